This is an optimization exercise on Yosys and OpenROAD, whose aim is small area and a short achievable clock period, not a production implementation.
RTL that was checked went through simulation tests only; none was proved equivalent to the original.
Order is by start time. A run may have started before the one above it ended, and the first run may already hold edits.
The series may have gaps, and a smaller design here may also do less where the tests do not look.
Only the layout flow was run in runs 3 and 4; the RTL was not checked for function there.
Power and IR drop assume default switching activity.

===== design/flow/run.sh =====
#!/bin/bash
# synth_recipe.tcl (not shown) runs the flow's synth.tcl, then flattens the netlist and writes it again
# the make line also repeats each setting of config.mk as NAME=value (left out here)
make -C /OpenROAD-flow-scripts/flow DESIGN_CONFIG=/design/flow/config.mk WORK_HOME=/design/flow/orfs CLKGATE_MAP_FILE= SYNTH_SCRIPT=/design/flow/synth_recipe.tcl finish

===== design/flow/config.mk =====
export PLATFORM = sky130hd
export DESIGN_NAME = coast_cpu
export DESIGN_NICKNAME = coast_cpu
export VERILOG_FILES = /design/flow/design.v
export SDC_FILE = /design/flow/constraint.sdc
export NUM_CORES = 4
export LEC_CHECK = 0
export CAP_MARGIN = 20
export CORE_MARGIN = 2
export CORE_UTILIZATION = 40
export SLEW_MARGIN = 20

===== design/flow/constraint.sdc =====
create_clock -name core_clock -period 26.0 [get_ports {clk_i}]
set_input_delay 5.2000 -clock core_clock [delete_from_list [all_inputs] [get_ports {clk_i}]]
set_output_delay 5.2000 -clock core_clock [all_outputs]
set_load 0.01 [all_outputs]

===== design/flow/design.v =====
module rom
(
     clk_i
    ,rst_i
    ,pc_i
    ,w_rom_data
    ,w_rom_addr
    ,en_w_rom
    ,inst_o
);
    input clk_i;
    input rst_i;
    input [15:0] pc_i;
    input [31:0] w_rom_data;
    input [15:0] w_rom_addr;
    input en_w_rom; 
    output reg [31:0] inst_o;
reg [31:0] ROM[63:0];
integer row;
always @(posedge clk_i) begin
    if (rst_i == 1'b1) begin
        inst_o <= 32'b00010001010000000000000000000000;
        for(row = 0; row <= 63; row = row + 1)
            ROM[row] <= 32'b00010001010000000000000000000000;
    end
    else if (en_w_rom == 1'b1) begin
        inst_o <= 32'b00010001000000000000000000000000;
        ROM[w_rom_addr[5:0]] <= w_rom_data;
    end
    else begin
        inst_o <= ROM[pc_i[5:0]];
    end
end
endmodule
module inst_mode
(
     clk_i
    ,rst_i
    ,mode_sel_i
    ,imm_inst_i
    ,rom_inst_i
    ,inst_o
);
    input clk_i;
    input rst_i;
    input mode_sel_i;
    input [31:0] imm_inst_i;
    input [31:0] rom_inst_i;
    output [31:0] inst_o;
reg [1:0] bubble_counter;
always @(posedge clk_i) begin
    if (rst_i == 1'b1) begin
        bubble_counter <= 0;
    end
    else if(mode_sel_i == 1'b1) begin
        if (bubble_counter == 3) begin
            bubble_counter <= 0;
        end
        else begin
            bubble_counter <= bubble_counter + 1;
        end
    end
    else begin
        bubble_counter <= 0;
    end
end
assign inst_o = (bubble_counter == 0)?((mode_sel_i)?rom_inst_i:imm_inst_i):32'b00010001000000000000000000000000;
endmodule
module decode
(
     inst_i
    ,alu_o
    ,pc_o
    ,reg_o
    ,imm_o
    ,mem_o
    ,reg_addr_1_o
    ,reg_addr_2_o
    ,reg_addr_3_o
    ,reg_addr_4_o
    ,ram_addr_o
    ,imm_data_1_o
    ,imm_data_2_o
    ,npu_ram_addr_o
    ,npu_w_reg_addr_o
);
    input [31:0] inst_i;
    output [7:0] alu_o;
    output [1:0] pc_o;
    output [1:0] reg_o;
    output imm_o;
    output mem_o;
    output [4:0] reg_addr_1_o;
    output [4:0] reg_addr_2_o;
    output [4:0] reg_addr_3_o;
    output [4:0] reg_addr_4_o;
    output [15:0] ram_addr_o;
    output [7:0] imm_data_1_o;
    output [7:0] imm_data_2_o;
    output [7:0] npu_ram_addr_o;
    output [4:0] npu_w_reg_addr_o;
function [4:0] reg_addr_1;
    input [31:0] inst_i;
    case(inst_i[19])
        1'b1: begin
            case(inst_i[31:24])
                8'b00000001: reg_addr_1 = inst_i[9:5];
                8'b00000010: reg_addr_1 = inst_i[9:5];
                8'b00000101: reg_addr_1 = inst_i[9:5];
                8'b00000110: reg_addr_1 = inst_i[9:5];
                8'b00000111: reg_addr_1 = inst_i[9:5];
                8'b00001000: reg_addr_1 = inst_i[9:5];
                8'b00001001: reg_addr_1 = inst_i[9:5];
                8'b00001010: reg_addr_1 = inst_i[9:5];
                default: reg_addr_1 = 8'b00000000;
            endcase
        end
        1'b0: begin
            case(inst_i[31:24])
                8'b00000001: reg_addr_1 = inst_i[17:13];
                8'b00000010: reg_addr_1 = inst_i[17:13];
                8'b00000011: reg_addr_1 = inst_i[17:13];
                8'b00000100: reg_addr_1 = inst_i[17:13];
                8'b00000101: reg_addr_1 = inst_i[17:13];
                8'b00000110: reg_addr_1 = inst_i[17:13];
                8'b00000111: reg_addr_1 = inst_i[17:13];
                8'b00001000: reg_addr_1 = inst_i[17:13];
                8'b00001001: reg_addr_1 = inst_i[17:13];
                8'b00001010: reg_addr_1 = inst_i[17:13];            
                8'b00001011: reg_addr_1 = inst_i[17:13];
                8'b00001101: reg_addr_1 = inst_i[17:13];
                8'b00001110: reg_addr_1 = inst_i[17:13];
                8'b00001111: reg_addr_1 = inst_i[17:13];
                8'b00010000: reg_addr_1 = inst_i[17:13];
                8'b00010001: reg_addr_1 = 8'b00000000;
                8'b00010010:  reg_addr_1 = 5'd27;
                default: reg_addr_1 = 8'b00000000;
            endcase
        end
        default: reg_addr_1 = 8'b00000000;
    endcase
endfunction
function [4:0] reg_addr_2;
    input [31:0] inst_i;
    case(inst_i[19])
        1'b1: begin
            case(inst_i[31:24])
                8'b00000001: reg_addr_2 = inst_i[4:0];
                8'b00000010: reg_addr_2 = inst_i[4:0];
                8'b00000101: reg_addr_2 = inst_i[4:0];
                8'b00000110: reg_addr_2 = inst_i[4:0];
                8'b00001000: reg_addr_2 = inst_i[4:0];
                8'b00001001: reg_addr_2 = inst_i[4:0];
                default: reg_addr_2 = 8'b00000000;
            endcase
        end
        1'b0: begin
            case(inst_i[31:24])
                8'b00000001: reg_addr_2 = inst_i[12:8];
                8'b00000010: reg_addr_2 = inst_i[12:8];
                8'b00000011: reg_addr_2 = inst_i[12:8];
                8'b00000100: reg_addr_2 = inst_i[12:8];
                8'b00000101: reg_addr_2 = inst_i[12:8];
                8'b00000110: reg_addr_2 = inst_i[12:8];
                8'b00000111: reg_addr_2 = inst_i[12:8];
                8'b00001000: reg_addr_2 = inst_i[12:8];
                8'b00001001: reg_addr_2 = inst_i[12:8];
                8'b00001010: reg_addr_2 = inst_i[12:8];            
                8'b00001011: reg_addr_2 = inst_i[12:8];
                8'b00001101: reg_addr_2 = inst_i[12:8];
                8'b00001110: reg_addr_2 = inst_i[12:8];
                8'b00001111: reg_addr_2 = inst_i[12:8];
                8'b00010000: reg_addr_2 = inst_i[12:8];
                8'b00010001: reg_addr_2 = 8'b00000000;
                default: reg_addr_2 = 8'b00000000;
            endcase
        end
        default: reg_addr_2 = 8'b00000000;
    endcase
endfunction
function [4:0] reg_addr_3;
    input [31:0] inst_i;
    case(inst_i[19])
        1'b1: begin
            case(inst_i[31:24])
                default: reg_addr_3 = 8'b00000000;
            endcase
        end
        1'b0: begin
            case(inst_i[31:24])
                8'b00000001: reg_addr_3 = inst_i[7:3];
                8'b00000010: reg_addr_3 = inst_i[7:3];
                8'b00000011: reg_addr_3 = inst_i[7:3];
                8'b00000100: reg_addr_3 = 5'd24;
                8'b00000101: reg_addr_3 = inst_i[7:3];
                8'b00000110: reg_addr_3 = inst_i[7:3];
                8'b00001000: reg_addr_3 = inst_i[7:3];
                8'b00001001: reg_addr_3 = inst_i[7:3];           
                8'b00001011: reg_addr_3 = inst_i[7:3];
                8'b00001110: reg_addr_3 = 5'd30;
                8'b00001111: reg_addr_3 = 5'd30;
                8'b00010000: reg_addr_3 = inst_i[7:3];
                8'b00010001: reg_addr_3 = 8'b00000000;
                default: reg_addr_3 = 8'b00000000;
            endcase
        end
        default: reg_addr_3 = 8'b00000000;
    endcase
endfunction
function [4:0] reg_addr_4;
    input [31:0] inst_i;
    case(inst_i[19])
        1'b1: begin
            case(inst_i[31:24])
                default: reg_addr_4 = 8'b00000000;
            endcase
        end
        1'b0: begin
            case(inst_i[31:24])
                8'b00000100: reg_addr_4 = 5'd23;
                8'b00001110: reg_addr_4 = 5'd29;
                8'b00001111: reg_addr_4 = 5'd29;
                8'b00010001: reg_addr_4 = 8'b00000000;
                default: reg_addr_4 = 8'b00000000;
            endcase
        end
        default: reg_addr_4 = 8'b00000000;
    endcase
endfunction
function [7:0] imm_data_1;
    input [31:0]inst_i;
    case(inst_i[19])
        1'b1: begin
            case(inst_i[31:24])
                8'b00000001: imm_data_1 = inst_i[17:10];
                8'b00000010: imm_data_1 = inst_i[17:10];
                8'b00000101: imm_data_1 = inst_i[17:10];
                8'b00000110: imm_data_1 = inst_i[17:10];
                8'b00000111: imm_data_1 = inst_i[17:10];
                8'b00001000: imm_data_1 = inst_i[17:10];
                8'b00001001: imm_data_1 = inst_i[17:10];
                8'b00001010: imm_data_1 = inst_i[17:10];
                8'b00001100: imm_data_1 = inst_i[17:10];
                default: imm_data_1 = 8'b00000000;
            endcase
        end
        1'b0: begin
            case(inst_i[31:24])
                default: imm_data_1 = 8'b00000000;
            endcase
        end
        default: imm_data_1 = 8'b00000000;
    endcase
endfunction
function [7:0] imm_data_2;
    input [31:0]inst_i;
    case(inst_i[19])
        1'b1: begin
            case(inst_i[31:24])
                8'b00001100: imm_data_2 = inst_i[9:2];
                default: imm_data_2 = 8'b00000000;
            endcase
        end
        1'b0: begin
            case(inst_i[31:24])
                default: imm_data_2 = 8'b00000000;
            endcase
        end
        default: imm_data_2 = 8'b00000000;
    endcase
endfunction
assign alu_o = inst_i[31:24];
assign pc_o = inst_i[23:22];
assign reg_o = inst_i[21:20];
assign imm_o = inst_i[19];
assign mem_o = inst_i[18];
assign reg_addr_1_o = reg_addr_1(inst_i);
assign reg_addr_2_o = reg_addr_2(inst_i);
assign reg_addr_3_o = reg_addr_3(inst_i);
assign reg_addr_4_o = reg_addr_4(inst_i);
assign ram_addr_o = (alu_o == 8'b00001100)?inst_i[17:2]:8'b00000000;
assign imm_data_1_o = imm_data_1(inst_i);
assign imm_data_2_o = imm_data_2(inst_i);
assign npu_ram_addr_o = inst_i[17:10];
assign npu_w_reg_addr_o = inst_i[9:5];
endmodule
module ram
(
     clk_i
    ,rst_i
    ,en_w_ram_i
    ,w_ram_data_i
    ,w_ram_addr_i
    ,r_ram_addr_i
    ,r_ram_data_o
);
    input clk_i;
    input rst_i;
    input en_w_ram_i;
    input [7:0] w_ram_data_i;
    input [15:0] w_ram_addr_i;
    input [15:0] r_ram_addr_i;
    output reg [7:0] r_ram_data_o;
reg [7:0] RAM[63:0];
integer row;
always @(posedge clk_i) begin
    if (rst_i == 1'b1) begin
        r_ram_data_o <= 0;
        for(row = 0; row <= 63; row = row + 1)
            RAM[row] <= 0;
    end
    else if (en_w_ram_i == 1'b1) begin
        r_ram_data_o <= 0;
        RAM[w_ram_addr_i[5:0]] <= w_ram_data_i;
    end
    else begin
        r_ram_data_o <= RAM[r_ram_addr_i[5:0]];
    end
end
endmodule
module register
(
     clk_i
    ,rst_i
    ,en_w_reg_i
    ,w_reg_data_1_i
    ,w_reg_data_2_i
    ,w_reg_addr_1_i
    ,w_reg_addr_2_i
    ,r_reg_addr_1_i
    ,r_reg_addr_2_i
    ,r_reg_addr_3_i
    ,r_reg_addr_4_i
    ,r_reg_data_1_o
    ,r_reg_data_2_o
    ,r_reg_data_3_o
    ,r_reg_data_4_o
);
    input clk_i;
    input rst_i;
    input en_w_reg_i;
    input [7:0] w_reg_data_1_i;
    input [7:0] w_reg_data_2_i;
    input [4:0] w_reg_addr_1_i;
    input [4:0] w_reg_addr_2_i;
    input [4:0] r_reg_addr_1_i;
    input [4:0] r_reg_addr_2_i;
    input [4:0] r_reg_addr_3_i;
    input [4:0] r_reg_addr_4_i;
    output reg [7:0] r_reg_data_1_o;
    output reg [7:0] r_reg_data_2_o;
    output reg [7:0] r_reg_data_3_o;
    output reg [7:0] r_reg_data_4_o;
reg [7:0] REG[31:0];  
integer row;
always @(posedge clk_i) begin
    if (rst_i == 1'b1) begin
        r_reg_data_1_o <= 0;
        r_reg_data_2_o <= 0;
        r_reg_data_3_o <= 0;
        r_reg_data_4_o <= 0;
        for(row = 0; row <= 31; row = row + 1)
            REG[row] <= 0;
    end
    else if (en_w_reg_i == 1'b1) begin
        r_reg_data_1_o <= 0;
        r_reg_data_2_o <= 0;
        r_reg_data_3_o <= 0;
        r_reg_data_4_o <= 0;
        REG[w_reg_addr_1_i] <= w_reg_data_1_i;
        REG[w_reg_addr_2_i] <= w_reg_data_2_i;
    end
    else begin
        r_reg_data_1_o <= REG[r_reg_addr_1_i];
        r_reg_data_2_o <= REG[r_reg_addr_2_i];
        r_reg_data_3_o <= REG[r_reg_addr_3_i];
        r_reg_data_4_o <= REG[r_reg_addr_4_i];
    end
end
endmodule
module inst_buffer
(
     clk_i
    ,rst_i
    ,alu_i
    ,pc_i
    ,reg_i
    ,imm_i
    ,mem_i
    ,reg_addr_1_i
    ,reg_addr_2_i
    ,reg_addr_3_i
    ,reg_addr_4_i
    ,ram_addr_i
    ,imm_data_1_i
    ,imm_data_2_i
    ,npu_ram_addr_i
    ,npu_w_reg_addr_i
    ,alu_o
    ,pc_o
    ,reg_o
    ,imm_o
    ,mem_o
    ,reg_addr_1_o
    ,reg_addr_2_o
    ,reg_addr_3_o
    ,reg_addr_4_o
    ,ram_addr_o
    ,imm_data_1_o
    ,imm_data_2_o
    ,npu_ram_addr_o
    ,npu_w_reg_addr_o
);
    input clk_i;
    input rst_i;
    input [7:0] alu_i;
    input [1:0] pc_i;
    input [1:0] reg_i;
    input imm_i;
    input mem_i;
    input [4:0] reg_addr_1_i;
    input [4:0] reg_addr_2_i;
    input [4:0] reg_addr_3_i;
    input [4:0] reg_addr_4_i;
    input [15:0] ram_addr_i;
    input [7:0] imm_data_1_i;
    input [7:0] imm_data_2_i;
    input [7:0] npu_ram_addr_i;
    input [4:0] npu_w_reg_addr_i;
    output reg [7:0] alu_o;
    output reg [1:0] pc_o;
    output reg [1:0] reg_o;
    output reg imm_o;
    output reg mem_o;
    output reg [4:0] reg_addr_1_o;
    output reg [4:0] reg_addr_2_o;
    output reg [4:0] reg_addr_3_o;
    output reg [4:0] reg_addr_4_o;
    output reg [15:0] ram_addr_o;
    output reg [7:0] imm_data_1_o;
    output reg [7:0] imm_data_2_o;
    output reg [7:0] npu_ram_addr_o;
    output reg [4:0] npu_w_reg_addr_o;
always @(posedge clk_i) begin
    if (rst_i == 1'b1) begin
        alu_o <= 0;
        pc_o <= 0;
        reg_o <= 0;
        imm_o <= 0;
        mem_o <= 0;
        reg_addr_1_o <= 0;
        reg_addr_2_o <= 0;
        reg_addr_3_o <= 0;
        reg_addr_4_o <= 0;
        ram_addr_o <= 0;
        npu_ram_addr_o <= 0;
        npu_w_reg_addr_o <= 0;
    end
    else begin
        alu_o <= alu_i;
        pc_o <= pc_i;
        reg_o <= reg_i;
        imm_o <= imm_i;
        mem_o <= mem_i;
        reg_addr_1_o <= reg_addr_1_i;
        reg_addr_2_o <= reg_addr_2_i;
        reg_addr_3_o <= reg_addr_3_i;
        reg_addr_4_o <= reg_addr_4_i;
        ram_addr_o <= ram_addr_i;
        imm_data_1_o <= imm_data_1_i;
        imm_data_2_o <= imm_data_2_i;
        npu_ram_addr_o <= npu_ram_addr_i;
        npu_w_reg_addr_o <= npu_w_reg_addr_i;
    end
end
endmodule
module alu
(
     clk_i
    ,rst_i
    ,mode_sel
    ,alu_i
    ,pc_i
    ,reg_i
    ,imm_i
    ,mem_i
    ,reg_addr_1_i
    ,reg_addr_2_i
    ,reg_addr_3_i
    ,reg_addr_4_i
    ,ram_addr_i
    ,imm_data_1_i
    ,imm_data_2_i
    ,r_ram_data_i
    ,r_reg_data_1_i
    ,r_reg_data_2_i
    ,r_reg_data_3_i
    ,r_reg_data_4_i
    ,r_pc_data_i
    ,en_w_reg_o
    ,en_w_ram_o
    ,w_ram_data_o
    ,w_ram_addr_o
    ,w_reg_data_1_o
    ,w_reg_data_2_o
    ,w_reg_addr_1_o
    ,w_reg_addr_2_o
    ,w_pc_data_o
);
    input clk_i;
    input rst_i;
    input mode_sel;
    input [7:0] alu_i;
    input [1:0] pc_i;
    input [1:0] reg_i;
    input imm_i;
    input mem_i;
    input [4:0] reg_addr_1_i;
    input [4:0] reg_addr_2_i;
    input [4:0] reg_addr_3_i;
    input [4:0] reg_addr_4_i;
    input [15:0] ram_addr_i;
    input [7:0] imm_data_1_i;
    input [7:0] imm_data_2_i;
    input [7:0] r_ram_data_i;
    input [7:0] r_reg_data_1_i;
    input [7:0] r_reg_data_2_i;
    input [7:0] r_reg_data_3_i;
    input [7:0] r_reg_data_4_i;
    input [15:0] r_pc_data_i;
    output reg en_w_reg_o;
    output reg en_w_ram_o;
    output reg [7:0] w_ram_data_o;
    output reg [15:0] w_ram_addr_o;
    output reg [7:0] w_reg_data_1_o;
    output reg [7:0] w_reg_data_2_o;
    output reg [4:0] w_reg_addr_1_o;
    output reg [4:0] w_reg_addr_2_o;
    output reg [15:0] w_pc_data_o;
reg [15:0] mul_div_rslt;
always @(posedge clk_i) begin
    if (rst_i == 1'b1) begin
        en_w_reg_o <= 0;
        en_w_ram_o <= 0;
        w_ram_data_o <= 0;
        w_ram_addr_o <= 0;
        w_reg_data_1_o <= 0;
        w_reg_data_2_o <= 0;
        w_reg_addr_1_o <= 0;
        w_reg_addr_2_o <= 0;
        mul_div_rslt = 0;
        w_pc_data_o <= 0;
    end
    else begin
        case(alu_i)
            8'b00000001: begin
                if (imm_i == 1'b1) begin
                    if (imm_data_1_i[7] == 1 && r_reg_data_1_i[7] == 1) begin
                        w_reg_addr_1_o <= reg_addr_2_i;
                        w_reg_addr_2_o <= 5'd26;
                        w_reg_data_1_o <= imm_data_1_i + r_reg_data_1_i;
                        w_reg_data_2_o <= 8'b11111111;
                    end
                    else begin
                        w_reg_addr_1_o <= reg_addr_2_i;
                        w_reg_addr_2_o <= 5'd26;
                        w_reg_data_1_o <= imm_data_1_i + r_reg_data_1_i;
                        w_reg_data_2_o <= 8'b00000000;
                    end
                end
                else begin
                    if (r_reg_data_2_i[7] == 1 && r_reg_data_1_i[7] == 1) begin
                        w_reg_addr_1_o <= reg_addr_3_i;
                        w_reg_addr_2_o <= 5'd26;
                        w_reg_data_1_o <= r_reg_data_2_i + r_reg_data_1_i;
                        w_reg_data_2_o <= 8'b11111111;
                    end
                    else begin
                        w_reg_addr_1_o <= reg_addr_3_i;
                        w_reg_addr_2_o <= 5'd26;
                        w_reg_data_1_o <= r_reg_data_2_i + r_reg_data_1_i;
                        w_reg_data_2_o <= 8'b00000000;
                    end
                end
                en_w_reg_o <= 1;
                en_w_ram_o <= 0;
                w_ram_data_o <= 0;
                w_ram_addr_o <= 0;
                if (mode_sel == 1'b0) begin
                    w_pc_data_o <= r_pc_data_i;
                end
                else begin
                    if (r_pc_data_i >= 63) begin
                        w_pc_data_o <= 0;
                    end
                    else begin
                        w_pc_data_o <= r_pc_data_i + 1;
                    end
                end
            end
            8'b00000010: begin
                if (imm_i == 1'b1) begin
                    w_reg_addr_1_o <= reg_addr_2_i;
                    w_reg_addr_2_o <= 5'd25;
                    w_reg_data_1_o <= r_reg_data_1_i - imm_data_1_i;
                    if (imm_data_1_i <= r_reg_data_1_i) begin
                        w_reg_data_2_o <= 8'b00000000;
                    end
                    else begin
                        w_reg_data_2_o <= 8'b11111111;
                    end
                end
                else begin
                    w_reg_addr_1_o <= reg_addr_3_i;
                    w_reg_addr_2_o <= 5'd25;
                    w_reg_data_1_o <= r_reg_data_1_i - r_reg_data_2_i;
                    if (r_reg_data_2_i <= r_reg_data_1_i) begin
                        w_reg_data_2_o <= 8'b00000000;
                    end
                    else begin
                        w_reg_data_2_o <= 8'b11111111;
                    end
                end
                en_w_reg_o <= 1;
                en_w_ram_o <= 0;
                w_ram_data_o <= 0;
                w_ram_addr_o <= 0;
                if (mode_sel == 1'b0) begin
                    w_pc_data_o <= r_pc_data_i;
                end
                else begin
                    if (r_pc_data_i >= 63) begin
                        w_pc_data_o <= 0;
                    end
                    else begin
                        w_pc_data_o <= r_pc_data_i + 1;
                    end
                end
            end
            8'b00000011: begin
                if (imm_i == 1'b1) begin
                    w_reg_addr_1_o <= 5'd24;
                    w_reg_addr_2_o <= 5'd23;
                    mul_div_rslt = r_reg_data_1_i * imm_data_1_i;
                    w_reg_data_1_o <= mul_div_rslt[15:8];
                    w_reg_data_2_o <= mul_div_rslt[7:0];
                end
                else begin
                    w_reg_addr_1_o <= 5'd24;
                    w_reg_addr_2_o <= 5'd23;
                    mul_div_rslt = r_reg_data_1_i * r_reg_data_2_i;
                    w_reg_data_1_o <= mul_div_rslt[15:8];
                    w_reg_data_2_o <= mul_div_rslt[7:0];
                end
                en_w_reg_o <= 1;
                en_w_ram_o <= 0;
                w_ram_data_o <= 0;
                w_ram_addr_o <= 0;
                if (mode_sel == 1'b0) begin
                    w_pc_data_o <= r_pc_data_i;
                end
                else begin
                    if (r_pc_data_i >= 63) begin
                        w_pc_data_o <= 0;
                    end
                    else begin
                        w_pc_data_o <= r_pc_data_i + 1;
                    end
                end
            end
            8'b00000100: begin
                if (imm_i == 1'b1) begin
                    en_w_reg_o <= 0;
                    en_w_ram_o <= 0;
                    w_ram_data_o <= 0;
                    w_ram_addr_o <= 0;
                    w_reg_data_1_o <= 0;
                    w_reg_data_2_o <= 0;
                    w_reg_addr_1_o <= 0;
                    w_reg_addr_2_o <= 0;
                end
                else begin
                    w_reg_addr_1_o <= 5'd24;
                    w_reg_addr_2_o <= 5'd23;
                    mul_div_rslt = ({r_reg_data_1_i, r_reg_data_2_i} == 16'd0) ? 16'hFFFF : {r_reg_data_3_i, r_reg_data_4_i}/{r_reg_data_1_i, r_reg_data_2_i};
                    w_reg_data_1_o <= mul_div_rslt[15:8];
                    w_reg_data_2_o <= mul_div_rslt[7:0];
                end
                en_w_reg_o <= 1;
                en_w_ram_o <= 0;
                w_ram_data_o <= 0;
                w_ram_addr_o <= 0;
                if (mode_sel == 1'b0) begin
                    w_pc_data_o <= r_pc_data_i;
                end
                else begin
                    if (r_pc_data_i >= 63) begin
                        w_pc_data_o <= 0;
                    end
                    else begin
                        w_pc_data_o <= r_pc_data_i + 1;
                    end
                end
            end
            8'b00000101: begin
                if (imm_i == 1'b1) begin
                    w_reg_addr_1_o <= reg_addr_2_i;
                    w_reg_data_1_o <= imm_data_1_i & r_reg_data_1_i;
                end
                else begin
                    w_reg_addr_1_o <= reg_addr_3_i;
                    w_reg_data_1_o <= r_reg_data_2_i & r_reg_data_1_i;
                end
                w_reg_addr_2_o <= 5'd0;
                w_reg_data_2_o <= 8'b00000000;
                en_w_reg_o <= 1;
                en_w_ram_o <= 0;
                w_ram_data_o <= 0;
                w_ram_addr_o <= 0;
                if (mode_sel == 1'b0) begin
                    w_pc_data_o <= r_pc_data_i;
                end
                else begin
                    if (r_pc_data_i >= 63) begin
                        w_pc_data_o <= 0;
                    end
                    else begin
                        w_pc_data_o <= r_pc_data_i + 1;
                    end
                end
            end
            8'b00000110: begin
                if (imm_i == 1'b1) begin
                    w_reg_addr_1_o <= reg_addr_2_i;
                    w_reg_data_1_o <= imm_data_1_i | r_reg_data_1_i;
                end
                else begin
                    w_reg_addr_1_o <= reg_addr_3_i;
                    w_reg_data_1_o <= r_reg_data_2_i | r_reg_data_1_i;
                end
                w_reg_addr_2_o <= 5'd0;
                w_reg_data_2_o <= 8'b00000000;
                en_w_reg_o <= 1;
                en_w_ram_o <= 0;
                w_ram_data_o <= 0;
                w_ram_addr_o <= 0;
                if (mode_sel == 1'b0) begin
                    w_pc_data_o <= r_pc_data_i;
                end
                else begin
                    if (r_pc_data_i >= 63) begin
                        w_pc_data_o <= 0;
                    end
                    else begin
                        w_pc_data_o <= r_pc_data_i + 1;
                    end
                end
            end
            8'b00000111: begin
                if (imm_i == 1'b1) begin
                    w_reg_addr_1_o <= reg_addr_1_i;
                    w_reg_data_1_o <= ~ imm_data_1_i;
                end
                else begin
                    w_reg_addr_1_o <= reg_addr_2_i;
                    w_reg_data_1_o <= ~ r_reg_data_1_i;
                end
                w_reg_addr_2_o <= 5'd0;
                w_reg_data_2_o <= 8'b00000000;
                en_w_reg_o <= 1;
                en_w_ram_o <= 0;
                w_ram_data_o <= 0;
                w_ram_addr_o <= 0;
                if (mode_sel == 1'b0) begin
                    w_pc_data_o <= r_pc_data_i;
                end
                else begin
                    if (r_pc_data_i >= 63) begin
                        w_pc_data_o <= 0;
                    end
                    else begin
                        w_pc_data_o <= r_pc_data_i + 1;
                    end
                end
            end
            8'b00001000: begin
                if (imm_i == 1'b1) begin
                    w_reg_addr_1_o <= reg_addr_2_i;
                    w_reg_data_1_o <= r_reg_data_1_i >> imm_data_1_i;
                end
                else begin
                    w_reg_addr_1_o <= reg_addr_3_i;
                    w_reg_data_1_o <= r_reg_data_1_i >> r_reg_data_2_i;
                end
                w_reg_addr_2_o <= 5'd0;
                w_reg_data_2_o <= 8'b00000000;
                en_w_reg_o <= 1;
                en_w_ram_o <= 0;
                w_ram_data_o <= 0;
                w_ram_addr_o <= 0;
                if (mode_sel == 1'b0) begin
                    w_pc_data_o <= r_pc_data_i;
                end
                else begin
                    if (r_pc_data_i >= 63) begin
                        w_pc_data_o <= 0;
                    end
                    else begin
                        w_pc_data_o <= r_pc_data_i + 1;
                    end
                end
            end
            8'b00001001: begin
                if (imm_i == 1'b1) begin
                    w_reg_addr_1_o <= reg_addr_2_i;
                    w_reg_data_1_o <= r_reg_data_1_i << imm_data_1_i;
                end
                else begin
                    w_reg_addr_1_o <= reg_addr_3_i;
                    w_reg_data_1_o <= r_reg_data_1_i << r_reg_data_2_i;
                end
                w_reg_addr_2_o <= 5'd0;
                w_reg_data_2_o <= 8'b00000000;
                en_w_reg_o <= 1;
                en_w_ram_o <= 0;
                w_ram_data_o <= 0;
                w_ram_addr_o <= 0;
                if (mode_sel == 1'b0) begin
                    w_pc_data_o <= r_pc_data_i;
                end
                else begin
                    if (r_pc_data_i >= 63) begin
                        w_pc_data_o <= 0;
                    end
                    else begin
                        w_pc_data_o <= r_pc_data_i + 1;
                    end
                end
            end
            8'b00001010: begin
                if (imm_i == 1'b1) begin
                    w_reg_addr_1_o <= reg_addr_1_i;
                    w_reg_data_1_o <= imm_data_1_i;
                end
                else begin
                    w_reg_addr_1_o <= reg_addr_2_i;
                    w_reg_data_1_o <= r_reg_data_1_i;
                end
                w_reg_addr_2_o <= 5'd0;
                w_reg_data_2_o <= 8'b00000000;
                en_w_reg_o <= 1;
                en_w_ram_o <= 0;
                w_ram_data_o <= 0;
                w_ram_addr_o <= 0;
                if (mode_sel == 1'b0) begin
                    w_pc_data_o <= r_pc_data_i;
                end
                else begin
                    if (r_pc_data_i >= 63) begin
                        w_pc_data_o <= 0;
                    end
                    else begin
                        w_pc_data_o <= r_pc_data_i + 1;
                    end
                end
            end
            8'b00001011: begin
                if (imm_i == 1'b1) begin
                    en_w_reg_o <= 0;
                    en_w_ram_o <= 0;
                    w_ram_data_o <= 0;
                    w_ram_addr_o <= 0;
                    w_reg_data_1_o <= 0;
                    w_reg_data_2_o <= 0;
                    w_reg_addr_1_o <= 0;
                    w_reg_addr_2_o <= 0;
                end
                else begin
                    w_reg_addr_1_o <= 5'd0;
                    w_reg_data_1_o <= 8'b00000000;
                    w_reg_addr_2_o <= 5'd0;
                    w_reg_data_2_o <= 8'b00000000;
                    en_w_reg_o <= 0;
                    en_w_ram_o <= 1;
                    w_ram_data_o <= r_reg_data_1_i;
                    w_ram_addr_o <= {r_reg_data_2_i,r_reg_data_3_i};
                end
                if (mode_sel == 1'b0) begin
                    w_pc_data_o <= r_pc_data_i;
                end
                else begin
                    if (r_pc_data_i >= 63) begin
                        w_pc_data_o <= 0;
                    end
                    else begin
                        w_pc_data_o <= r_pc_data_i + 1;
                    end
                end
            end
            8'b00001100: begin
                if (imm_i == 1'b1) begin
                    en_w_reg_o <= 1;
                    en_w_ram_o <= 0;
                    w_ram_data_o <= 0;
                    w_ram_addr_o <= 0;
                    w_reg_data_1_o <= r_ram_data_i;
                    w_reg_data_2_o <= 5'd0;
                    w_reg_addr_1_o <= 5'd28;
                    w_reg_addr_2_o <= 8'b00000000;
                end
                else begin
                    en_w_reg_o <= 0;
                    en_w_ram_o <= 0;
                    w_ram_data_o <= 0;
                    w_ram_addr_o <= 0;
                    w_reg_data_1_o <= 0;
                    w_reg_data_2_o <= 0;
                    w_reg_addr_1_o <= 0;
                    w_reg_addr_2_o <= 0;
                end
                if (mode_sel == 1'b0) begin
                    w_pc_data_o <= r_pc_data_i;
                end
                else begin
                    if (r_pc_data_i >= 63) begin
                        w_pc_data_o <= 0;
                    end
                    else begin
                        w_pc_data_o <= r_pc_data_i + 1;
                    end
                end
            end
            8'b00001101: begin
                if (imm_i == 1'b1) begin
                    en_w_reg_o <= 0;
                    en_w_ram_o <= 0;
                    w_ram_data_o <= 0;
                    w_ram_addr_o <= 0;
                    w_reg_data_1_o <= 0;
                    w_reg_data_2_o <= 0;
                    w_reg_addr_1_o <= 0;
                    w_reg_addr_2_o <= 0;
                    w_pc_data_o <= r_pc_data_i + 1;
                end
                else begin
                    w_pc_data_o <= {r_reg_data_1_i,r_reg_data_2_i};
                end
            end
            8'b00001110: begin
                if (imm_i == 1'b1) begin
                    en_w_reg_o <= 0;
                    en_w_ram_o <= 0;
                    w_ram_data_o <= 0;
                    w_ram_addr_o <= 0;
                    w_reg_data_1_o <= 0;
                    w_reg_data_2_o <= 0;
                    w_reg_addr_1_o <= 0;
                    w_reg_addr_2_o <= 0;
                    w_pc_data_o <= r_pc_data_i + 1;
                end
                else begin
                    if (r_reg_data_1_i == r_reg_data_2_i) begin
                        w_pc_data_o <= {r_reg_data_3_i,r_reg_data_4_i};
                    end
                    else begin
                        w_pc_data_o <= r_pc_data_i + 1;
                    end
                end
            end
            8'b00001111: begin
                if (imm_i == 1'b1) begin
                    en_w_reg_o <= 0;
                    en_w_ram_o <= 0;
                    w_ram_data_o <= 0;
                    w_ram_addr_o <= 0;
                    w_reg_data_1_o <= 0;
                    w_reg_data_2_o <= 0;
                    w_reg_addr_1_o <= 0;
                    w_reg_addr_2_o <= 0;
                    w_pc_data_o <= r_pc_data_i + 1;
                end
                else begin
                    if (r_reg_data_1_i != r_reg_data_2_i) begin
                        w_pc_data_o <= {r_reg_data_3_i,r_reg_data_4_i};
                    end
                    else begin
                        w_pc_data_o <= r_pc_data_i + 1;
                    end
                end
            end
            8'b00010000: begin
                if (imm_i == 1'b1) begin
                    en_w_reg_o <= 0;
                    w_reg_data_1_o <= 0;
                    w_reg_data_2_o <= 0;
                    w_reg_addr_1_o <= 0;
                    w_reg_addr_2_o <= 0;
                end
                else begin
                    en_w_reg_o <= 1;
                    w_reg_data_1_o <= (r_reg_data_1_i > r_reg_data_2_i)?r_reg_data_1_i:r_reg_data_2_i;
                    w_reg_data_2_o <= (r_reg_data_1_i > r_reg_data_2_i)?8'b11111111:8'b00000000;
                    w_reg_addr_1_o <= r_reg_data_3_i;
                    w_reg_addr_2_o <= 5'd31;
                end
                en_w_ram_o <= 0;
                w_ram_data_o <= 0;
                w_ram_addr_o <= 0;
                if (mode_sel == 1'b0) begin
                    w_pc_data_o <= r_pc_data_i;
                end
                else begin
                    if (r_pc_data_i >= 63) begin
                        w_pc_data_o <= 0;
                    end
                    else begin
                        w_pc_data_o <= r_pc_data_i + 1;
                    end
                end
            end
            8'b00010001: begin
                en_w_ram_o <= 0;
                en_w_reg_o <= 0;
                w_ram_data_o <= 0;
                w_ram_addr_o <= 0;
                w_reg_data_1_o <= 0;
                w_reg_data_2_o <= 0;
                w_reg_addr_1_o <= 0;
                w_reg_addr_2_o <= 0;
                if (pc_i == 2'b00 || pc_i == 2'b11 || mode_sel == 1'b0) begin
                    w_pc_data_o <= r_pc_data_i;
                end
                else begin
                    if (r_pc_data_i >= 63) begin
                        w_pc_data_o <= 0;
                    end
                    else begin
                        w_pc_data_o <= r_pc_data_i + 1;
                    end
                end
            end
            8'b00010010: begin  
                if (imm_i == 1'b1) begin
                    en_w_reg_o <= 0;
                    en_w_ram_o <= 0;
                    w_ram_data_o <= 0;
                    w_ram_addr_o <= 0;
                    w_reg_data_1_o <= 0;
                    w_reg_data_2_o <= 0;
                    w_reg_addr_1_o <= 0;
                    w_reg_addr_2_o <= 0;
                    if (mode_sel == 1'b0) begin
                        w_pc_data_o <= r_pc_data_i;
                    end
                    else begin
                        if (r_pc_data_i >= 63) begin
                            w_pc_data_o <= 0;
                        end
                        else begin
                            w_pc_data_o <= r_pc_data_i + 1;
                        end
                    end
                end
                else begin
                    en_w_reg_o <= 0;
                    en_w_ram_o <= 0;
                    w_ram_data_o <= 0;
                    w_ram_addr_o <= 0;
                    w_reg_data_1_o <= 0;
                    w_reg_data_2_o <= 0;
                    w_reg_addr_1_o <= 0;
                    w_reg_addr_2_o <= 0;
                    if (mode_sel == 1'b0) begin
                        w_pc_data_o <= r_pc_data_i;
                    end
                    else begin
                        if (r_pc_data_i >= 63) begin
                            w_pc_data_o <= 0;
                        end
                        else begin
                            w_pc_data_o <= r_pc_data_i + 1;
                        end
                    end
                end
            end
            default: begin
                en_w_ram_o <= 0;
                en_w_reg_o <= 0;
                w_ram_data_o <= 0;
                w_ram_addr_o <= 0;
                w_reg_data_1_o <= 0;
                w_reg_data_2_o <= 0;
                w_reg_addr_1_o <= 0;
                w_reg_addr_2_o <= 0;
                if (mode_sel == 1'b0) begin
                    w_pc_data_o <= r_pc_data_i;
                end
                else begin
                    if (r_pc_data_i >= 63) begin
                        w_pc_data_o <= 0;
                    end
                    else begin
                        w_pc_data_o <= r_pc_data_i + 1;
                    end
                end
            end
        endcase
    end
end
endmodule
module coast_cpu
(
     clk_i
    ,rst_i
    ,rst_rom_i
    ,mode_sel_i
    ,en_w_rom_i
    ,w_rom_addr_i
    ,w_rom_data_i
    ,instruction_i
    ,WB_RAM_data_o
    ,WB_reg_data_1_o
    ,WB_reg_data_2_o
);
    input clk_i;
    input rst_i;
    input rst_rom_i;
    input mode_sel_i;
    input en_w_rom_i;
    input [15:0] w_rom_addr_i;
    input [31:0] w_rom_data_i;
    input [31:0] instruction_i;
    output [7:0] WB_RAM_data_o;
    output [7:0] WB_reg_data_1_o;
    output [7:0] WB_reg_data_2_o;
wire [15:0] pc_s30;
wire [1:0] pc_sgin_s12;
wire [1:0] pc_sgin_s23;
wire [31:0] rom_inst_s12;
wire [31:0] inst_s12;
wire [7:0] alu_s12;
wire [1:0] reg_s12;
wire imm_s12;
wire mem_s12;
wire [4:0] r_reg_addr_1_s12;
wire [4:0] r_reg_addr_2_s12;
wire [4:0] r_reg_addr_3_s12;
wire [4:0] r_reg_addr_4_s12;
wire [15:0] r_ram_addr_s12;
wire [7:0] imm_data_1_s12;
wire [7:0] imm_data_2_s12;
wire [7:0] npu_ram_addr_s12;
wire [4:0] npu_w_reg_addr_s12;
wire [7:0] alu_s23;
wire [1:0] reg_s23;
wire imm_s23;
wire mem_s23;
wire [4:0] r_reg_addr_1_s23;
wire [4:0] r_reg_addr_2_s23;
wire [4:0] r_reg_addr_3_s23;
wire [4:0] r_reg_addr_4_s23;
wire [15:0] r_ram_addr_s23;
wire [7:0] imm_data_1_s23;
wire [7:0] imm_data_2_s23;
wire [7:0] npu_ram_addr_s23;
wire [4:0] npu_w_reg_addr_s23;
wire [7:0] r_reg_data_1;
wire [7:0] r_reg_data_2;
wire [7:0] r_reg_data_3;
wire [7:0] r_reg_data_4;
wire [7:0] r_ram_data;
wire en_w_reg;
wire en_w_ram;
wire [7:0] w_ram_data;
wire [15:0] w_ram_addr;
wire [7:0] w_reg_data_1;
wire [7:0] w_reg_data_2;
wire [4:0] w_reg_addr_1;
wire [4:0] w_reg_addr_2;
rom rom(
     .clk_i(clk_i)
    ,.rst_i(rst_rom_i)
    ,.pc_i(pc_s30)
    ,.w_rom_data(w_rom_data_i)
    ,.w_rom_addr(w_rom_addr_i)
    ,.en_w_rom(en_w_rom_i)
    ,.inst_o(rom_inst_s12)
);
inst_mode inst_mode(
     .clk_i(clk_i)
    ,.rst_i(rst_i)
    ,.mode_sel_i(mode_sel_i)
    ,.imm_inst_i(instruction_i)
    ,.rom_inst_i(rom_inst_s12)
    ,.inst_o(inst_s12)
);
decode decode(
     .inst_i(inst_s12)
    ,.alu_o(alu_s12)
    ,.pc_o(pc_sgin_s12)
    ,.reg_o(reg_s12)
    ,.imm_o(imm_s12)
    ,.mem_o(mem_s12)
    ,.reg_addr_1_o(r_reg_addr_1_s12)
    ,.reg_addr_2_o(r_reg_addr_2_s12)
    ,.reg_addr_3_o(r_reg_addr_3_s12)
    ,.reg_addr_4_o(r_reg_addr_4_s12)
    ,.ram_addr_o(r_ram_addr_s12)
    ,.imm_data_1_o(imm_data_1_s12)
    ,.imm_data_2_o(imm_data_2_s12)
    ,.npu_ram_addr_o(npu_ram_addr_s12)
    ,.npu_w_reg_addr_o(npu_w_reg_addr_s12)
);
ram ram(
     .clk_i(clk_i)
    ,.rst_i(rst_i)
    ,.en_w_ram_i(en_w_ram)
    ,.w_ram_data_i(w_ram_data)
    ,.w_ram_addr_i(w_ram_addr)
    ,.r_ram_addr_i(r_ram_addr_s12)
    ,.r_ram_data_o(r_ram_data)
);
register register(
     .clk_i(clk_i)
    ,.rst_i(rst_i)
    ,.en_w_reg_i(en_w_reg)
    ,.w_reg_data_1_i(w_reg_data_1)
    ,.w_reg_data_2_i(w_reg_data_2)
    ,.w_reg_addr_1_i(w_reg_addr_1)
    ,.w_reg_addr_2_i(w_reg_addr_2)
    ,.r_reg_addr_1_i(r_reg_addr_1_s12)
    ,.r_reg_addr_2_i(r_reg_addr_2_s12)
    ,.r_reg_addr_3_i(r_reg_addr_3_s12)
    ,.r_reg_addr_4_i(r_reg_addr_4_s12)
    ,.r_reg_data_1_o(r_reg_data_1)
    ,.r_reg_data_2_o(r_reg_data_2)
    ,.r_reg_data_3_o(r_reg_data_3)
    ,.r_reg_data_4_o(r_reg_data_4)
);
inst_buffer inst_buffer(
     .clk_i(clk_i)
    ,.rst_i(rst_i)
    ,.alu_i(alu_s12)
    ,.pc_i(pc_sgin_s12)
    ,.reg_i(reg_s12)
    ,.imm_i(imm_s12)
    ,.mem_i(mem_s12)
    ,.reg_addr_1_i(r_reg_addr_1_s12)
    ,.reg_addr_2_i(r_reg_addr_2_s12)
    ,.reg_addr_3_i(r_reg_addr_3_s12)
    ,.reg_addr_4_i(r_reg_addr_4_s12)
    ,.ram_addr_i(r_ram_addr_s12)
    ,.imm_data_1_i(imm_data_1_s12)
    ,.imm_data_2_i(imm_data_2_s12)
    ,.npu_ram_addr_i(npu_ram_addr_s12)
    ,.npu_w_reg_addr_i(npu_w_reg_addr_s12)
    ,.alu_o(alu_s23)
    ,.pc_o(pc_sgin_s23)
    ,.reg_o(reg_s23)
    ,.imm_o(imm_s23)
    ,.mem_o(mem_s23)
    ,.reg_addr_1_o(r_reg_addr_1_s23)
    ,.reg_addr_2_o(r_reg_addr_2_s23)
    ,.reg_addr_3_o(r_reg_addr_3_s23)
    ,.reg_addr_4_o(r_reg_addr_4_s23)
    ,.ram_addr_o(r_ram_addr_s23)
    ,.imm_data_1_o(imm_data_1_s23)
    ,.imm_data_2_o(imm_data_2_s23)
    ,.npu_ram_addr_o(npu_ram_addr_s23)
    ,.npu_w_reg_addr_o(npu_w_reg_addr_s23)
);
alu alu(
     .clk_i(clk_i)
    ,.rst_i(rst_i)
    ,.mode_sel(mode_sel_i)
    ,.alu_i(alu_s23)
    ,.pc_i(pc_sgin_s23)
    ,.reg_i(reg_s23)
    ,.imm_i(imm_s23)
    ,.mem_i(mem_s23)
    ,.reg_addr_1_i(r_reg_addr_1_s23)
    ,.reg_addr_2_i(r_reg_addr_2_s23)
    ,.reg_addr_3_i(r_reg_addr_3_s23)
    ,.reg_addr_4_i(r_reg_addr_4_s23)
    ,.ram_addr_i(r_ram_addr_s23)
    ,.imm_data_1_i(imm_data_1_s23)
    ,.imm_data_2_i(imm_data_2_s23)
    ,.r_ram_data_i(r_ram_data)
    ,.r_reg_data_1_i(r_reg_data_1)
    ,.r_reg_data_2_i(r_reg_data_2)
    ,.r_reg_data_3_i(r_reg_data_3)
    ,.r_reg_data_4_i(r_reg_data_4)
    ,.r_pc_data_i(pc_s30)
    ,.en_w_reg_o(en_w_reg)
    ,.en_w_ram_o(en_w_ram)
    ,.w_ram_data_o(w_ram_data)
    ,.w_ram_addr_o(w_ram_addr)
    ,.w_reg_data_1_o(w_reg_data_1)
    ,.w_reg_data_2_o(w_reg_data_2)
    ,.w_reg_addr_1_o(w_reg_addr_1)
    ,.w_reg_addr_2_o(w_reg_addr_2)
    ,.w_pc_data_o(pc_s30)
);
assign WB_RAM_data_o = w_ram_data;
assign WB_reg_data_1_o = w_reg_data_1;
assign WB_reg_data_2_o = w_reg_data_2;
endmodule

==> Flow_metrics.wiki, run 1 <==
{| class="wikitable"
! Metric !! Value
|-
| Antenna violations before repair || 50
|-
| GR Overflow Total || 0
|-
| Average instance area after synthesis || 12.6 µm²
|-
| H-tree level count || 5
|-
| Wire length of the first global-routing pass || 693 mm
|-
| CTS sink count || 2793
|-
| Maximum capacitance violations || 0
|-
| EDFF count, synth || 2632
|-
| Critical path endpoint category || flip-flop
|-
| Post-route worst hold slack || 0.472 ns
|-
| Routed WL per cell || 28.9 µm
|-
| Asr flop ratio synth || 0
|-
| Critical setup path kind || flip-flop to flip-flop
|-
| DRT iter0 DRCs || 12400
|-
| WL final || 484 mm
|-
| Die area || 0.369 mm²
|-
| Top flop regs || rom.ROM: 1856 flops, ram.RAM: 512 flops, register.REG: 256 flops
|-
| Number of global-route vias before repair || 98100
|-
| Buffer cell driving the clock tree root || clkbuf_16
|-
| Setup-failing EPs final || 0
|-
| Post-DP HPWL || 306 mm
|-
| YS warnings || 7
|-
| Worst-skew pair later-pin latency || 0.96 ns
|-
| Top fanout value on the critical path || 8
|-
| Initial cell density of the core || 0.402
|-
| Core footprint || 0.363 mm²
|-
| Final Util || 0.455
|-
| Overall fraction of global-route tracks in use || 0.255
|-
| Arrival time reported for the critical path endpoint || 25.70 ns
|-
| Number of storage elements in the synthesis netlist || 2793
|-
| GPL Wtd Cong || 0.981
|-
| Prevailing post-synth register cell || edfxtp_1
|-
| Relative area change from synthesis to final layout || 13.2%
|-
| Crit-path max cell delay || 0.57 ns
|-
| Fraction of final layout cells sized beyond drive strength 1 || 0.180
|-
| HP Class || flip-flop to flip-flop
|-
| Launching element type of the critical path || flip-flop
|-
| Worst Path Required || 26.75 ns
|-
| Achievable frequency || 0.0401 GHz
|-
| Most repeated library cell on the critical path || buf_4
|-
| Commonest non-fill, non-tap cell in the layout || edfxtp_1
|-
| Commonest cells after routing, fill and taps aside || 2632 x edfxtp_1, 2235 x and2_1, 909 x nand2_1, 680 x buf_4, 627 x mux4_2
|-
| Final Net Count || 12100
|-
| Via count normalized by instance count || 5.98
|-
| Normalized max-slew margin || 0.201
|-
| Num CTS Buffers || 309
|-
| I/O pin count || 109
|-
| Antenna Nets Post-Route || 0
|-
| Result of the run || no timing/DRC/antenna violations
|-
| TritonCTS clock tree || done
|-
| Number of buffers added to fix hold violations after cts || 0
|-
| Floorplan die height || 608 µm
|-
| Length of the first detailed-routing pass in iterations || 10
|-
| Site Rows || 221
|-
| Vias after detailed routing || 100000
|-
| Slowest stage cell on the critical path || or4_4
|-
| Unique masters post-synth || 95
|-
| Post-Route Skew || 0.0814 ns
|-
| Maximum count of clock buffers along a single path || 4
|-
| Overall power consumption || 0.0269 W
|-
| Area of the mapped netlist || 0.146 mm²
|-
| Worst-margin pin slew || 1.20 ns
|-
| Most flop-heavy register || rom.ROM
|-
| LEAKAGE || 58.0 nW
|-
| Hold violation total from the final report || 0
|-
| Number of I/O port buffers || 92
|-
| Flip-flop count of the largest register after layout || 1856
|-
| DRC violation count after routing || 0
|-
| Highest ir drop seen on vdd || 1.00 mV
|-
| Synthesized netlist net count || 12000
|-
| Max-slew violation count || 0
|-
| P per Cell Area || 163 mW/mm²
|-
| Final clock period utilization by the worst path || 0.960
|-
| Die Width || 608 µm
|-
| Largest net degree at the start of global routing || 129
|-
| Clock-pin slew reported for the worst setup and hold paths after clock tree synthesis || 0.06 ns
|-
| Number of cells produced by synthesis || 11600
|-
| Proportion of synthesized chip area in sequential cells || 0.564
|-
| Min cycle time layout || 24.95 ns
|}
[cell type report]
type	instances	area (µm²)
Inverter	194	729
Clock buffer	393	8290
Timing Repair Buffer	787	6080
Antenna cell	26	65.1
Fill cell	32200	197000
Tap cell	4794	6000
Sequential cell	2793	82300
Clock inverter	157	1600
Multi-Input combinational cell	7599	60000
[synthesized netlist by cell type, types with 36 or more instances]
cell type | n | share of area
and3_1 | 47 | 0.0020
o211ai_1 | 65 | 0.0033
o22ai_1 | 87 | 0.0037
a22o_1 | 286 | 0.017
o221ai_1 | 68 | 0.0041
a221oi_1 | 42 | 0.0025
ha_1 | 261 | 0.022
nor3_1 | 121 | 0.0042
nand2_1 | 917 | 0.024
a22oi_1 | 36 | 0.0019
buf_2 | 49 | 0.0017
mux2i_1 | 152 | 0.010
a31oi_1 | 124 | 0.0053
dfxtp_1 | 161 | 0.022
nor2_1 | 535 | 0.014
inv_1 | 188 | 0.0048
and2_1 | 2239 | 0.096
xnor2_1 | 73 | 0.0044
clkbuf_1 | 836 | 0.022
nand4_1 | 46 | 0.0020
a21oi_1 | 232 | 0.0080
nand3_1 | 283 | 0.0097
buf_1 | 127 | 0.0033
o21a_1 | 36 | 0.0019
fa_1 | 75 | 0.010
or3_1 | 210 | 0.0090
edfxtp_1 | 2632 | 0.54
nor2b_1 | 51 | 0.0022
a21o_1 | 68 | 0.0035
or2_2 | 76 | 0.0033
o21ai_1 | 60 | 0.0021
a211oi_1 | 96 | 0.0049
o21ai_0 | 214 | 0.0073
xor2_1 | 44 | 0.0026
mux2_2 | 50 | 0.0039
mux4_2 | 627 | 0.097
[through the flow]
stage | area, µm² | instances | setup slack [ns] | TNS (ns)
after floorplan | 146000 | 11600 | 0.130 | 0
after global placement | 154000 | 16100 | -1.18 | -1.18
after detailed placement | 154000 | 16100 | -1.28 | -1.28
after CTS | 164000 | 16700 | 0.0353 | 0
after global routing | 165000 | 16700 | -0.0832 | -0.0832
final | 165000 | 16700 | 1.05 | 0
[where the power goes]
group	switching (W)	internal (W)	total, W
Combinational	0.00840	0.00885	0.0172
Sequential	0.000104	0.00513	0.00523
Clock	0.00185	0.00254	0.00438
[worst max-delay path, delay by kind of cell (launching register included)]
family / cells / cell delay [ns]
compound gates: 45 / 9.36
xor+xnor: 1 / 0.13
fa+ha+maj: 15 / 4.18
buf+inv: 19 / 2.79
flops: 1 / 0.32
mux: 6 / 1.89
simple gates: 37 / 6.16
[logic make-up (layout without fill, tap and decap cells)]
logic type,Yosys count,count (layout),share of synthesized area
AND/OR/NAND/NOR,4668,4668,0.173
AO/OA/AOI/OAI,1645,1645,0.0798
buffers and inverters,1208,1531,0.0316
flip-flops,2793,2793,0.564
multiplexers,833,833,0.111
other,0,26,0
adder cells (fa/ha/maj),336,336,0.0327
XOR/XNOR,117,117,0.00703
[metal layers]
metal | wire, µm | track usage | vias to the layer above
met5 | 71 | 0 | -
met4 | 22600 | 0.112 | 10
li1 | - | - | 43100
met2 | 219000 | 0.392 | 4999
met3 | 45800 | 0.0511 | 916
met1 | 196000 | 0.349 | 51100
[path summary, 6_finish.rpt]
path	startpoint	end	slack (ns)	cells past startpoint
worst min register to register	rom.inst_o[22]	inst_buffer.pc_o[0]	0.47	2
worst max register to register	register.r_reg_data_2_o[4]	alu.w_reg_data_2_o[0]	1.05	123
worst min-delay path	rom.inst_o[22]	inst_buffer.pc_o[0]	0.47	2
worst max-delay path	register.r_reg_data_2_o[4]	alu.w_reg_data_2_o[0]	1.05	123
[repair_timing]
action,4_1_cts,5_1_grt
endpoints found under the setup margin,1,2
buffers inserted,7,27
gates resized for setup,34,126
hold endpoints to repair,0,0
pin swaps,7,49
==> run 2, diff against run 1 <==
==> design/flow/design.v (replaced) <==
module divrow #(parameter J = 0) (
    input  [15:0] r,
    input  [15:0] d,
    input  [17:0] d3,
    output [15:0] ro,
    output [1:0]  q
);
    localparam W = 16 - 2*J;
    wire [W-1:0] w = r[15:2*J];
    wire f1 = (d >> W) == 16'd0;                        
    wire f2 = (d >> (W-1)) == 16'd0;                    
    wire f3 = (d <= ((17'd1 << W) - 17'd1) / 17'd3);    
    wire [W-1:0] d2 = d << 1;
    wire [W:0] t1 = {1'b0, w} - {1'b0, d[W-1:0]};
    wire [W:0] t2 = {1'b0, w} - {1'b0, d2};
    wire [W:0] t3 = {1'b0, w} - {1'b0, d3[W-1:0]};
    wire g1 = f1 & ~t1[W];
    wire g2 = f2 & ~t2[W];
    wire g3 = f3 & ~t3[W];
    wire [W-1:0] ws = g3 ? t3[W-1:0] : g2 ? t2[W-1:0] : g1 ? t1[W-1:0] : w;
    if (J > 0) begin : lo
        assign ro = {ws, r[2*J-1:0]};
    end else begin : nolo
        assign ro = ws;
    end
    assign q  = {g2, g3 | (g1 & ~g2)};
endmodule
module coast_cpu (
     clk_i
    ,rst_i
    ,rst_rom_i
    ,mode_sel_i
    ,en_w_rom_i
    ,w_rom_addr_i
    ,w_rom_data_i
    ,instruction_i
    ,WB_RAM_data_o
    ,WB_reg_data_1_o
    ,WB_reg_data_2_o
);
    input clk_i;
    input rst_i;
    input rst_rom_i;
    input mode_sel_i;
    input en_w_rom_i;
    input [15:0] w_rom_addr_i;
    input [31:0] w_rom_data_i;
    input [31:0] instruction_i;
    output [7:0] WB_RAM_data_o;
    output [7:0] WB_reg_data_1_o;
    output [7:0] WB_reg_data_2_o;
localparam [4:0] C_NOP  = 5'h00, C_ADDR = 5'h01, C_SUBR = 5'h02, C_MULR = 5'h03,
                 C_DIVR = 5'h04, C_ANDR = 5'h05, C_ORR  = 5'h06, C_NOTR = 5'h07,
                 C_RSHR = 5'h08, C_LSHR = 5'h09, C_MOVR = 5'h0A, C_MOUT = 5'h0B,
                 C_MTH  = 5'h0C, C_JMPR = 5'h0D, C_EJR  = 5'h0E, C_NEJR = 5'h0F,
                 C_ADDI = 5'h11, C_SUBI = 5'h12, C_MULI = 5'h13, C_DIVI = 5'h14,
                 C_ANDI = 5'h15, C_ORI  = 5'h16, C_NOTI = 5'h17, C_RSHI = 5'h18,
                 C_LSHI = 5'h19, C_MOVI = 5'h1A, C_MIN  = 5'h1C, C_JIMM = 5'h1D,
                 C_HOLD = 5'h1E;
function [4:0] enc;
    input [31:0] i;
    begin
        case (i[31:24])
            8'h01, 8'h02, 8'h03, 8'h04, 8'h05, 8'h06, 8'h07, 8'h08, 8'h09, 8'h0A:
                enc = {i[19], i[27:24]};
            8'h0B: enc = i[19] ? C_NOP : C_MOUT;
            8'h0C: enc = i[19] ? C_MIN : C_NOP;
            8'h0D, 8'h0E, 8'h0F: enc = i[19] ? C_JIMM : {1'b0, i[27:24]};
            8'h10: enc = i[19] ? C_NOP : C_MTH;
            8'h11: enc = (i[23] == i[22]) ? C_HOLD : C_NOP;
            default: enc = C_NOP;
        endcase
    end
endfunction
reg [22:0] rom_q;           
reg [1:0]  bubble;
reg [15:0] pc;
reg        en_w_reg;
reg        en_w_ram;
reg [7:0]  w_ram_data;
reg [5:0]  w_ram_addr;
reg [7:0]  w_reg_data_1;
reg [7:0]  w_reg_data_2;
reg [4:0]  w_reg_addr_1;
reg [4:0]  w_reg_addr_2;    
reg        dv_tail;
reg [15:0] dv_r;
reg [15:0] dv_d;
reg [15:0] dv_d3;
reg [4:0]  p_cls;
reg [7:0]  p_a;
reg [7:0]  p_x;
reg [7:0]  p_c;
reg [7:0]  p_d;
reg [7:0]  p_rm;
reg [4:0]  p_dest;
reg [15:0] p_r;             
reg [3:0]  p_q;             
reg [15:0] p_d3;            
localparam [20:0] W_NOP = {2'b11, 4'h0, 1'b1, 3'd0, 11'd0};
function [20:0] pack;
    input [31:0] i;
    reg [7:0] op;
    begin
        op = i[31:24];
        pack = W_NOP;
        if (i[19]) begin
            case (op)
                8'h01: pack = {3'd0, i[17:0]};
                8'h02: pack = {3'd1, i[17:0]};
                8'h05: pack = {3'd2, i[17:0]};
                8'h06: pack = {3'd3, i[17:0]};
                8'h08: pack = {3'd4, i[17:0]};
                8'h09: pack = {3'd5, i[17:0]};
                8'h07: pack = {2'b11, 4'h0, 1'b0, 1'b0, i[17:5]};
                8'h0A: pack = {2'b11, 4'h0, 1'b0, 1'b1, i[17:5]};
                8'h04: pack = {2'b11, 4'h0, 1'b1, 3'd3, 11'd0};
                8'h03: pack = {2'b11, 4'h0, 1'b1, 3'd4, 11'd0};
                8'h0C: pack = {2'b11, 4'h0, 1'b1, 3'd5, 5'd0, i[7:2]};
                8'h0D, 8'h0E, 8'h0F: pack = {2'b11, 4'h0, 1'b1, 3'd2, 11'd0};
                8'h11: pack = {2'b11, 4'h0, 1'b1, (i[23] == i[22]) ? 3'd1 : 3'd0, 11'd0};
                default: pack = W_NOP;
            endcase
        end
        else begin
            case (op)
                8'h01, 8'h02, 8'h03, 8'h04, 8'h05, 8'h06, 8'h07, 8'h08, 8'h09,
                8'h0A, 8'h0B, 8'h0D, 8'h0E, 8'h0F:
                    pack = {2'b11, op[3:0], i[17:3]};
                8'h10: pack = {2'b11, 4'hC, i[17:3]};
                8'h11: pack = {2'b11, 4'h0, 1'b1, (i[23] == i[22]) ? 3'd1 : 3'd0, 11'd0};
                default: pack = W_NOP;
            endcase
        end
    end
endfunction
function [22:0] unpack;
    input [20:0] w;
    begin
        if (w[20:19] != 2'b11) begin
            case (w[20:18])
                3'd0: unpack = {C_ADDI, w[17:0]};
                3'd1: unpack = {C_SUBI, w[17:0]};
                3'd2: unpack = {C_ANDI, w[17:0]};
                3'd3: unpack = {C_ORI,  w[17:0]};
                3'd4: unpack = {C_RSHI, w[17:0]};
                default: unpack = {C_LSHI, w[17:0]};
            endcase
        end
        else if (w[18:15] != 4'h0)
            unpack = {1'b0, w[18:15], w[14:0], 3'd0};
        else if (!w[14])
            unpack = {w[13] ? C_MOVI : C_NOTI, w[12:0], 5'd0};
        else begin
            case (w[13:11])
                3'd1: unpack = {C_HOLD, 18'd0};
                3'd2: unpack = {C_JIMM, 18'd0};
                3'd3: unpack = {C_DIVI, 18'd0};
                3'd4: unpack = {C_MULI, 18'd0};
                3'd5: unpack = {C_MIN, 10'd0, w[5:0], 2'd0};
                default: unpack = {C_NOP, 18'd0};
            endcase
        end
    end
endfunction
wire [20:0] rom_wd = rst_rom_i ? W_NOP : pack(w_rom_data_i);
wire [20:0] rom_rd;
wire [20:0] rom_arr [0:63];
genvar gw;
generate
    for (gw = 0; gw < 64; gw = gw + 1) begin : romw
        reg [20:0] word;
        always @(posedge clk_i)
            if (rst_rom_i | (en_w_rom_i & (w_rom_addr_i[5:0] == gw)))
                word <= rom_wd;
        assign rom_arr[gw] = word;
    end
endgenerate
assign rom_rd = rom_arr[pc[5:0]];
always @(posedge clk_i) begin
    if (rst_rom_i)
        rom_q <= {C_NOP, 18'd0};
    else if (en_w_rom_i)
        rom_q <= {C_HOLD, 18'd0};
    else
        rom_q <= unpack(rom_rd);
end
wire [7:0] wb1 = WB_reg_data_1_o;
wire [7:0] wb2 = WB_reg_data_2_o;
wire [7:0] reg_arr [0:31];
generate
    for (gw = 0; gw < 32; gw = gw + 1) begin : regw
        reg [7:0] r;
        wire h1 = en_w_reg & (w_reg_addr_1 == gw);
        wire h2 = en_w_reg & (w_reg_addr_2 == gw) &
                  ((gw == 0) || (gw == 23) || (gw == 25) || (gw == 26) || (gw == 31));
        always @(posedge clk_i)
            if (rst_i | h1 | h2)
                r <= rst_i ? 8'd0 : (h2 ? wb2 : wb1);
        assign reg_arr[gw] = r;
    end
endgenerate
wire [7:0] ram_arr [0:63];
wire [7:0] ram_wd = rst_i ? 8'd0 : w_ram_data;
generate
    for (gw = 0; gw < 64; gw = gw + 1) begin : ramw
        reg [7:0] m;
        always @(posedge clk_i)
            if (rst_i | (en_w_ram & (w_ram_addr == gw)))
                m <= ram_wd;
        assign ram_arr[gw] = m;
    end
endgenerate
wire        use_rom = mode_sel_i;
wire [4:0]  i_cls = enc(instruction_i);
wire [4:0]  cls = (bubble != 2'd0) ? C_HOLD : (use_rom ? rom_q[22:18] : i_cls);
wire [17:0] fld = use_rom ? rom_q[17:0] : instruction_i[17:0];
wire [4:0] a_addr_i = instruction_i[19] ? instruction_i[9:5] : instruction_i[17:13];
wire [4:0] a_addr_r = rom_q[22] ? rom_q[9:5] : rom_q[17:13];
wire [4:0] a_addr = use_rom ? a_addr_r : a_addr_i;
wire [7:0] a_val = en_w_reg ? 8'd0 : reg_arr[a_addr];
wire [7:0] b_val = en_w_reg ? 8'd0 : reg_arr[fld[12:8]];
wire [7:0] c_raw = (cls == C_DIVR) ? reg_arr[24] :
                   (cls == C_EJR || cls == C_NEJR) ? reg_arr[30] : reg_arr[fld[7:3]];
wire [7:0] d_raw = (cls == C_DIVR) ? reg_arr[23] : reg_arr[29];
wire [7:0] c_val = en_w_reg ? 8'd0 : c_raw;
wire [7:0] d_val = en_w_reg ? 8'd0 : d_raw;
wire [7:0] rm_val = en_w_ram ? 8'd0 : ram_arr[fld[7:2]];
reg [4:0] dest;
always @(*) begin
    case (cls)
        C_ADDR, C_SUBR, C_ANDR, C_ORR, C_RSHR, C_LSHR: dest = fld[7:3];
        C_NOTR, C_MOVR:                               dest = fld[12:8];
        C_ADDI, C_SUBI, C_ANDI, C_ORI, C_RSHI, C_LSHI: dest = fld[4:0];
        C_NOTI, C_MOVI:                               dest = fld[9:5];
        C_MULR, C_MULI, C_DIVR:                       dest = 5'd24;
        C_MIN:                                        dest = 5'd28;
        default:                                      dest = 5'd0;
    endcase
end
wire [15:0] s1_d  = {a_val, b_val};
wire [17:0] s1_d3 = {2'b0, s1_d} + {1'b0, s1_d, 1'b0};
wire [15:0] r7, r6;
wire [1:0]  q7, q6;
divrow #(7) u_r7 (.r({c_val, d_val}), .d(s1_d), .d3(s1_d3), .ro(r7), .q(q7));
divrow #(6) u_r6 (.r(r7), .d(s1_d), .d3(s1_d3), .ro(r6), .q(q6));
always @(posedge clk_i) begin
    if (rst_i)
        bubble <= 2'd0;
    else if (mode_sel_i)
        bubble <= bubble + 2'd1;
    else
        bubble <= 2'd0;
end
always @(posedge clk_i) begin
    if (rst_i)
        p_cls <= C_NOP;
    else
        p_cls <= cls;
    p_a    <= a_val;
    p_x    <= cls[4] ? fld[17:10] : b_val;
    p_c    <= c_val;
    p_d    <= d_val;
    p_rm   <= rm_val;
    p_dest <= dest;
    p_r    <= r6;
    p_q    <= {q7, q6};
    p_d3   <= s1_d3[15:0];
end
wire [15:0] pc_inc  = pc + 16'd1;
wire        pc_wrap = (pc[15:6] != 10'd0) || (pc[5:0] == 6'd63);
wire [15:0] pc_norm = mode_sel_i ? (pc_wrap ? 16'd0 : pc_inc) : pc;
wire [15:0] mul = p_a * p_x;
wire [8:0]  sub = {1'b0, p_a} - {1'b0, p_x};
wire [15:0] dvd = {p_a, p_x};
wire [17:0] dvd3 = {2'b0, p_d3};
wire [15:0] r5, r4, r3, r2;
wire [1:0]  q5, q4, q3, q2;
divrow #(5) u_r5 (.r(p_r), .d(dvd), .d3(dvd3), .ro(r5), .q(q5));
divrow #(4) u_r4 (.r(r5), .d(dvd), .d3(dvd3), .ro(r4), .q(q4));
divrow #(3) u_r3 (.r(r4), .d(dvd), .d3(dvd3), .ro(r3), .q(q3));
divrow #(2) u_r2 (.r(r3), .d(dvd), .d3(dvd3), .ro(r2), .q(q2));
wire hold = (p_cls == C_JMPR) || (p_cls == C_EJR) || (p_cls == C_NEJR);
always @(posedge clk_i) begin
    if (rst_i) begin
        en_w_reg     <= 1'b0;
        en_w_ram     <= 1'b0;
        w_ram_data   <= 8'd0;
        w_ram_addr   <= 6'd0;
        w_reg_data_1 <= 8'd0;
        w_reg_data_2 <= 8'd0;
        w_reg_addr_1 <= 5'd0;
        w_reg_addr_2 <= 5'd0;
        dv_tail      <= 1'b0;
    end
    else if (!hold) begin
        en_w_reg     <= 1'b0;
        en_w_ram     <= 1'b0;
        w_ram_data   <= 8'd0;
        w_ram_addr   <= p_c[5:0];
        w_reg_data_1 <= 8'd0;
        w_reg_data_2 <= 8'd0;
        w_reg_addr_1 <= p_dest;
        w_reg_addr_2 <= 5'd0;
        dv_tail      <= 1'b0;
        case (p_cls)
            C_ADDR, C_ADDI: begin
                en_w_reg     <= 1'b1;
                w_reg_data_1 <= p_a + p_x;
                w_reg_data_2 <= {8{p_a[7] & p_x[7]}};
                w_reg_addr_2 <= 5'd26;
            end
            C_SUBR, C_SUBI: begin
                en_w_reg     <= 1'b1;
                w_reg_data_1 <= sub[7:0];
                w_reg_data_2 <= {8{sub[8]}};
                w_reg_addr_2 <= 5'd25;
            end
            C_MULR: begin
                en_w_reg     <= 1'b1;
                w_reg_data_1 <= mul[15:8];
                w_reg_data_2 <= mul[7:0];
                w_reg_addr_2 <= 5'd23;
            end
            C_MULI: begin
                en_w_reg     <= 1'b1;
                w_reg_addr_2 <= 5'd23;
            end
            C_DIVR: begin
                en_w_reg     <= 1'b1;
                w_reg_data_1 <= {p_q, q5, q4};
                w_reg_data_2 <= {q3, q2, 4'd0};
                w_reg_addr_2 <= 5'd23;
                dv_tail      <= 1'b1;
            end
            C_DIVI: begin
                en_w_reg     <= 1'b1;
            end
            C_ANDR, C_ANDI: begin
                en_w_reg     <= 1'b1;
                w_reg_data_1 <= p_a & p_x;
            end
            C_ORR, C_ORI: begin
                en_w_reg     <= 1'b1;
                w_reg_data_1 <= p_a | p_x;
            end
            C_NOTR: begin
                en_w_reg     <= 1'b1;
                w_reg_data_1 <= ~p_a;
            end
            C_NOTI: begin
                en_w_reg     <= 1'b1;
                w_reg_data_1 <= ~p_x;
            end
            C_RSHR, C_RSHI: begin
                en_w_reg     <= 1'b1;
                w_reg_data_1 <= p_a >> p_x;
            end
            C_LSHR, C_LSHI: begin
                en_w_reg     <= 1'b1;
                w_reg_data_1 <= p_a << p_x;
            end
            C_MOVR: begin
                en_w_reg     <= 1'b1;
                w_reg_data_1 <= p_a;
            end
            C_MOVI: begin
                en_w_reg     <= 1'b1;
                w_reg_data_1 <= p_x;
            end
            C_MOUT: begin
                en_w_ram     <= 1'b1;
                w_ram_data   <= p_a;
            end
            C_MIN: begin
                en_w_reg     <= 1'b1;
                w_reg_data_1 <= p_rm;
            end
            C_MTH: begin
                en_w_reg     <= 1'b1;
                w_reg_data_1 <= (p_a > p_x) ? p_a : p_x;
                w_reg_data_2 <= {8{p_a > p_x}};
                w_reg_addr_1 <= p_c[4:0];
                w_reg_addr_2 <= 5'd31;
            end
            default: ;
        endcase
    end
end
always @(posedge clk_i) begin
    if (!hold) begin
        dv_r  <= r2;
        dv_d  <= dvd;
        dv_d3 <= p_d3;
    end
end
always @(posedge clk_i) begin
    if (rst_i)
        pc <= 16'd0;
    else begin
        case (p_cls)
            C_JMPR: pc <= {p_a, p_x};
            C_EJR:  pc <= (p_a == p_x) ? {p_c, p_d} : pc_inc;
            C_NEJR: pc <= (p_a != p_x) ? {p_c, p_d} : pc_inc;
            C_JIMM: pc <= pc_inc;
            C_HOLD: pc <= pc;
            default: pc <= pc_norm;
        endcase
    end
end
wire [15:0] r1, r0;
wire [1:0]  q1, q0;
divrow #(1) u_r1 (.r(dv_r), .d(dv_d), .d3({2'b0, dv_d3}), .ro(r1), .q(q1));
divrow #(0) u_r0 (.r(r1), .d(dv_d), .d3({2'b0, dv_d3}), .ro(r0), .q(q0));
assign WB_RAM_data_o   = w_ram_data;
assign WB_reg_data_1_o = w_reg_data_1;
assign WB_reg_data_2_o = dv_tail ? {w_reg_data_2[7:4], q1, q0} : w_reg_data_2;
endmodule
==> run 2 against run 1 <==
Routed wire length increased by 4.5%. Sequential share of layout area increased by 5.1 points. Worst hold slack got worse by 0.061 ns. Sequential power decreased by about 10%. Via count decreased by 15%. First-iteration DRC count increased by 18%. Critical path depth decreased by 98. Largest power group is now sequential cells.
==> Flow_metrics.wiki, run 2 <==
{| class="wikitable"
! Metric !! Value
|-
| Initial cell density of the core || 0.402 (about the same)
|-
| LEAKAGE || 44.1 nW (-24%)
|-
| Final clock period utilization by the worst path || 0.499 (-0.461)
|-
| Sw frac || 0.360 (-0.0254)
|-
| Normalized max-slew margin || 0.154 (-0.0468)
|-
| Setup-failing EPs final || 0 (unchanged)
|-
| P per Cell Area || 102 mW/mm² (-37%)
|-
| EDFF count, synth || 2160 (-18%)
|-
| Commonest cells after routing, fill and taps aside || 2160 x edfxtp_1, 842 x a22oi_1, 546 x nand2_1, 449 x buf_4, 433 x nor2_1
|-
| Maximum capacitance violations || 0 (unchanged)
|-
| GPL Wtd Cong || 1.00 (+2.2%)
|-
| Via count normalized by instance count || 6.86 (+15%)
|-
| Unique masters post-synth || 113 (+19%)
|-
| Commonest non-fill, non-tap cell in the layout || edfxtp_1
|-
| I/O pin count || 109 (unchanged)
|-
| Worst Path Required || 20.80 ns (-5.95 ns)
|-
| Worst-margin pin slew || 1.27 ns (+0.0688 ns)
|-
| HP Class || flip-flop to flip-flop
|-
| Top flop regs || romw.word: 1344 flops, ramw.m: 512 flops, regw.r: 256 flops
|-
| Number of buffers added to fix hold violations after cts || 0 (unchanged)
|-
| Part of the total power dissipated in the clock network || 0.281 (+0.118)
|-
| Largest net degree at the start of global routing || 65 (-50%)
|-
| Core footprint || 0.268 mm² (-26%)
|-
| Post-route worst hold slack || 0.411 ns (-0.0614 ns)
|-
| Antenna violations before repair || 28 (-44%)
|-
| Launching element type of the critical path || flip-flop
|-
| Min cycle time layout || 12.98 ns (-11.98 ns)
|-
| DRC violation count after routing || 0 (unchanged)
|-
| Share of the synthesized area in the top cell type || 0.603 (+0.0609)
|-
| Count of instances resized after the clock tree is built || 0 (-100%)
|-
| Share of power burned in registers || 0.373 (+0.178)
|-
| Wire length of the first global-routing pass || 674 mm (-2.7%)
|-
| TritonCTS clock tree || done
|-
| Max-slew violation count || 0 (unchanged)
|-
| Arrival time reported for the critical path endpoint || 7.78 ns (-17.92 ns)
|-
| Top fanout value on the critical path || 15 (+7)
|-
| Buffer cell driving the clock tree root || clkbuf_16
|-
| Synthesized netlist net count || 8688 (-28%)
|-
| Average instance area after synthesis || 13.1 µm² (+3.8%)
|-
| Worst slack at placement || 12.61 ns (+13.90 ns)
|-
| Worst-skew pair later-pin latency || 0.98 ns (+0.02 ns)
|-
| Min-Delay Startpoint || p_d3[15]
|-
| Prevailing post-synth register cell || edfxtp_1
|-
| Synth area leaders || edfxtp_1 60%, a22oi_1 6.0%, ha_1 3.5%, dfxtp_1 2.9%, nand2_1 1.9%
|-
| Number of I/O port buffers || 92 (unchanged)
|-
| Critical path endpoint category || output pin
|-
| H-tree level count || 4 (-1)
|-
| Critical setup path kind || flip-flop to output pin
|-
| Register-to-register setup slack || 13.68 ns (+12.63 ns)
|-
| Number of filler instances in the final layout || 23800 (-26%)
|-
| Post-Route Skew || 0.0992 ns (+0.0177 ns)
|-
| Number of cells produced by synthesis || 8241 (-29%)
|-
| Hold violation total from the final report || 0 (unchanged)
|-
| Relative area change from synthesis to final layout || 15.1%
|-
| Highest ir drop seen on vdd || 0.0775 mV (-92%)
|-
| Num CTS Buffers || 245 (-21%)
|-
| Number of storage elements in the synthesis netlist || 2318 (-17%)
|-
| Antenna Nets Post-Route || 0 (unchanged)
|-
| Cell internal power dissipation || 0.00807 W (-51%)
|-
| Most frequently used cell type in the post-synthesis netlist || edfxtp_1
|-
| Combinational power share || 0.346 (-0.296)
|-
| Proportion of synthesized chip area in sequential cells || 0.632 (+0.0682)
|-
| Flip-flop count of the largest register after layout || 1344 (-28%)
|-
| Number of buffers inserted to repair setup after CTS || 0 (-7)
|-
| Die Width || 523 µm (-14%)
|-
| Clock-pin slew reported for the worst setup and hold paths after clock tree synthesis || 0.06 ns (about the same)
|-
| Overall fraction of global-route tracks in use || 0.360 (+0.105)
|-
| WL final || 506 mm (+4.5%)
|-
| Setup repair after global routing missed its margin || false
|-
| Routed WL per cell || 40.8 µm (+41%)
|-
| Achievable frequency || 0.0771 GHz (+92%)
|-
| R2r startpoint || p_a[5]
|-
| Vias after detailed routing || 85100 (-15%)
|-
| Most area-hungry cell type in the Yosys netlist || edfxtp_1
|-
| Post-Route Setup TNS || 0 ns (unchanged)
|-
| Worst Hold Endpoint || dv_d3[15]
|-
| Net switching power figure || 0.00453 W (-56%)
|-
| Ranking of synthesized cells by instance count || 2160 x edfxtp_1, 856 x a22oi_1, 547 x nand2_1
|-
| Endpoint of the worst-slack reg-to-reg timing path || dv_r[8]
|-
| Number of global-route vias before repair || 78900 (-20%)
|-
| Asr flop ratio synth || 0 (unchanged)
|-
| Area of the mapped netlist || 0.108 mm² (-26%)
|-
| Final worst-path setup slack || 13.02 ns (+11.98 ns)
|-
| YS warnings || 1 (-6)
|-
| Result of the run || no timing/DRC/antenna violations
|-
| Die area || 0.273 mm² (-26%)
|-
| Final Net Count || 9077 (-25%)
|-
| Fraction of final layout cells sized beyond drive strength 1 || 0.128 (-0.0520)
|-
| Reg2reg path depth || 34 (-72%)
|-
| Overall power consumption || 0.0126 W (-53%)
|-
| CTS sink count || 2318 (-17%)
|-
| GR Overflow Total || 0 (unchanged)
|-
| Length of the first detailed-routing pass in iterations || 9 (-1)
|-
| Maximum count of clock buffers along a single path || 4 (unchanged)
|-
| Most flop-heavy register || romw.word
|-
| Cell depth of the worst hold path || 0 (-2)
|-
| DRT iter0 DRCs || 14600 (+18%)
|-
| Floorplan die height || 523 µm (-14%)
|-
| Post-DP HPWL || 325 mm (+6.0%)
|-
| Site Rows || 190 (-14%)
|}
## run 2: cell types whose count changed after synthesis, sizes merged, moves of 118 or more
cell    previous run  this run
a22o             286       140
a22oi             37       857
and2            2240        49
and3              47       167
clkbuf           836       321
edfxtp          2632      2160
mux4             627         8
nand2            917       548
nand4             46       164
or3              210        27
## run 2: worst max path at each step
stage          depth (start not counted)            endpoint              from  slack (ns)
6_report                              25  WB_reg_data_2_o[0]           dv_d[0]       13.02
3_5_place_dp                          27             p_r[15]  instruction_i[9]       12.61
3_3_place_gp                          27             p_r[15]  instruction_i[9]       12.62
2_1_floorplan                         30             p_r[13]        mode_sel_i       15.02
4_1_cts                               25  WB_reg_data_2_o[0]           dv_d[0]       13.04
5_1_grt                               35             dv_r[8]            p_a[5]       12.56
## run 2: kinds of logic (layout without fill, tap and decap cells)
group,after synthesis,count (layout),synth area share
AO/OA/AOI/OAI,2419,2419,0.167
multiplexers,124,124,0.0128
buffers and inverters,658,1251,0.0245
adder cells (fa/ha/maj),362,362,0.0462
XOR/XNOR,132,132,0.0107
flip-flops,2318,2318,0.632
other,0,20,0
AND/OR/NAND/NOR,2228,2228,0.106
## run 2: final cells by class
| type | count | area [µm²] | share of cell area |
|---|---|---|---|
| antenna | 20 | 50.0 | 0.000404 |
| timing repair buffer | 542 | 4300 | 0.0347 |
| tap | 3552 | 4440 | 0.0359 |
| inverter | 258 | 970 | 0.00783 |
| sequential | 2318 | 68000 | 0.550 |
| clock inverter | 147 | 1410 | 0.0114 |
| multi-input combinational | 5265 | 38000 | 0.307 |
| clock buffer | 304 | 6530 | 0.0527 |
## run 2: power by group through the flow
stage / combinational, W / sequential [W] / clock [W]
6_report: 0.00436 / 0.00470 / 0.00354
5_1_grt: 0.00473 / 0.00472 / 0.00368
2_1_floorplan: 0.00290 / 0.00463 / 0
3_3_place_gp: 0.00418 / 0.00476 / 0
4_1_cts: 0.00426 / 0.00469 / 0.00354
3_5_place_dp: 0.00423 / 0.00477 / 0
## run 2: metal layers
| metal | GRT usage | wire length [µm] | share of wire | vias to the layer above |
|---|---|---|---|---|
| li1 | - | - | - | 33900 |
| met1 | 0.465 | 184000 | 0.36 | 42600 |
| met2 | 0.527 | 215000 | 0.42 | 6966 |
| met3 | 0.103 | 67600 | 0.13 | 1638 |
| met4 | 0.234 | 39600 | 0.078 | 6 |
| met5 | 0 | 36 | 0.000071 | - |
## run 2: metrics by stage
stage	std cells	instance area (µm²)	util
finish	12400	124000	0.462
global route	12400	124000	0.462
CTS	12400	124000	0.462
detailed placement	11900	116000	0.432
global placement	11900	116000	0.432
floorplan	8241	108000	-
## run 2: critical path, cell delays in order (launching register included)
cell and delay, ns:
edfxtp_1 0.47, ha_1 0.21, inv_1 0.06, fa_1 0.41, a21o_1 0.19, a21o_1 0.21, a2111oi_0 0.46, nor3_1 0.15
a41o_1 0.29, o41ai_1 0.42, o21ai_1 0.13, buf_4 0.22, mux2_2 0.29, o211ai_1 0.19, o21ai_0 0.25, ha_1 0.37
a21o_1 0.16, a21o_1 0.17, a21oi_1 0.18, nand2_1 0.06, o21ai_0 0.34, a2bb2oi_1 0.23, a21boi_0 0.31, nor2_1 0.07
a21oi_1 0.44, clkdlybuf4s50_1 0.63
==> run 3, diff against run 2 <==
--- a/design/flow/design.v
+++ b/design/flow/design.v
@@ -91,10 +91,10 @@
 reg [7:0]  p_a;
 reg [7:0]  p_x;
-reg [7:0]  p_c;
-reg [7:0]  p_d;
-reg [7:0]  p_rm;
+reg        p_zr;            
+reg        p_zm;            
+reg [5:0]  p_maddr;         
 reg [4:0]  p_dest;
 reg [15:0] p_r;             
-reg [3:0]  p_q;             
+reg [5:0]  p_q;             
 reg [15:0] p_d3;            
 localparam [20:0] W_NOP = {2'b11, 4'h0, 1'b1, 3'd0, 11'd0};
@@ -221,10 +221,5 @@
 wire [7:0] a_val = en_w_reg ? 8'd0 : reg_arr[a_addr];
 wire [7:0] b_val = en_w_reg ? 8'd0 : reg_arr[fld[12:8]];
-wire [7:0] c_raw = (cls == C_DIVR) ? reg_arr[24] :
-                   (cls == C_EJR || cls == C_NEJR) ? reg_arr[30] : reg_arr[fld[7:3]];
-wire [7:0] d_raw = (cls == C_DIVR) ? reg_arr[23] : reg_arr[29];
-wire [7:0] c_val = en_w_reg ? 8'd0 : c_raw;
-wire [7:0] d_val = en_w_reg ? 8'd0 : d_raw;
-wire [7:0] rm_val = en_w_ram ? 8'd0 : ram_arr[fld[7:2]];
+wire [15:0] s1_n = en_w_reg ? 16'd0 : {reg_arr[24], reg_arr[23]};
 reg [4:0] dest;
 always @(*) begin
@@ -241,8 +236,286 @@
 wire [15:0] s1_d  = {a_val, b_val};
 wire [17:0] s1_d3 = {2'b0, s1_d} + {1'b0, s1_d, 1'b0};
-wire [15:0] r7, r6;
-wire [1:0]  q7, q6;
-divrow #(7) u_r7 (.r({c_val, d_val}), .d(s1_d), .d3(s1_d3), .ro(r7), .q(q7));
-divrow #(6) u_r6 (.r(r7), .d(s1_d), .d3(s1_d3), .ro(r6), .q(q6));
+wire [3:0]  n4 = s1_n[15:12];
+reg [7:0] nibtab [0:15];
+always @(*) begin
+    nibtab[0] = {4'hF, n4};
+    case (n4)
+        4'd0: nibtab[1] = {4'd0, 4'd0};
+        4'd1: nibtab[1] = {4'd1, 4'd0};
+        4'd2: nibtab[1] = {4'd2, 4'd0};
+        4'd3: nibtab[1] = {4'd3, 4'd0};
+        4'd4: nibtab[1] = {4'd4, 4'd0};
+        4'd5: nibtab[1] = {4'd5, 4'd0};
+        4'd6: nibtab[1] = {4'd6, 4'd0};
+        4'd7: nibtab[1] = {4'd7, 4'd0};
+        4'd8: nibtab[1] = {4'd8, 4'd0};
+        4'd9: nibtab[1] = {4'd9, 4'd0};
+        4'd10: nibtab[1] = {4'd10, 4'd0};
+        4'd11: nibtab[1] = {4'd11, 4'd0};
+        4'd12: nibtab[1] = {4'd12, 4'd0};
+        4'd13: nibtab[1] = {4'd13, 4'd0};
+        4'd14: nibtab[1] = {4'd14, 4'd0};
+        4'd15: nibtab[1] = {4'd15, 4'd0};
+    endcase
+    case (n4)
+        4'd0: nibtab[2] = {4'd0, 4'd0};
+        4'd1: nibtab[2] = {4'd0, 4'd1};
+        4'd2: nibtab[2] = {4'd1, 4'd0};
+        4'd3: nibtab[2] = {4'd1, 4'd1};
+        4'd4: nibtab[2] = {4'd2, 4'd0};
+        4'd5: nibtab[2] = {4'd2, 4'd1};
+        4'd6: nibtab[2] = {4'd3, 4'd0};
+        4'd7: nibtab[2] = {4'd3, 4'd1};
+        4'd8: nibtab[2] = {4'd4, 4'd0};
+        4'd9: nibtab[2] = {4'd4, 4'd1};
+        4'd10: nibtab[2] = {4'd5, 4'd0};
+        4'd11: nibtab[2] = {4'd5, 4'd1};
+        4'd12: nibtab[2] = {4'd6, 4'd0};
+        4'd13: nibtab[2] = {4'd6, 4'd1};
+        4'd14: nibtab[2] = {4'd7, 4'd0};
+        4'd15: nibtab[2] = {4'd7, 4'd1};
+    endcase
+    case (n4)
+        4'd0: nibtab[3] = {4'd0, 4'd0};
+        4'd1: nibtab[3] = {4'd0, 4'd1};
+        4'd2: nibtab[3] = {4'd0, 4'd2};
+        4'd3: nibtab[3] = {4'd1, 4'd0};
+        4'd4: nibtab[3] = {4'd1, 4'd1};
+        4'd5: nibtab[3] = {4'd1, 4'd2};
+        4'd6: nibtab[3] = {4'd2, 4'd0};
+        4'd7: nibtab[3] = {4'd2, 4'd1};
+        4'd8: nibtab[3] = {4'd2, 4'd2};
+        4'd9: nibtab[3] = {4'd3, 4'd0};
+        4'd10: nibtab[3] = {4'd3, 4'd1};
+        4'd11: nibtab[3] = {4'd3, 4'd2};
+        4'd12: nibtab[3] = {4'd4, 4'd0};
+        4'd13: nibtab[3] = {4'd4, 4'd1};
+        4'd14: nibtab[3] = {4'd4, 4'd2};
+        4'd15: nibtab[3] = {4'd5, 4'd0};
+    endcase
+    case (n4)
+        4'd0: nibtab[4] = {4'd0, 4'd0};
+        4'd1: nibtab[4] = {4'd0, 4'd1};
+        4'd2: nibtab[4] = {4'd0, 4'd2};
+        4'd3: nibtab[4] = {4'd0, 4'd3};
+        4'd4: nibtab[4] = {4'd1, 4'd0};
+        4'd5: nibtab[4] = {4'd1, 4'd1};
+        4'd6: nibtab[4] = {4'd1, 4'd2};
+        4'd7: nibtab[4] = {4'd1, 4'd3};
+        4'd8: nibtab[4] = {4'd2, 4'd0};
+        4'd9: nibtab[4] = {4'd2, 4'd1};
+        4'd10: nibtab[4] = {4'd2, 4'd2};
+        4'd11: nibtab[4] = {4'd2, 4'd3};
+        4'd12: nibtab[4] = {4'd3, 4'd0};
+        4'd13: nibtab[4] = {4'd3, 4'd1};
+        4'd14: nibtab[4] = {4'd3, 4'd2};
+        4'd15: nibtab[4] = {4'd3, 4'd3};
+    endcase
+    case (n4)
+        4'd0: nibtab[5] = {4'd0, 4'd0};
+        4'd1: nibtab[5] = {4'd0, 4'd1};
+        4'd2: nibtab[5] = {4'd0, 4'd2};
+        4'd3: nibtab[5] = {4'd0, 4'd3};
+        4'd4: nibtab[5] = {4'd0, 4'd4};
+        4'd5: nibtab[5] = {4'd1, 4'd0};
+        4'd6: nibtab[5] = {4'd1, 4'd1};
+        4'd7: nibtab[5] = {4'd1, 4'd2};
+        4'd8: nibtab[5] = {4'd1, 4'd3};
+        4'd9: nibtab[5] = {4'd1, 4'd4};
+        4'd10: nibtab[5] = {4'd2, 4'd0};
+        4'd11: nibtab[5] = {4'd2, 4'd1};
+        4'd12: nibtab[5] = {4'd2, 4'd2};
+        4'd13: nibtab[5] = {4'd2, 4'd3};
+        4'd14: nibtab[5] = {4'd2, 4'd4};
+        4'd15: nibtab[5] = {4'd3, 4'd0};
+    endcase
+    case (n4)
+        4'd0: nibtab[6] = {4'd0, 4'd0};
+        4'd1: nibtab[6] = {4'd0, 4'd1};
+        4'd2: nibtab[6] = {4'd0, 4'd2};
+        4'd3: nibtab[6] = {4'd0, 4'd3};
+        4'd4: nibtab[6] = {4'd0, 4'd4};
+        4'd5: nibtab[6] = {4'd0, 4'd5};
+        4'd6: nibtab[6] = {4'd1, 4'd0};
+        4'd7: nibtab[6] = {4'd1, 4'd1};
+        4'd8: nibtab[6] = {4'd1, 4'd2};
+        4'd9: nibtab[6] = {4'd1, 4'd3};
+        4'd10: nibtab[6] = {4'd1, 4'd4};
+        4'd11: nibtab[6] = {4'd1, 4'd5};
+        4'd12: nibtab[6] = {4'd2, 4'd0};
+        4'd13: nibtab[6] = {4'd2, 4'd1};
+        4'd14: nibtab[6] = {4'd2, 4'd2};
+        4'd15: nibtab[6] = {4'd2, 4'd3};
+    endcase
+    case (n4)
+        4'd0: nibtab[7] = {4'd0, 4'd0};
+        4'd1: nibtab[7] = {4'd0, 4'd1};
+        4'd2: nibtab[7] = {4'd0, 4'd2};
+        4'd3: nibtab[7] = {4'd0, 4'd3};
+        4'd4: nibtab[7] = {4'd0, 4'd4};
+        4'd5: nibtab[7] = {4'd0, 4'd5};
+        4'd6: nibtab[7] = {4'd0, 4'd6};
+        4'd7: nibtab[7] = {4'd1, 4'd0};
+        4'd8: nibtab[7] = {4'd1, 4'd1};
+        4'd9: nibtab[7] = {4'd1, 4'd2};
+        4'd10: nibtab[7] = {4'd1, 4'd3};
+        4'd11: nibtab[7] = {4'd1, 4'd4};
+        4'd12: nibtab[7] = {4'd1, 4'd5};
+        4'd13: nibtab[7] = {4'd1, 4'd6};
+        4'd14: nibtab[7] = {4'd2, 4'd0};
+        4'd15: nibtab[7] = {4'd2, 4'd1};
+    endcase
+    case (n4)
+        4'd0: nibtab[8] = {4'd0, 4'd0};
+        4'd1: nibtab[8] = {4'd0, 4'd1};
+        4'd2: nibtab[8] = {4'd0, 4'd2};
+        4'd3: nibtab[8] = {4'd0, 4'd3};
+        4'd4: nibtab[8] = {4'd0, 4'd4};
+        4'd5: nibtab[8] = {4'd0, 4'd5};
+        4'd6: nibtab[8] = {4'd0, 4'd6};
+        4'd7: nibtab[8] = {4'd0, 4'd7};
+        4'd8: nibtab[8] = {4'd1, 4'd0};
+        4'd9: nibtab[8] = {4'd1, 4'd1};
+        4'd10: nibtab[8] = {4'd1, 4'd2};
+        4'd11: nibtab[8] = {4'd1, 4'd3};
+        4'd12: nibtab[8] = {4'd1, 4'd4};
+        4'd13: nibtab[8] = {4'd1, 4'd5};
+        4'd14: nibtab[8] = {4'd1, 4'd6};
+        4'd15: nibtab[8] = {4'd1, 4'd7};
+    endcase
+    case (n4)
+        4'd0: nibtab[9] = {4'd0, 4'd0};
+        4'd1: nibtab[9] = {4'd0, 4'd1};
+        4'd2: nibtab[9] = {4'd0, 4'd2};
+        4'd3: nibtab[9] = {4'd0, 4'd3};
+        4'd4: nibtab[9] = {4'd0, 4'd4};
+        4'd5: nibtab[9] = {4'd0, 4'd5};
+        4'd6: nibtab[9] = {4'd0, 4'd6};
+        4'd7: nibtab[9] = {4'd0, 4'd7};
+        4'd8: nibtab[9] = {4'd0, 4'd8};
+        4'd9: nibtab[9] = {4'd1, 4'd0};
+        4'd10: nibtab[9] = {4'd1, 4'd1};
+        4'd11: nibtab[9] = {4'd1, 4'd2};
+        4'd12: nibtab[9] = {4'd1, 4'd3};
+        4'd13: nibtab[9] = {4'd1, 4'd4};
+        4'd14: nibtab[9] = {4'd1, 4'd5};
+        4'd15: nibtab[9] = {4'd1, 4'd6};
+    endcase
+    case (n4)
+        4'd0: nibtab[10] = {4'd0, 4'd0};
+        4'd1: nibtab[10] = {4'd0, 4'd1};
+        4'd2: nibtab[10] = {4'd0, 4'd2};
+        4'd3: nibtab[10] = {4'd0, 4'd3};
+        4'd4: nibtab[10] = {4'd0, 4'd4};
+        4'd5: nibtab[10] = {4'd0, 4'd5};
+        4'd6: nibtab[10] = {4'd0, 4'd6};
+        4'd7: nibtab[10] = {4'd0, 4'd7};
+        4'd8: nibtab[10] = {4'd0, 4'd8};
+        4'd9: nibtab[10] = {4'd0, 4'd9};
+        4'd10: nibtab[10] = {4'd1, 4'd0};
+        4'd11: nibtab[10] = {4'd1, 4'd1};
+        4'd12: nibtab[10] = {4'd1, 4'd2};
+        4'd13: nibtab[10] = {4'd1, 4'd3};
+        4'd14: nibtab[10] = {4'd1, 4'd4};
+        4'd15: nibtab[10] = {4'd1, 4'd5};
+    endcase
+    case (n4)
+        4'd0: nibtab[11] = {4'd0, 4'd0};
+        4'd1: nibtab[11] = {4'd0, 4'd1};
+        4'd2: nibtab[11] = {4'd0, 4'd2};
+        4'd3: nibtab[11] = {4'd0, 4'd3};
+        4'd4: nibtab[11] = {4'd0, 4'd4};
+        4'd5: nibtab[11] = {4'd0, 4'd5};
+        4'd6: nibtab[11] = {4'd0, 4'd6};
+        4'd7: nibtab[11] = {4'd0, 4'd7};
+        4'd8: nibtab[11] = {4'd0, 4'd8};
+        4'd9: nibtab[11] = {4'd0, 4'd9};
+        4'd10: nibtab[11] = {4'd0, 4'd10};
+        4'd11: nibtab[11] = {4'd1, 4'd0};
+        4'd12: nibtab[11] = {4'd1, 4'd1};
+        4'd13: nibtab[11] = {4'd1, 4'd2};
+        4'd14: nibtab[11] = {4'd1, 4'd3};
+        4'd15: nibtab[11] = {4'd1, 4'd4};
+    endcase
+    case (n4)
+        4'd0: nibtab[12] = {4'd0, 4'd0};
+        4'd1: nibtab[12] = {4'd0, 4'd1};
+        4'd2: nibtab[12] = {4'd0, 4'd2};
+        4'd3: nibtab[12] = {4'd0, 4'd3};
+        4'd4: nibtab[12] = {4'd0, 4'd4};
+        4'd5: nibtab[12] = {4'd0, 4'd5};
+        4'd6: nibtab[12] = {4'd0, 4'd6};
+        4'd7: nibtab[12] = {4'd0, 4'd7};
+        4'd8: nibtab[12] = {4'd0, 4'd8};
+        4'd9: nibtab[12] = {4'd0, 4'd9};
+        4'd10: nibtab[12] = {4'd0, 4'd10};
+        4'd11: nibtab[12] = {4'd0, 4'd11};
+        4'd12: nibtab[12] = {4'd1, 4'd0};
+        4'd13: nibtab[12] = {4'd1, 4'd1};
+        4'd14: nibtab[12] = {4'd1, 4'd2};
+        4'd15: nibtab[12] = {4'd1, 4'd3};
+    endcase
+    case (n4)
+        4'd0: nibtab[13] = {4'd0, 4'd0};
+        4'd1: nibtab[13] = {4'd0, 4'd1};
+        4'd2: nibtab[13] = {4'd0, 4'd2};
+        4'd3: nibtab[13] = {4'd0, 4'd3};
+        4'd4: nibtab[13] = {4'd0, 4'd4};
+        4'd5: nibtab[13] = {4'd0, 4'd5};
+        4'd6: nibtab[13] = {4'd0, 4'd6};
+        4'd7: nibtab[13] = {4'd0, 4'd7};
+        4'd8: nibtab[13] = {4'd0, 4'd8};
+        4'd9: nibtab[13] = {4'd0, 4'd9};
+        4'd10: nibtab[13] = {4'd0, 4'd10};
+        4'd11: nibtab[13] = {4'd0, 4'd11};
+        4'd12: nibtab[13] = {4'd0, 4'd12};
+        4'd13: nibtab[13] = {4'd1, 4'd0};
+        4'd14: nibtab[13] = {4'd1, 4'd1};
+        4'd15: nibtab[13] = {4'd1, 4'd2};
+    endcase
+    case (n4)
+        4'd0: nibtab[14] = {4'd0, 4'd0};
+        4'd1: nibtab[14] = {4'd0, 4'd1};
+        4'd2: nibtab[14] = {4'd0, 4'd2};
+        4'd3: nibtab[14] = {4'd0, 4'd3};
+        4'd4: nibtab[14] = {4'd0, 4'd4};
+        4'd5: nibtab[14] = {4'd0, 4'd5};
+        4'd6: nibtab[14] = {4'd0, 4'd6};
+        4'd7: nibtab[14] = {4'd0, 4'd7};
+        4'd8: nibtab[14] = {4'd0, 4'd8};
+        4'd9: nibtab[14] = {4'd0, 4'd9};
+        4'd10: nibtab[14] = {4'd0, 4'd10};
+        4'd11: nibtab[14] = {4'd0, 4'd11};
+        4'd12: nibtab[14] = {4'd0, 4'd12};
+        4'd13: nibtab[14] = {4'd0, 4'd13};
+        4'd14: nibtab[14] = {4'd1, 4'd0};
+        4'd15: nibtab[14] = {4'd1, 4'd1};
+    endcase
+    case (n4)
+        4'd0: nibtab[15] = {4'd0, 4'd0};
+        4'd1: nibtab[15] = {4'd0, 4'd1};
+        4'd2: nibtab[15] = {4'd0, 4'd2};
+        4'd3: nibtab[15] = {4'd0, 4'd3};
+        4'd4: nibtab[15] = {4'd0, 4'd4};
+        4'd5: nibtab[15] = {4'd0, 4'd5};
+        4'd6: nibtab[15] = {4'd0, 4'd6};
+        4'd7: nibtab[15] = {4'd0, 4'd7};
+        4'd8: nibtab[15] = {4'd0, 4'd8};
+        4'd9: nibtab[15] = {4'd0, 4'd9};
+        4'd10: nibtab[15] = {4'd0, 4'd10};
+        4'd11: nibtab[15] = {4'd0, 4'd11};
+        4'd12: nibtab[15] = {4'd0, 4'd12};
+        4'd13: nibtab[15] = {4'd0, 4'd13};
+        4'd14: nibtab[15] = {4'd0, 4'd14};
+        4'd15: nibtab[15] = {4'd1, 4'd0};
+    endcase
+end
+wire        d_small = (s1_d[15:4] == 12'd0);
+wire [7:0]  qr76 = nibtab[s1_d[3:0]];
+wire [3:0]  q76 = d_small ? qr76[7:4] : 4'd0;
+wire [3:0]  r76 = d_small ? qr76[3:0] : n4;
+wire [15:0] r5s;
+wire [1:0]  q5s;
+divrow #(5) u_r5 (.r({r76, s1_n[11:0]}), .d(s1_d), .d3(s1_d3), .ro(r5s), .q(q5s));
 always @(posedge clk_i) begin
     if (rst_i)
@@ -260,12 +533,15 @@
     p_a    <= a_val;
     p_x    <= cls[4] ? fld[17:10] : b_val;
-    p_c    <= c_val;
-    p_d    <= d_val;
-    p_rm   <= rm_val;
+    p_zr   <= en_w_reg;
+    p_zm   <= en_w_ram;
+    p_maddr <= fld[7:2];
     p_dest <= dest;
-    p_r    <= r6;
-    p_q    <= {q7, q6};
+    p_r    <= r5s;
+    p_q    <= {q76, q5s};
     p_d3   <= s1_d3[15:0];
 end
+wire [5:0]  s2_c  = p_zr ? 6'd0 : reg_arr[p_maddr[5:1]][5:0];
+wire [15:0] s2_jt = p_zr ? 16'd0 : {reg_arr[30], reg_arr[29]};
+wire [7:0]  s2_rm = p_zm ? 8'd0 : ram_arr[p_maddr];
 wire [15:0] pc_inc  = pc + 16'd1;
 wire        pc_wrap = (pc[15:6] != 10'd0) || (pc[5:0] == 6'd63);
@@ -275,10 +551,10 @@
 wire [15:0] dvd = {p_a, p_x};
 wire [17:0] dvd3 = {2'b0, p_d3};
-wire [15:0] r5, r4, r3, r2;
-wire [1:0]  q5, q4, q3, q2;
-divrow #(5) u_r5 (.r(p_r), .d(dvd), .d3(dvd3), .ro(r5), .q(q5));
-divrow #(4) u_r4 (.r(r5), .d(dvd), .d3(dvd3), .ro(r4), .q(q4));
+wire [15:0] r4, r3, r2, r1;
+wire [1:0]  q4, q3, q2, q1;
+divrow #(4) u_r4 (.r(p_r), .d(dvd), .d3(dvd3), .ro(r4), .q(q4));
 divrow #(3) u_r3 (.r(r4), .d(dvd), .d3(dvd3), .ro(r3), .q(q3));
 divrow #(2) u_r2 (.r(r3), .d(dvd), .d3(dvd3), .ro(r2), .q(q2));
+divrow #(1) u_r1 (.r(r2), .d(dvd), .d3(dvd3), .ro(r1), .q(q1));
 wire hold = (p_cls == C_JMPR) || (p_cls == C_EJR) || (p_cls == C_NEJR);
 always @(posedge clk_i) begin
@@ -294,9 +570,13 @@
         dv_tail      <= 1'b0;
     end
-    else if (!hold) begin
+    else if (hold) begin
+        w_reg_data_2 <= WB_reg_data_2_o;
+        dv_tail      <= 1'b0;
+    end
+    else begin
         en_w_reg     <= 1'b0;
         en_w_ram     <= 1'b0;
         w_ram_data   <= 8'd0;
-        w_ram_addr   <= p_c[5:0];
+        w_ram_addr   <= s2_c;
         w_reg_data_1 <= 8'd0;
         w_reg_data_2 <= 8'd0;
@@ -329,6 +609,6 @@
             C_DIVR: begin
                 en_w_reg     <= 1'b1;
-                w_reg_data_1 <= {p_q, q5, q4};
-                w_reg_data_2 <= {q3, q2, 4'd0};
+                w_reg_data_1 <= {p_q, q4};
+                w_reg_data_2 <= {q3, q2, q1, 2'd0};
                 w_reg_addr_2 <= 5'd23;
                 dv_tail      <= 1'b1;
@@ -375,5 +655,5 @@
             C_MIN: begin
                 en_w_reg     <= 1'b1;
-                w_reg_data_1 <= p_rm;
+                w_reg_data_1 <= s2_rm;
             end
             C_MTH: begin
@@ -381,5 +661,5 @@
                 w_reg_data_1 <= (p_a > p_x) ? p_a : p_x;
                 w_reg_data_2 <= {8{p_a > p_x}};
-                w_reg_addr_1 <= p_c[4:0];
+                w_reg_addr_1 <= s2_c[4:0];
                 w_reg_addr_2 <= 5'd31;
             end
@@ -389,9 +669,7 @@
 end
 always @(posedge clk_i) begin
-    if (!hold) begin
-        dv_r  <= r2;
-        dv_d  <= dvd;
-        dv_d3 <= p_d3;
-    end
+    dv_r  <= r1;
+    dv_d  <= dvd;
+    dv_d3 <= p_d3;
 end
 always @(posedge clk_i) begin
@@ -401,6 +679,6 @@
         case (p_cls)
             C_JMPR: pc <= {p_a, p_x};
-            C_EJR:  pc <= (p_a == p_x) ? {p_c, p_d} : pc_inc;
-            C_NEJR: pc <= (p_a != p_x) ? {p_c, p_d} : pc_inc;
+            C_EJR:  pc <= (p_a == p_x) ? s2_jt : pc_inc;
+            C_NEJR: pc <= (p_a != p_x) ? s2_jt : pc_inc;
             C_JIMM: pc <= pc_inc;
             C_HOLD: pc <= pc;
@@ -409,10 +687,9 @@
     end
 end
-wire [15:0] r1, r0;
-wire [1:0]  q1, q0;
-divrow #(1) u_r1 (.r(dv_r), .d(dv_d), .d3({2'b0, dv_d3}), .ro(r1), .q(q1));
-divrow #(0) u_r0 (.r(r1), .d(dv_d), .d3({2'b0, dv_d3}), .ro(r0), .q(q0));
+wire [15:0] r0;
+wire [1:0]  q0;
+divrow #(0) u_r0 (.r(dv_r), .d(dv_d), .d3({2'b0, dv_d3}), .ro(r0), .q(q0));
 assign WB_RAM_data_o   = w_ram_data;
 assign WB_reg_data_1_o = w_reg_data_1;
-assign WB_reg_data_2_o = dv_tail ? {w_reg_data_2[7:4], q1, q0} : w_reg_data_2;
+assign WB_reg_data_2_o = dv_tail ? {w_reg_data_2[7:2], q0} : w_reg_data_2;
 endmodule
==> design/flow/flow/run.sh (new file) <==
#!/bin/bash
# The standard layout (standard.sh); the only change is that timing repair
# aims at a larger setup margin, so that positive-slack paths are sized up too.
set -e
export SETUP_SLACK_MARGIN=18
bash standard.sh finish > flow_standard.log 2>&1
==> design/flow/standard.sh (new file) <==
#!/bin/bash
# synth_recipe.tcl (not shown) runs the flow's synth.tcl, then flattens the netlist and writes it again
# the make line also repeats each setting of config.mk as NAME=value (left out here)
make -C /OpenROAD-flow-scripts/flow DESIGN_CONFIG=/design/flow/config.mk WORK_HOME=/design/flow/orfs CLKGATE_MAP_FILE= SYNTH_SCRIPT=/design/flow/synth_recipe.tcl "${@:-finish}"
removed: design/flow/run.sh
==> run 3 against run 2 <==
Final cell count is 1.5% higher. Global-route usage fell by 0.17 points. Combinational power is 37% higher. Count of clock-buffer cells in the layout decreased by 11. Final area is 2.6% higher. Sequential power decreased by 1%. Worst setup slack improved by 3.0 ns. Critical path type is now input port to flip-flop. Largest power group is now combinational cells.
==> Flow_metrics.wiki, run 3 <==
{| class="wikitable"
! Metric !! Value
|-
| Result of the run || no timing/DRC/antenna violations
|-
| Prevailing post-synth register cell || edfxtp_1
|-
| Compound-cell area share of the yosys netlist || 0.165 (-0.00220)
|-
| Floorplan die height || 520 µm (-0.50%)
|-
| Arrival time reported for the critical path endpoint || 10.66 ns (+2.88 ns)
|-
| Xor-xnor portion of the synthesized cell area || 0.0105 (-0.000219)
|-
| Length of the first detailed-routing pass in iterations || 27 (+18)
|-
| Routed WL per cell || 39.8 µm (-2.5%)
|-
| Number of I/O port buffers || 92 (unchanged)
|-
| Clock-pin slew reported for the worst setup and hold paths after clock tree synthesis || 0.06 ns (about the same)
|-
| Main combinational cell family by area after synthesis || compound AO/OA/AOI/OAI gates
|-
| Final instance area || 0.127 mm² (+2.6%)
|-
| Proportion of synthesized chip area in sequential cells || 0.634 (+0.00158)
|-
| Site Rows || 189 (-0.53%)
|-
| DRC violation count after routing || 0 (unchanged)
|-
| Post-Route Skew || 0.108 ns (+0.00925 ns)
|-
| P per Cell Area || 111 mW/mm² (+8.8%)
|-
| Top layer used by detailed routing || met5
|-
| Average instance area after synthesis || 12.9 µm² (-1.1%)
|-
| Worst slack at placement || 12.98 ns (+0.363 ns)
|-
| Worst Path Required || 26.73 ns (+5.93 ns)
|-
| LEAKAGE || 45.7 nW (+3.5%)
|-
| Area after detailed placement || 0.115 mm² (-0.71%)
|-
| Initial cell density of the core || 0.402 (about the same)
|-
| Final clock period utilization by the worst path || 0.382 (-0.117)
|-
| Unique masters post-synth || 100 (-12%)
|-
| Critical setup path kind || input port to flip-flop
|-
| Most flop-heavy register || romw.word
|-
| Core footprint || 0.265 mm² (-0.97%)
|-
| Maximum count of clock buffers along a single path || 4 (unchanged)
|-
| Top flop regs || romw.word: 1344 flops, ramw.m: 512 flops, regw.r: 256 flops
|-
| Launching element type of the critical path || input port
|-
| Share of the synthesized area in the top cell type || 0.596 (-0.00737)
|-
| Number of global-route vias before repair || 79100 (+0.22%)
|-
| Achievable frequency || 0.101 GHz (+31%)
|-
| Post-DP HPWL || 314 mm (-3.3%)
|-
| Most frequently used cell type in the post-synthesis netlist || edfxtp_1
|-
| Via count normalized by instance count || 6.79 (-1.1%)
|-
| Final Net Count || 9286 (+2.3%)
|-
| Slowest stage cell on the critical path || nor2_2
|-
| Cell depth of the worst hold path || 0 (unchanged)
|-
| Max-slew violation count || 0 (unchanged)
|-
| Normalized max-slew margin || 0.184 (+0.0298)
|-
| Vias after detailed routing || 85500 (+0.45%)
|-
| WL met3 || 61.5 mm (-8.9%)
|-
| Worst-skew pair later-pin latency || 1.01 ns (+0.03 ns)
|-
| Antenna violations before repair || 26 (-7.1%)
|-
| Antenna Nets Post-Route || 0 (unchanged)
|-
| Largest net degree at the start of global routing || 88 (+35%)
|-
| Crit-path max cell delay || 0.87 ns (+0.24 ns)
|-
| Ranking of synthesized cells by instance count || 2112 x edfxtp_1, 873 x a22oi_1, 581 x nor2_1
|-
| YS warnings || 2 (+1)
|-
| Num CTS Buffers || 244 (-0.41%)
|-
| Reg2reg path depth || 43 (+26%)
|-
| Routed wl met2 || 221 mm (+2.8%)
|-
| Number of filler instances in the final layout || 23200 (-2.5%)
|-
| Layout Cells excl Fill || 12600 (+1.5%)
|-
| Met1 WL || 175 mm (-4.9%)
|-
| Number of cells produced by synthesis || 8250 (+0.11%)
|-
| Post-route worst hold slack || 0.324 ns (-0.0871 ns)
|-
| Hold violation total from the final report || 0 (unchanged)
|-
| Storage cell area || 0.0675 mm² (-0.73%)
|-
| Setup repair after global routing missed its margin || true
|-
| Overall fraction of global-route tracks in use || 0.358 (-0.00166)
|-
| Most area-hungry cell type in the Yosys netlist || edfxtp_1
|-
| GR Overflow Total || 0 (unchanged)
|-
| Asr flop ratio synth || 0 (unchanged)
|-
| Setup-failing EPs final || 0 (unchanged)
|-
| Final worst-path setup slack || 16.07 ns (+3.05 ns)
|-
| Synthesized netlist net count || 8691 (+0.035%)
|-
| GPL Wtd Cong || 1.02 (+1.5%)
|-
| Multiplexer area fraction after synthesis || 0.0140 (+0.00122)
|-
| Flip-flop count of the largest register after layout || 1344 (unchanged)
|-
| Top fanout value on the critical path || 7 (-8)
|-
| Highest ir drop seen on vdd || 0.166 mV (+110%)
|-
| Post-Route Setup TNS || 0 ns (unchanged)
|-
| Multi-input logic area || 0.0400 mm² (+5.0%)
|-
| Commonest cells after routing, fill and taps aside || 2112 x edfxtp_1, 857 x a22oi_1, 548 x buf_4, 466 x nand2_1, 447 x nor2_1
|-
| Adder and majority gate portion of the synthesized area || 0.0457 (-0.000491)
|-
| HP Class || flip-flop to flip-flop
|-
| Critical path endpoint category || flip-flop
|-
| Maximum capacitance violations || 0 (unchanged)
|-
| Fraction of final layout cells sized beyond drive strength 1 || 0.183 (+0.0553)
|-
| TritonCTS clock tree || done
|-
| Dpl cells || 11900 (-0.44%)
|-
| WL final || 501 mm (-0.97%)
|-
| Die Width || 520 µm (-0.50%)
|-
| Synth area leaders || edfxtp_1 60%, a22oi_1 6.2%, dfxtp_1 3.8%, ha_1 3.5%, nor2_1 2.0%
|-
| Min cycle time layout || 9.93 ns (-3.05 ns)
|-
| CTS sink count || 2316 (-0.086%)
|-
| I/O pin count || 109 (unchanged)
|-
| Commonest non-fill, non-tap cell in the layout || edfxtp_1
|-
| Buffer cell driving the clock tree root || clkbuf_16
|-
| Number of storage elements in the synthesis netlist || 2316 (-0.086%)
|-
| DRT iter0 DRCs || 14000 (-4.4%)
|-
| Relative area change from synthesis to final layout || 19.2%
|-
| Die area || 0.270 mm² (-1.0%)
|-
| Wire length of the first global-routing pass || 668 mm (-0.88%)
|-
| Worst-margin pin slew || 1.19 ns (-0.0774 ns)
|-
| Area of the mapped netlist || 0.106 mm² (-1.0%)
|-
| EDFF count, synth || 2112 (-2.2%)
|-
| Area fraction in and, or, nand and nor cells after synthesis || 0.108 (+0.00158)
|-
| H-tree level count || 4 (unchanged)
|}
run 3: changes by cell type after synthesis, moves of 25 or more:
cell | previous run | this run
a222oi_1 | 60 | 28
a221oi_1 | 148 | 95
and3_1 | 163 | 127
nor2_1 | 494 | 581
a221o_1 | 22 | 47
nand2b_1 | 57 | 83
o221ai_1 | 50 | 13
nand3_1 | 195 | 264
and2_1 | 47 | 22
edfxtp_1 | 2160 | 2112
nor2b_1 | 77 | 106
a21o_1 | 106 | 162
dfxtp_1 | 158 | 204
nand2_1 | 547 | 481
run 3: kinds of logic (layout without fill, tap and decap cells):
kind of cell,after synthesis,in the layout
XOR/XNOR,128,128
multiplexers,144,144
AO/OA/AOI/OAI,2397,2401
flip-flops,2316,2316
adder cells (fa/ha/maj),357,357
AND/OR/NAND/NOR,2288,2288
other,0,20
buffers and inverters,620,1408
run 3: repair_timing:
item                       in CTS  in global routing
hold buffers                    0                  0
setup endpoints to repair     195                123
hold endpoints to repair        0                  0
resized for setup             433                 85
pin swaps                     144                 92
cloned                         10                  1
setup buffers                 191                 47
run 3: layout make-up:
type                    count  share of cell area
flip-flops and latches   2316               0.532
multi-input cells        5318               0.315
clock buffers             293              0.0503
repair buffers            722              0.0493
well taps                3533              0.0348
clock inverters           150              0.0109
inverters                 243             0.00761
diodes                     20            0.000394
run 3: path summary, 6_finish.rpt:
path | from | endpoint | slack [ns]
worst max register to register | p_d3[1] | dv_r[6] | 16.41
worst min-delay path | p_r[1] | dv_r[1] | 0.32
worst max-delay path | instruction_i[15] | p_r[12] | 16.07
worst min register to register | p_r[1] | dv_r[1] | 0.32
run 3: worst max-delay path, delay by kind of cell:
family	cells	cell delay [ns]
AO/OA/AOI/OAI	9	1.53
multiplexers	1	0.30
AND/OR/NAND/NOR	10	2.33
buffers and inverters	4	0.73
adder cells (fa/ha/maj)	2	0.54
run 3: metal layers:
| metal | vias to the layer above | GRT usage |
|---|---|---|
| met5 | - | 0 |
| met4 | 18 | 0.251 |
| met3 | 1741 | 0.0906 |
| met2 | 6938 | 0.547 |
| met1 | 42700 | 0.445 |
| li1 | 34100 | - |
run 3: through the flow:
stage               power, W  utilization
CTS                   0.0137        0.476
global route          0.0146        0.479
global placement     0.00960        0.433
detailed placement   0.00970        0.433
finish                0.0141        0.479
floorplan            0.00818            -
run 3: report_power, final:
group	switching (W)	internal [W]	total [W]
sequential	0.000230	0.00440	0.00463
combinational	0.00355	0.00240	0.00596
clock	0.00150	0.00197	0.00347
total	0.00528	0.00877	0.0141
==> run 4, diff against run 3 <==
--- a/design/flow/design.v
+++ b/design/flow/design.v
@@ -26,4 +26,39 @@
     assign q  = {g2, g3 | (g1 & ~g2)};
 endmodule
+module divcmp #(parameter J = 0, parameter W = 16 - 2*J) (
+    input  [15:0]  r,
+    input  [15:0]  d,
+    input  [17:0]  d3,
+    output [W-1:0] w,
+    output [W-1:0] t1,
+    output [W-1:0] t2,
+    output [W-1:0] t3,
+    output [2:0]   g
+);
+    assign w = r[15:2*J];
+    wire f1 = (d >> W) == 16'd0;
+    wire f2 = (d >> (W-1)) == 16'd0;
+    wire f3 = (d <= ((17'd1 << W) - 17'd1) / 17'd3);
+    wire [W-1:0] d2 = d << 1;
+    wire [W:0] u1 = {1'b0, w} - {1'b0, d[W-1:0]};
+    wire [W:0] u2 = {1'b0, w} - {1'b0, d2};
+    wire [W:0] u3 = {1'b0, w} - {1'b0, d3[W-1:0]};
+    assign t1 = u1[W-1:0];
+    assign t2 = u2[W-1:0];
+    assign t3 = u3[W-1:0];
+    assign g = {f3 & ~u3[W], f2 & ~u2[W], f1 & ~u1[W]};
+endmodule
+module divsel #(parameter W = 16) (
+    input  [W-1:0] w,
+    input  [W-1:0] t1,
+    input  [W-1:0] t2,
+    input  [W-1:0] t3,
+    input  [2:0]   g,
+    output [W-1:0] ws,
+    output [1:0]   q
+);
+    assign ws = g[2] ? t3 : g[1] ? t2 : g[0] ? t1 : w;
+    assign q  = {g[1], g[2] | (g[0] & ~g[1])};
+endmodule
 module coast_cpu (
      clk_i
@@ -85,5 +120,10 @@
 reg [4:0]  w_reg_addr_2;    
 reg        dv_tail;
-reg [15:0] dv_r;
+reg [13:0] dv_w;            
+reg [13:0] dv_t1;
+reg [13:0] dv_t2;
+reg [13:0] dv_t3;
+reg [2:0]  dv_g;
+reg [1:0]  dv_rlo;
 reg [15:0] dv_d;
 reg [15:0] dv_d3;
@@ -95,6 +135,11 @@
 reg [5:0]  p_maddr;         
 reg [4:0]  p_dest;
-reg [15:0] p_r;             
-reg [5:0]  p_q;             
+reg [5:0]  p_w5;            
+reg [5:0]  p_t1;
+reg [5:0]  p_t2;
+reg [5:0]  p_t3;
+reg [2:0]  p_g5;
+reg [9:0]  p_nlo;           
+reg [3:0]  p_q;             
 reg [15:0] p_d3;            
 localparam [20:0] W_NOP = {2'b11, 4'h0, 1'b1, 3'd0, 11'd0};
@@ -515,7 +560,7 @@
 wire [3:0]  q76 = d_small ? qr76[7:4] : 4'd0;
 wire [3:0]  r76 = d_small ? qr76[3:0] : n4;
-wire [15:0] r5s;
-wire [1:0]  q5s;
-divrow #(5) u_r5 (.r({r76, s1_n[11:0]}), .d(s1_d), .d3(s1_d3), .ro(r5s), .q(q5s));
+wire [5:0]  w5s, t15s, t25s, t35s;
+wire [2:0]  g5s;
+divcmp #(5) u_c5 (.r({r76, s1_n[11:0]}), .d(s1_d), .d3(s1_d3), .w(w5s), .t1(t15s), .t2(t25s), .t3(t35s), .g(g5s));
 always @(posedge clk_i) begin
     if (rst_i)
@@ -537,6 +582,11 @@
     p_maddr <= fld[7:2];
     p_dest <= dest;
-    p_r    <= r5s;
-    p_q    <= {q76, q5s};
+    p_w5   <= w5s;
+    p_t1   <= t15s;
+    p_t2   <= t25s;
+    p_t3   <= t35s;
+    p_g5   <= g5s;
+    p_nlo  <= s1_n[9:0];
+    p_q    <= q76;
     p_d3   <= s1_d3[15:0];
 end
@@ -551,10 +601,15 @@
 wire [15:0] dvd = {p_a, p_x};
 wire [17:0] dvd3 = {2'b0, p_d3};
-wire [15:0] r4, r3, r2, r1;
-wire [1:0]  q4, q3, q2, q1;
-divrow #(4) u_r4 (.r(p_r), .d(dvd), .d3(dvd3), .ro(r4), .q(q4));
+wire [5:0]  ws5;
+wire [1:0]  q5;
+divsel #(6) u_s5 (.w(p_w5), .t1(p_t1), .t2(p_t2), .t3(p_t3), .g(p_g5), .ws(ws5), .q(q5));
+wire [15:0] r4, r3, r2;
+wire [1:0]  q4, q3, q2;
+divrow #(4) u_r4 (.r({ws5, p_nlo}), .d(dvd), .d3(dvd3), .ro(r4), .q(q4));
 divrow #(3) u_r3 (.r(r4), .d(dvd), .d3(dvd3), .ro(r3), .q(q3));
 divrow #(2) u_r2 (.r(r3), .d(dvd), .d3(dvd3), .ro(r2), .q(q2));
-divrow #(1) u_r1 (.r(r2), .d(dvd), .d3(dvd3), .ro(r1), .q(q1));
+wire [13:0] w1s, t11s, t21s, t31s;
+wire [2:0]  g1s;
+divcmp #(1) u_c1 (.r(r2), .d(dvd), .d3(dvd3), .w(w1s), .t1(t11s), .t2(t21s), .t3(t31s), .g(g1s));
 wire hold = (p_cls == C_JMPR) || (p_cls == C_EJR) || (p_cls == C_NEJR);
 always @(posedge clk_i) begin
@@ -609,6 +664,6 @@
             C_DIVR: begin
                 en_w_reg     <= 1'b1;
-                w_reg_data_1 <= {p_q, q4};
-                w_reg_data_2 <= {q3, q2, q1, 2'd0};
+                w_reg_data_1 <= {p_q, q5, q4};
+                w_reg_data_2 <= {q3, q2, 4'd0};
                 w_reg_addr_2 <= 5'd23;
                 dv_tail      <= 1'b1;
@@ -669,5 +724,10 @@
 end
 always @(posedge clk_i) begin
-    dv_r  <= r1;
+    dv_w   <= w1s;
+    dv_t1  <= t11s;
+    dv_t2  <= t21s;
+    dv_t3  <= t31s;
+    dv_g   <= g1s;
+    dv_rlo <= r2[1:0];
     dv_d  <= dvd;
     dv_d3 <= p_d3;
@@ -687,9 +747,12 @@
     end
 end
+wire [13:0] ws1;
+wire [1:0]  q1;
+divsel #(14) u_s1 (.w(dv_w), .t1(dv_t1), .t2(dv_t2), .t3(dv_t3), .g(dv_g), .ws(ws1), .q(q1));
 wire [15:0] r0;
 wire [1:0]  q0;
-divrow #(0) u_r0 (.r(dv_r), .d(dv_d), .d3({2'b0, dv_d3}), .ro(r0), .q(q0));
+divrow #(0) u_r0 (.r({ws1, dv_rlo}), .d(dv_d), .d3({2'b0, dv_d3}), .ro(r0), .q(q0));
 assign WB_RAM_data_o   = w_ram_data;
 assign WB_reg_data_1_o = w_reg_data_1;
-assign WB_reg_data_2_o = dv_tail ? {w_reg_data_2[7:2], q0} : w_reg_data_2;
+assign WB_reg_data_2_o = dv_tail ? {w_reg_data_2[7:4], q1, q0} : w_reg_data_2;
 endmodule
--- a/design/flow/config.mk
+++ b/design/flow/config.mk
@@ -8,4 +8,6 @@
 export CAP_MARGIN = 20
 export CORE_MARGIN = 2
-export CORE_UTILIZATION = 40
+export CORE_UTILIZATION = 55
+export CTS_CLUSTER_DIAMETER = 100
+export CTS_CLUSTER_SIZE = 30
 export SLEW_MARGIN = 20
==> run 4 against run 3 <==
Die area decreased by 26%. Total power is 16% higher. Via count increased by 3.2%. Critical path type unchanged. Area after synthesis grew 2.2%. Flip-flop and latch count up 61. Clock power fell by 42%.
==> Flow_metrics.wiki, run 4 <==
{| class="wikitable"
! Metric !! Value
|-
| Overall power consumption || 0.0163 W (+16%)
|-
| Worst-margin pin slew || 1.34 ns (+0.154 ns)
|-
| TritonCTS clock tree || done
|-
| Maximum capacitance violations || 0 (unchanged)
|-
| Post-Route Setup TNS || 0 ns (unchanged)
|-
| GR Overflow Total || 0 (unchanged)
|-
| Most flop-heavy register || romw.word
|-
| Max-slew violation count || 0 (unchanged)
|-
| Length of the first detailed-routing pass in iterations || 12 (-56%)
|-
| Die Width || 449 µm (-14%)
|-
| Post-Route Skew || 0.0774 ns (-0.0310 ns)
|-
| Min cycle time layout || 9.33 ns (-0.597 ns)
|-
| Final clock period utilization by the worst path || 0.359 (-0.0230)
|-
| Hold violation total from the final report || 0 (unchanged)
|-
| Initial cell density of the core || 0.552 (+0.151)
|-
| Ranking of synthesized cells by instance count || 2112 x edfxtp_1, 709 x a22oi_1, 657 x nand2_1
|-
| CTS sink count || 2377 (+2.6%)
|-
| Critical path endpoint category || flip-flop
|-
| Highest ir drop seen on vdd || 0.350 mV (+110%)
|-
| Top flop regs || romw.word: 1344 flops, ramw.m: 512 flops, regw.r: 256 flops
|-
| Worst-skew pair later-pin latency || 0.86 ns (-0.15 ns)
|-
| Proportion of synthesized chip area in sequential cells || 0.632 (-0.00228)
|-
| Commonest non-fill, non-tap cell in the layout || edfxtp_1
|-
| Slowest stage cell on the critical path || nor3_4
|-
| Launching element type of the critical path || input port
|-
| Die area || 0.201 mm² (-26%)
|-
| Clock-pin slew reported for the worst setup and hold paths after clock tree synthesis || 0.12 ns (+0.06 ns)
|-
| Maximum count of clock buffers along a single path || 3 (-1)
|-
| Synthesized netlist net count || 9083 (+4.5%)
|-
| Relative area change from synthesis to final layout || 15.5%
|-
| Prevailing post-synth register cell || edfxtp_1
|-
| Overall fraction of global-route tracks in use || 0.472 (+0.114)
|-
| Fraction of final layout cells sized beyond drive strength 1 || 0.180 (-0.00308)
|-
| H-tree level count || 3 (-1)
|-
| Most frequently used cell type in the post-synthesis netlist || edfxtp_1
|-
| Number of storage elements in the synthesis netlist || 2377 (+2.6%)
|-
| HP Class || flip-flop to flip-flop
|-
| LEAKAGE || 45.7 nW (about the same)
|-
| Via count normalized by instance count || 7.45 (+9.7%)
|-
| Antenna violations before repair || 51 (+96%)
|-
| Number of buffers added to fix hold violations after cts || 0 (unchanged)
|-
| YS warnings || 2 (unchanged)
|-
| Top fanout value on the critical path || 8 (+1)
|-
| EDFF count, synth || 2112 (unchanged)
|-
| P per Cell Area || 130 mW/mm² (+17%)
|-
| Arrival time reported for the critical path endpoint || 10.06 ns (-0.60 ns)
|-
| Synth area leaders || edfxtp_1 58%, a22oi_1 4.9%, dfxtp_1 4.9%, ha_1 3.5%, nand2_1 2.3%
|-
| Floorplan die height || 449 µm (-14%)
|-
| Asr flop ratio synth || 0 (unchanged)
|-
| Num CTS Buffers || 96 (-61%)
|-
| Number of global-route vias before repair || 81100 (+2.5%)
|-
| I/O pin count || 109 (unchanged)
|-
| Critical setup path kind || input port to flip-flop
|-
| Post-DP HPWL || 308 mm (-1.9%)
|-
| Crit-path max cell delay || 0.48 ns (-0.39 ns)
|-
| Setup-failing EPs final || 0 (unchanged)
|-
| Area of the mapped netlist || 0.109 mm² (+2.2%)
|-
| Average instance area after synthesis || 12.6 µm² (-2.4%)
|-
| Normalized max-slew margin || 0.101 (-0.0829)
|-
| Unique masters post-synth || 107 (+7.0%)
|-
| Flip-flop count of the largest register after layout || 1344 (unchanged)
|-
| Antenna Nets Post-Route || 0 (unchanged)
|-
| Routed WL per cell || 41.5 µm (+4.4%)
|-
| Wire length of the first global-routing pass || 659 mm (-1.5%)
|-
| Vias after detailed routing || 88200 (+3.2%)
|-
| Site Rows || 163 (-14%)
|-
| Worst Path Required || 26.73 ns (about the same)
|-
| Commonest cells after routing, fill and taps aside || 2112 x edfxtp_1, 702 x a22oi_1, 629 x nand2_1, 623 x buf_4, 485 x nor2_1
|-
| Number of I/O port buffers || 92 (unchanged)
|-
| WL final || 492 mm (-1.8%)
|-
| Largest net degree at the start of global routing || 100 (+14%)
|-
| Achievable frequency || 0.107 GHz (+6.4%)
|-
| Setup repair after global routing missed its margin || true
|-
| Buffer cell driving the clock tree root || clkbuf_16
|-
| Number of cells produced by synthesis || 8639 (+4.7%)
|-
| DRT iter0 DRCs || 16700 (+19%)
|-
| Core footprint || 0.197 mm² (-26%)
|-
| Share of the synthesized area in the top cell type || 0.583 (-0.0127)
|-
| GPL Wtd Cong || 1.13 (+11%)
|-
| Final Net Count || 9579 (+3.2%)
|-
| DRC violation count after routing || 0 (unchanged)
|-
| Result of the run || no timing/DRC/antenna violations
|-
| Most area-hungry cell type in the Yosys netlist || edfxtp_1
|}
==> run 4: where the power goes <==
group          internal, W  switching (W)
Combinational      0.00411        0.00532
Sequential         0.00462       0.000245
Clock             0.000768        0.00124
==> run 4: critical path, delay by kind of cell <==
family	cells	cell delay [ns]
buffers and inverters	8	1.17
and+or+nand+nor	6	0.91
muxes	1	0.22
adders and majority gates	2	0.35
AOI/OAI and AO/OA	12	2.20
==> run 4: metal layers <==
layer | part of all wire | global-route usage
met5 | 0.00093 | 0.00521
met1 | 0.32 | 0.570
met4 | 0.10 | 0.377
met3 | 0.14 | 0.149
met2 | 0.43 | 0.702
==> run 4: logic make-up (layout without fill, tap and decap cells) <==
logic type | Yosys count | count (layout) | synth area share
buffers and inverters | 732 | 1271 | 0.0271
XOR/XNOR | 119 | 119 | 0.00958
multiplexers | 142 | 142 | 0.0144
AND/OR/NAND/NOR | 2701 | 2703 | 0.126
adder cells (fa/ha/maj) | 360 | 360 | 0.0451
other | 0 | 23 | 0
flip-flops | 2377 | 2377 | 0.632
AO/OA/AOI/OAI | 2208 | 2208 | 0.146
==> run 4: timing repair <==
item / CTS / global route
hold endpoints to repair: 0 / 0
buffers inserted: 280 / 85
endpoints found under the setup margin: 751 / 943
pin swaps: 219 / 112
resized for setup: 635 / 160
gates cloned: 15 / 1
==> run 4: stage by stage <==
| stage | std cells | setup WS [ns] | instance area [µm²] | util | hold WS (ns) |
|---|---|---|---|---|---|
| 6_report | 11800 | 16.67 | 126000 | 0.638 | 0.340 |
| 5_1_grt | 11800 | 16.65 | 126000 | 0.638 | 0.353 |
| 4_1_cts | 11700 | 16.92 | 124000 | 0.630 | 0.339 |
| 3_5_place_dp | 11300 | 13.78 | 116000 | 0.588 | 0.314 |
| 3_3_place_gp | 11300 | 13.75 | 116000 | 0.588 | 0.315 |
| 2_1_floorplan | 8639 | 16.44 | 110000 | - | 0.310 |
==> run 4: final timing paths <==
check | startpoint | to | slack [ns] | depth (start not counted)
max | mode_sel_i | p_g5[1] | 16.67 | 29
min | p_nlo[1] | dv_rlo[1] | 0.34 | 0
max reg2reg | p_g5[0] | dv_t1[12] | 17.12 | 47
min reg2reg | p_nlo[1] | dv_rlo[1] | 0.34 | 0
==> run 4: area by class of cell <==
type / count / area [µm²]
antenna: 23 / 57.6
clock buffer: 114 / 2490
clock inverter: 29 / 587
fill: 14800 / 71300
inverter: 248 / 1000
multi-input combinational: 5532 / 41400
sequential: 2377 / 68800
tap: 2640 / 3300
timing repair buffer: 880 / 8110
==> run 5, diff against run 4 <==
--- a/design/flow/design.v
+++ b/design/flow/design.v
@@ -140,5 +140,4 @@
 reg [5:0]  p_t3;
 reg [2:0]  p_g5;
-reg [9:0]  p_nlo;           
 reg [3:0]  p_q;             
 reg [15:0] p_d3;            
@@ -587,5 +586,4 @@
     p_t3   <= t35s;
     p_g5   <= g5s;
-    p_nlo  <= s1_n[9:0];
     p_q    <= q76;
     p_d3   <= s1_d3[15:0];
@@ -606,5 +604,6 @@
 wire [15:0] r4, r3, r2;
 wire [1:0]  q4, q3, q2;
-divrow #(4) u_r4 (.r({ws5, p_nlo}), .d(dvd), .d3(dvd3), .ro(r4), .q(q4));
+wire [9:0]  s2_nlo = p_zr ? 10'd0 : {reg_arr[24][1:0], reg_arr[23]};
+divrow #(4) u_r4 (.r({ws5, s2_nlo}), .d(dvd), .d3(dvd3), .ro(r4), .q(q4));
 divrow #(3) u_r3 (.r(r4), .d(dvd), .d3(dvd3), .ro(r3), .q(q3));
 divrow #(2) u_r2 (.r(r3), .d(dvd), .d3(dvd3), .ro(r2), .q(q2));
==> design/flow/flow/run.sh (replaced) <==
#!/bin/bash
# The standard layout (standard.sh); the only change is that timing repair
# aims at a larger setup margin, so that positive-slack paths are sized up too
# (gate cloning is left off so that every register keeps its name).
set -e
export SETUP_SLACK_MARGIN=18
export SKIP_GATE_CLONING=1
bash standard.sh finish > flow_standard.log 2>&1
--- a/design/flow/config.mk
+++ b/design/flow/config.mk
@@ -9,5 +9,5 @@
 export CORE_MARGIN = 2
 export CORE_UTILIZATION = 55
-export CTS_CLUSTER_DIAMETER = 100
-export CTS_CLUSTER_SIZE = 30
+export CTS_CLUSTER_DIAMETER = 70
+export CTS_CLUSTER_SIZE = 22
 export SLEW_MARGIN = 20
==> run 5 against run 4 <==
Largest power group unchanged. Global-route usage is 0.63 points higher. Sequential share of layout area fell by 0.14 points. Highest routed layer unchanged. Final cell count fell by 3.2%. Critical path type unchanged. Now fails the layout checks on antenna violations. Worst setup slack worse by 0.11 ns. Worst hold slack got worse by 0.0039 ns. Non-clock buffer count down 17. Total power decreased by 0.44%. Combinational power decreased by 6.4%. Final area barely moved.
==> Flow_metrics.wiki, run 5 <==
{| class="wikitable"
! Metric !! Value
|-
| Die area || 0.199 mm² (-1.4%)
|-
| Ranking of synthesized cells by instance count || 2112 x edfxtp_1, 843 x a22oi_1, 553 x nor2_1
|-
| Top fanout value on the critical path || 10 (+2)
|-
| Vias after detailed routing || 86100 (-2.5%)
|-
| Final Net Count || 9272 (-3.2%)
|-
| Layout Check Failures || antenna violations
|-
| CP Capture Point || p_g5[1]
|-
| Most frequently used cell type in the post-synthesis netlist || edfxtp_1
|-
| HP Class || flip-flop to flip-flop
|-
| Critical path endpoint category || flip-flop
|-
| Commonest cells after routing, fill and taps aside || 2112 x edfxtp_1, 834 x a22oi_1, 630 x buf_4, 458 x nand2_1, 433 x nor2_1
|-
| Final clock period utilization by the worst path || 0.363 (+0.00431)
|-
| Synthesized netlist net count || 8682 (-4.4%)
|-
| Number of buffers added to fix hold violations after cts || 0 (unchanged)
|-
| Achievable frequency || 0.106 GHz (-1.2%)
|-
| Antenna Nets Post-Route || 1 (+1)
|-
| Storage cell area || 0.0686 mm² (-0.28%)
|-
| Core footprint || 0.194 mm² (-1.3%)
|-
| Antenna violations before repair || 27 (-47%)
|-
| Routed WL per cell || 42.5 µm (+2.4%)
|-
| Slowest stage cell on the critical path || nor2_4
|-
| Number of cells produced by synthesis || 8238 (-4.6%)
|-
| DRT iter0 DRCs || 16600 (-0.28%)
|-
| Wire length of the first global-routing pass || 647 mm (-1.7%)
|-
| Arrival time reported for the critical path endpoint || 10.17 ns (+0.11 ns)
|-
| LEAKAGE || 45.7 nW (about the same)
|-
| Worst Path Required || 26.72 ns (about the same)
|-
| Area of the mapped netlist || 0.107 mm² (-1.4%)
|-
| Relative area change from synthesis to final layout || 17.2%
|-
| Initial cell density of the core || 0.552 (-0.000587)
|-
| Unique masters post-synth || 98 (-8.4%)
|-
| Buffer cell driving the clock tree root || clkbuf_16
|-
| CTS sink count || 2367 (-0.42%)
|-
| Top flop regs || romw.word: 1344 flops, ramw.m: 512 flops, regw.r: 256 flops
|-
| Critical setup path kind || input port to flip-flop
|-
| Most area-hungry cell type in the Yosys netlist || edfxtp_1
|-
| Reg2reg path depth || 43 (-8.5%)
|-
| TritonCTS clock tree || done
|-
| Crit-path max cell delay || 0.51 ns (+0.03 ns)
|-
| Flip-flop count of the largest register after layout || 1344 (unchanged)
|-
| GR Overflow Total || 0 (unchanged)
|-
| Worst-skew pair later-pin latency || 0.87 ns (about the same)
|-
| Number of filler instances in the final layout || 14200 (-4.0%)
|-
| Startpoint of the worst setup timing path || mode_sel_i
|-
| Prevailing post-synth register cell || edfxtp_1
|-
| Clock-pin slew reported for the worst setup and hold paths after clock tree synthesis || 0.08 ns (-0.04 ns)
|-
| Register-to-register setup slack || 16.99 ns (-0.13 ns)
|-
| EDFF count, synth || 2112 (unchanged)
|-
| Overall fraction of global-route tracks in use || 0.479 (+0.00626)
|-
| P per Cell Area || 129 mW/mm² (-0.42%)
|-
| Worst-margin pin slew || 1.33 ns (-0.0128 ns)
|-
| Number of storage elements in the synthesis netlist || 2367 (-0.42%)
|-
| Post-DP HPWL || 305 mm (-1.1%)
|-
| Floorplan die height || 446 µm (-0.72%)
|-
| Launching element type of the critical path || input port
|-
| Post-Route Skew || 0.0609 ns (-0.0165 ns)
|-
| Hold violation total from the final report || 0 (unchanged)
|-
| Normalized max-slew margin || 0.105 (+0.00424)
|-
| Post-Route Setup TNS || 0 ns (unchanged)
|-
| Proportion of synthesized chip area in sequential cells || 0.639 (+0.00735)
|-
| Endpoint of the worst-slack reg-to-reg timing path || dv_t3[13]
|-
| Min cycle time layout || 9.45 ns (+0.112 ns)
|-
| Layout Cells excl Fill || 11500 (-3.2%)
|-
| Die Width || 446 µm (-0.72%)
|-
| Number of I/O port buffers || 92 (unchanged)
|-
| Highest ir drop seen on vdd || 0.278 mV (-20%)
|-
| R2r startpoint || p_g5[0]
|-
| Num CTS Buffers || 152 (+58%)
|-
| Most flop-heavy register || romw.word
|-
| H-tree level count || 4 (+1)
|-
| Length of the first detailed-routing pass in iterations || 11 (-1)
|-
| Share of the synthesized area in the top cell type || 0.591 (+0.00851)
|-
| Setup-failing EPs final || 0 (unchanged)
|-
| Commonest non-fill, non-tap cell in the layout || edfxtp_1
|-
| GPL Wtd Cong || 1.07 (-4.8%)
|-
| Dpl cells || 10800 (-4.2%)
|-
| Multi-input logic area || 0.0402 mm² (-2.9%)
|-
| Setup repair after global routing missed its margin || true
|-
| Number of global-route vias before repair || 79000 (-2.6%)
|-
| Most repeated library cell on the critical path || buf_4
|-
| YS warnings || 2 (unchanged)
|-
| Maximum capacitance violations || 0 (unchanged)
|-
| Asr flop ratio synth || 0 (unchanged)
|-
| Fraction of final layout cells sized beyond drive strength 1 || 0.198 (+0.0181)
|-
| Synth area leaders || edfxtp_1 59%, a22oi_1 5.9%, dfxtp_1 4.8%, ha_1 3.6%, nor2_1 1.9%
|-
| Result of the run || failed layout checks
|-
| WL final || 487 mm (-0.88%)
|-
| DRC violation count after routing || 0 (unchanged)
|-
| Site Rows || 162 (-0.61%)
|-
| I/O pin count || 109 (unchanged)
|-
| Largest net degree at the start of global routing || 114 (+14%)
|-
| Max-slew violation count || 0 (unchanged)
|-
| Via count normalized by instance count || 7.51 (+0.74%)
|-
| Maximum count of clock buffers along a single path || 3 (unchanged)
|-
| Average instance area after synthesis || 13.0 µm² (+3.4%)
|}
## run 5: worst max-delay path, delay by kind of cell
family                   cells  cell delay, ns
AND/OR/NAND/NOR              9            1.40
AO/OA/AOI/OAI               11            1.90
buffers and inverters        8            1.16
adder cells (fa/ha/maj)      2            0.47
## run 5: cells by family after synthesis
kind of cell,after synthesis,share of synthesized area
and+or+nand+nor,2178,0.102
DFF,2367,0.639
buffers and inverters,681,0.0254
adders and majority gates,360,0.0458
muxes,167,0.0182
AOI/OAI and AO/OA,2372,0.160
xor gates and xnor gates,113,0.00923
## run 5: layout make-up
| type | count | area share |
|---|---|---|
| inverter | 254 | 0.00793 |
| clock inverter | 64 | 0.00765 |
| multi-input combinational | 5190 | 0.320 |
| timing repair buffer | 863 | 0.0613 |
| sequential | 2367 | 0.545 |
| antenna | 15 | 0.000299 |
| clock buffer | 172 | 0.0321 |
| tap | 2542 | 0.0253 |
## run 5: layer usage
metal | up-vias | GRT usage | share of wire
li1 | 33700 | - | -
met1 | 42400 | 0.601 | 0.34
met2 | 7857 | 0.688 | 0.42
met3 | 2012 | 0.179 | 0.16
met4 | 36 | 0.330 | 0.089
met5 | - | 0.000977 | 0.00069
## run 5: repair_timing
action,CTS,global route
setup buffers,285,111
gates resized for setup,543,198
pin swaps,211,144
setup endpoints to repair,1268,141
## run 5: how the worst min path moves through the flow
stage,end,startpoint,cells after the start
after floorplan,dv_d3[14],p_d3[14],0
after global placement,dv_d3[14],p_d3[14],0
after detailed placement,dv_d3[15],p_d3[15],0
after CTS,dv_d3[15],p_d3[15],0
after global routing,dv_d3[14],p_d3[14],0
final,dv_d3[15],p_d3[15],0
## run 5: report_power, final
| group | total [W] | internal, W | leakage [nW] | switching [W] |
|---|---|---|---|---|
| logic | 0.00884 | 0.00401 | 20.3 | 0.00483 |
| registers | 0.00479 | 0.00457 | 23.0 | 0.000218 |
| clock network | 0.00260 | 0.00120 | 2.40 | 0.00140 |
| total | 0.0162 | 0.00979 | 45.7 | 0.00645 |
## run 5: through the flow
step	instance area (µm²)	hold slack, ns	utilization	power [W]	worst slack (ns)
2_1_floorplan	108000	0.310	-	0.00932	16.41
3_3_place_gp	114000	0.318	0.587	0.0108	12.94
3_5_place_dp	114000	0.315	0.587	0.0109	13.40
4_1_cts	124000	0.337	0.637	0.0149	16.74
5_1_grt	126000	0.348	0.646	0.0169	16.56
6_report	126000	0.337	0.647	0.0162	16.55

port drivers added, routing unchanged:
In the flow no input, the clock included, has a driving cell. The finished layouts below were timed again as built, in two steps. Step 1 assumes that a clkbuf_16 drives the clock port and a buf_2 every other input. Step 2 also shifts input and output timing later by t, the mid clock arrival at the registers, as if the neighbouring blocks saw the same clock. Slacks: ideal / step 1 / step 2; pairs: ideal / step 1.
run | t, ns | setup WS [ns] | worst hold slack (ns)
run 1 | 1.022 | 1.045 / 1.045 / 1.045 | 0.472 / 0.472 / 0.472
run 2 | 1.008 | 13.024 / 12.926 / 12.350 | 0.411 / 0.411 / 0.411
run 3 | 1.024 | 16.069 / 16.021 / 14.996 | 0.324 / 0.324 / 0.324
run 4 | 0.929 | 16.666 / 16.450 / 15.521 | 0.340 / 0.340 / 0.340
run 5 | 0.939 | 16.554 / 16.584 / 15.645 | 0.337 / 0.337 / 0.337
The setup slack of run 4, which loses most, moves by -0.216 ns with the drivers and by -1.145 ns with both steps.
